Context: an optimization exercise on an open-source flow, tuned for a short achievable clock period and few clock cycles. The choices shown serve that exercise and are no tape-out recipe.
The RTL was checked by simulation tests, not by an equivalence proof against the original design.
The runs stand in the order in which they began. Some may have run side by side, so a run need not build on the results above it, and the first need not be the original design.
The series may have gaps, and a smaller design here may also do less where the tests do not look.
Power and IR drop assume default switching activity.

<file path="flow/config.mk">
export PLATFORM = sky130hd
export DESIGN_NAME = NIOS_II
export DESIGN_NICKNAME = NIOS_II
export VERILOG_FILES = /design/flow/design.v
export SDC_FILE = /design/flow/constraint.sdc
export NUM_CORES = 4
export LEC_CHECK = 0
export CAP_MARGIN = 20
export CORE_MARGIN = 2
export CORE_UTILIZATION = 35
export SLEW_MARGIN = 20
</file>
<file path="flow/constraint.sdc">
create_clock -name core_clock -period 17.5 [get_ports {clock}]
set_input_delay 3.5000 -clock core_clock [delete_from_list [all_inputs] [get_ports {clock}]]
set_output_delay 3.5000 -clock core_clock [all_outputs]
set_load 0.01 [all_outputs]
</file>
<file path="flow/design.v">
`timescale 1ns/1ps
module pgm_cntr(pc_out, sign_ext_imme, inst_out, zero_flag, clock, reset);
output [31:0] pc_out;
input [31:0] sign_ext_imme;
input [31:0] inst_out;
input zero_flag, clock, reset;
reg [31:0] pc_out;
always@(posedge (clock) or posedge (reset))
 begin
   if(reset)
     begin
       pc_out <= 32'b0;
     end
   else
    begin
    if(zero_flag == 1'b0 && (inst_out[5:0] == 6'b010110))  
      pc_out <= sign_ext_imme;
   else if(zero_flag == 1'b1 && (inst_out[5:0] == 6'b000110))  
      pc_out <= sign_ext_imme; 
     else
      pc_out <= pc_out + 32'b100;
    end
 end
endmodule
`timescale 1ns/1ps
module reg_file (read_data_1, read_data_2, inst_out, WB_result, WB_reg, reset, clock, reg_write);
output [31:0] read_data_1, read_data_2;
input [31:0] WB_result,inst_out;
input [4:0] WB_reg;
input reset, clock, reg_write;
reg [31:0] read_data_1, read_data_2;
reg [31:0] register [0:31];  
always@(*)
 begin
	read_data_1 = register[inst_out[31:27]];
	read_data_2 = register[inst_out[26:22]];
 end
always@(posedge (clock) or posedge (reset))
 begin
  if(reset)
    begin 
		register [0] <= 32'b0;
                register [1] <= 32'b0;
		register [2] <= 32'b0;
		register [3] <= 32'b0;
		register [4] <= 32'b0;
		register [5] <= 32'b0;
		register [6] <= 32'b0;
		register [7] <= 32'b0;
		register [8] <= 32'b0;
		register [9] <= 32'b0;
		register [10] <= 32'b0;
		register [11] <= 32'b0;
		register [12] <= 32'b0;
		register [13] <= 32'b0;
		register [14] <= 32'b0;
		register [15] <= 32'b0;
		register [16] <= 32'b0;
		register [17] <= 32'b0;
		register [18] <= 32'b0;
		register [19] <= 32'b0;
		register [20] <= 32'b0;
		register [21] <= 32'b0;
		register [22] <= 32'b0;
		register [23] <= 32'b0;
		register [24] <= 32'b0;
		register [25] <= 32'b0;
		register [26] <= 32'b0;
		register [27] <= 32'b0;
		register [28] <= 32'b0;
		register [29] <= 32'b0;
		register [30] <= 32'b0;
		register [31] <= 32'b0;
	 end
	else if(reg_write)
          register[WB_reg] <= WB_result;
 end
  endmodule
`timescale 1ns/1ps
module ctrl_unit (reg_write,mem_write,mem_read,ALU_Src,RegDst,mem_to_reg,inst_out,reset);
output reg_write,mem_write,mem_read,ALU_Src,RegDst,mem_to_reg;
input [31:0]inst_out;
input reset;
reg reg_write,mem_write,mem_read,ALU_Src,RegDst,mem_to_reg;
always@(*)
 begin
      begin
	case(inst_out[5:0])
	6'b110100:                          
	begin
	  reg_write <= 1'b1;
	  mem_write <= 1'b0;
	  mem_read <= 1'b0;
	  ALU_Src <= 1'b1;
          RegDst <= 1'b0;
	  mem_to_reg <= 1'b0;
	end
	6'b010100:                          
	begin 
	  reg_write <= 1'b1;
	  mem_write <= 1'b0;
	  mem_read <= 1'b0;
	  ALU_Src <= 1'b1;
	  RegDst <= 1'b0;
	  mem_to_reg <= 1'b0;	
	end
	6'b010111:                       
	begin
	  reg_write <= 1'b1;
	  mem_write <= 1'b0;
	  mem_read <= 1'b1;
	  ALU_Src <= 1'b1;
	  RegDst <= 1'b0;
	  mem_to_reg <= 1'b1;
	end
	6'b111010:                       
	begin
	  reg_write <= 1'b1;
	  mem_write <= 1'b0;
	  mem_read <= 1'b0;
	  ALU_Src <= 1'b0;
	  RegDst <= 1'b1;
	  mem_to_reg <= 1'b0;
	end
	6'b000100:                       
	begin
	  reg_write <= 1'b1;
	  mem_write <= 1'b0;
	  mem_read <= 1'b0;
	  ALU_Src <= 1'b1;
	  RegDst <= 1'b0;
	  mem_to_reg <= 1'b0;
	end
	6'b010110:                       
	begin
	  reg_write <= 1'b0;
	  mem_write <= 1'b0;
	  mem_read <= 1'b0;
	  ALU_Src <= 1'b0;
	  RegDst <= 1'b0;
	  mem_to_reg <= 1'b0;
	end
	6'b010101:                       
	begin
	  reg_write <= 1'b0;
	  mem_write <= 1'b1;
	  mem_read <= 1'b0;
	  ALU_Src <= 1'b1;
	  RegDst <= 1'b0;
	  mem_to_reg <= 1'b0;
	end
        6'b000110:                       
	begin
	  reg_write <= 1'b0;
	  mem_write <= 1'b0;
	  mem_read <= 1'b0;
	  ALU_Src <= 1'b0;
	  RegDst <= 1'b0;
	  mem_to_reg <= 1'b0;
	end
	default:                         
	begin
	  reg_write <= 1'b0;
	  mem_write <= 1'b0;
	  mem_read <= 1'b0;
	  ALU_Src <= 1'b0;
	  RegDst <= 1'b0;
	  mem_to_reg <= 1'b0;
	end
	endcase
   end
end
endmodule
`timescale 1ns/1ps
module sign_ext(sign_ext_imme,inst_out,reset);
output [31:0] sign_ext_imme;
input [31:0] inst_out;
input reset;
reg [31:0] sign_ext_imme;
always@(*)
 begin
   if(inst_out[5:0] == 6'b110100)         
       sign_ext_imme = {inst_out[21:6], 16'b0};
   else if(inst_out[5:0] == 6'b010100)    
       sign_ext_imme = {16'b0, inst_out[21:6]};
   else
     begin
       sign_ext_imme [15:0] = inst_out[21:6];
       sign_ext_imme[31:16] = {16{inst_out[21]}};
     end
 end
endmodule
`timescale 1ns/1ps
module ALU_unit (ALU_result, zero_flag, read_data_1, mux_data_out, ALU_ctrl, reset);
output [31:0] ALU_result;
output zero_flag;
input [31:0] read_data_1, mux_data_out;
input [2:0] ALU_ctrl;
input reset;
reg [31:0] ALU_result;
reg zero_flag;
always@(*)
 begin
       case(ALU_ctrl)
	         3'b001: ALU_result = read_data_1 + mux_data_out;
		 3'b010: ALU_result = read_data_1 - mux_data_out;
		 3'b011: ALU_result = read_data_1 * mux_data_out;
		 3'b100: ALU_result = read_data_1 | mux_data_out;
		 3'b101: ALU_result = {31'b0, read_data_1 < mux_data_out};
	         default: ALU_result = 32'b0;
	endcase
 end
always@(*)
 begin
  if(ALU_result==0)
   zero_flag = 1'b1;
  else
   zero_flag = 1'b0;
 end
endmodule
`timescale 1ns/1ps
module ALU_ctrl(ALU_ctrl, inst_out, reset);
output [2:0] ALU_ctrl;
input [31:0] inst_out;
input reset;
reg [2:0] ALU_ctrl;
always@(*)
 begin
   if(inst_out[5:0] == 6'b110100)  
      ALU_ctrl = 3'b100;
   else if(inst_out[5:0] == 6'b010100)   
      ALU_ctrl = 3'b100;
   else if (inst_out[5:0] == 6'b010111)   
      ALU_ctrl = 3'b001;
   else if (inst_out[5:0] == 6'b111010 && inst_out[10:6] == 5'b00000 && inst_out[16:11] == 6'b110001)   
      ALU_ctrl = 3'b001;
   else if (inst_out[5:0] == 6'b111010 && inst_out[10:6] == 5'b00000 && inst_out[16:11] == 6'b100111)      
      ALU_ctrl = 3'b011;
   else if (inst_out[5:0] == 6'b000100)   
      ALU_ctrl = 3'b001;
  else if (inst_out[5:0] == 6'b010110)   
      ALU_ctrl = 3'b101;
  else if (inst_out[5:0] == 6'b010101)   
      ALU_ctrl = 3'b001;
  else if (inst_out[5:0] == 6'b000110)   
      ALU_ctrl = 3'b001;
  else
      ALU_ctrl = 3'b000;
 end
endmodule
`timescale 1ns/1ps
module mux_ALU(mux_data_out, read_data_2, sign_ext_imme, ALU_Src);
output [31:0] mux_data_out;
input [31:0] read_data_2, sign_ext_imme;
input ALU_Src;
assign mux_data_out = ALU_Src ? sign_ext_imme : read_data_2;
endmodule
`timescale 1ns/1ps
module mux_inst_type(WB_reg, inst_out, RegDst);
output [4:0] WB_reg;
input [31:0] inst_out;
input RegDst;
assign WB_reg = RegDst ? inst_out[21:17] : inst_out[26:22];
endmodule
`timescale 1ns/1ps
module mux_write_back(WB_result,ALU_result,read_mem_data,mem_to_reg);
output [31:0] WB_result;
input [31:0] read_mem_data;
input [31:0] ALU_result;
input mem_to_reg;
assign WB_result = mem_to_reg ? read_mem_data : ALU_result;
endmodule
`timescale 1ns/1ps
module NIOS_II(pc_out, inst_in, dmem_addr, dmem_wdata, dmem_we, dmem_re, dmem_rdata, clock, reset);
output [31:0] pc_out;
input  [31:0] inst_in;
output [31:0] dmem_addr;
output [31:0] dmem_wdata;
output dmem_we;
output dmem_re;
input  [31:0] dmem_rdata;
input clock;
input reset;
wire [31:0] pc_out, sign_ext_imme, inst_out, read_data_1, read_data_2, WB_result, ALU_result, mux_data_out, read_mem_data;
wire [4:0] WB_reg;
wire [2:0] ALU_ctrl;
wire zero_flag, reg_write, mem_write, mem_read, ALU_Src, RegDst, mem_to_reg;
assign inst_out = inst_in;
assign dmem_addr     = ALU_result;
assign dmem_wdata    = read_data_2;
assign dmem_we       = mem_write;
assign dmem_re       = mem_read;
assign read_mem_data = dmem_rdata;
pgm_cntr P1(.pc_out(pc_out), .sign_ext_imme(sign_ext_imme), .inst_out(inst_out), .zero_flag(zero_flag), .clock(clock), .reset(reset));
reg_file R2(.read_data_1(read_data_1), .read_data_2(read_data_2), .inst_out(inst_out), .WB_result(WB_result), .WB_reg(WB_reg), .reset(reset), .clock(clock), .reg_write(reg_write));
ctrl_unit C1(.reg_write(reg_write), .mem_write(mem_write), .mem_read(mem_read), .ALU_Src(ALU_Src), .RegDst(RegDst), .mem_to_reg(mem_to_reg), .inst_out(inst_out), .reset(reset));
sign_ext S1(.sign_ext_imme(sign_ext_imme), .inst_out(inst_out), .reset(reset));
ALU_unit A2(.ALU_result(ALU_result), .zero_flag(zero_flag), .read_data_1(read_data_1), .mux_data_out(mux_data_out), .ALU_ctrl(ALU_ctrl), .reset(reset));
ALU_ctrl A1(.ALU_ctrl(ALU_ctrl), .inst_out(inst_out), .reset(reset));
mux_ALU M1(.mux_data_out(mux_data_out), .read_data_2(read_data_2), .sign_ext_imme(sign_ext_imme), .ALU_Src(ALU_Src));
mux_inst_type M2(.WB_reg(WB_reg), .inst_out(inst_out), .RegDst(RegDst));
mux_write_back M3(.WB_result(WB_result), .ALU_result(ALU_result), .read_mem_data(read_mem_data), .mem_to_reg(mem_to_reg));
endmodule
</file>
<file path="flow/run.sh">
#!/bin/bash
# synth_recipe.tcl (not shown) runs the flow's synth.tcl, then flattens the netlist and writes it again
# the make line also repeats each setting of config.mk as NAME=value (left out here)
make -C /OpenROAD-flow-scripts/flow DESIGN_CONFIG=/design/flow/config.mk WORK_HOME=/design/flow/orfs CLKGATE_MAP_FILE= SYNTH_SCRIPT=/design/flow/synth_recipe.tcl finish
</file>
==> impl_metrics.json, run 1 <==
{
  "worstSetupStartpointType": "input pin",
  "rsz0062_at_grt": "yes",
  "synth_cells": 8283,
  "clockBufferDepth": 3,
  "ir_drop_uv": 97.8,
  "portBuffers": 163,
  "tightestPinTransition_ns": 1.31,
  "net-switching-power_mw": 1.72,
  "status": "timing/DRC/antenna clean",
  "synth.avg_cell_area_um2": 8.64,
  "syn_nets": 8977,
  "p_seq_share_pct": 41.3,
  "synthArstFlopShare_pct": 100,
  "yosysWarnings": 7,
  "gp_congestion": 1.08,
  "internal_power_mw": 4.42,
  "hpwl_um": 320000,
  "drt-total-wl_um": 444000,
  "first_iter_violations": 11500,
  "cts_sinks": 1056,
  "required_ns": 14.00,
  "final_cell_mix": "nand2_1 (1408), dfrtp_1 (1056), o21ai_0 (1050)",
  "crit_slowest_cell": "clkdlybuf4s50_1",
  "via_count": 73900,
  "synthXorXnorAreaFrac_pct": 1.70,
  "cts_tree": "done",
  "ys_seq_elements": 1056,
  "setup_violations": 0,
  "yosys.cell_types.count": 92,
  "power.density_mw_per_mm2": 70.4,
  "netSwitchingFraction_pct": 28.0,
  "grt_usage_pct": 41.6,
  "clock-root-buffer": "clkbuf_16",
  "die_area_mm2": 0.208,
  "multi_input_area_mm2": 0.0413,
  "slew_viol_final": 0,
  "area_delta_synth_final_pct": 21.7,
  "power.share.clock_pct": 47.4,
  "fp.coreArea_mm2": 0.204,
  "finalCriticalPeriod_ns": 17.33,
  "final_common_cell": "nand2_1",
  "crit_arrival_ns": 13.83,
  "finalNetCount": 9437,
  "max_freq_mhz": 57.7,
  "synth_top_family_by_area": "compound AO/OA/AOI/OAI gates",
  "worstPathMaxFanout": 11,
  "synth_edf_count": 0,
  "grt_pass1_wl_um": 601000,
  "critPathKind": "input pin to output port",
  "slew_headroom_pct": 12.2,
  "min_path_type": "flip-flop to flip-flop",
  "power.total_mw": 6.14,
  "period_share_pct": 99.1,
  "synth-compound-area-share_pct": 20.1,
  "nFillCells": 20200,
  "wl_per_cell_um": 38.3,
  "crit_top_cell": "buf_4",
  "synthSimpleGateAreaFrac_pct": 17.8,
  "fin_skew_ns": 0.122,
  "cts_buffers": 121,
  "drive_gt1_share_pct": 14.8,
  "grt_pass1_vias": 70600,
  "synth_mux_area_share_pct": 1.20,
  "routed_via_density": 6.39,
  "die_h_um": 456,
  "grt_start_max_net_pins": 181,
  "cts.htree.levels": 3,
  "synth_ff_type": "dfrtp_1",
  "initial_core_util_pct": 35.1,
  "slowest_delay_ns": 0.58,
  "drcViolationCount": 0,
  "max-cap-violations": 0,
  "p_leak_nw": 39.0,
  "ant_nets": 0,
  "die_w_um": 456,
  "grt_overflow_total": 0,
  "pwr-share-comb_pct": 11.3,
  "synth-adder-area-share_pct": 15.3,
  "antenna_found_initial": 46,
  "clk-insertion-delay-late_ns": 0.87,
  "fin_util_pct": 42.7,
  "end_kind": "output port",
  "dr.pass1.iters": 7,
  "io_pins": 164,
  "yosysSeqAreaShare_pct": 36.9,
  "rows": 166,
  "hold_violations": 0,
  "final-seq-area_mm2": 0.0264,
  "syn_area_mm2": 0.0716,
  "clkTransAtPathRegs_ns": 0.05
}
==> final timing paths <==
check,from,to,slack (ns),cells past startpoint
setup / recovery,inst_in[23],dmem_addr[27],0.17,37
hold / removal,P1.pc_out[1]$_DFFE_PP0P_,P1.pc_out[1]$_DFFE_PP0P_,0.48,1
setup reg to reg,R2.register[17][4]$_DFFE_PP0P_,P1.pc_out[3]$_DFF_PP0_,5.49,42
hold reg to reg,P1.pc_out[1]$_DFFE_PP0P_,P1.pc_out[1]$_DFFE_PP0P_,0.48,1
max in group asynchronous,reset,R2.register[12][23]$_DFFE_PP0P_,11.22,5
min in group asynchronous,reset,P1.pc_out[30]$_DFF_PP0_,3.14,2
==> critical path, delay by kind of cell <==
kind	cells	cell delay [ns]
compound gates	8	1.64
fa+ha+maj	9	3.58
buf+inv	14	2.69
simple gates	6	2.36
==> routing by layer <==
metal  share of wire (%)  wire [um]  up-vias  GRT usage [%]
li1                    -          -    29600              -
met1                  38     166000    36500           52.2
met2                  41     184000     5946           60.4
met3                  13      55700     1834           14.6
met4                 8.4      37200       28           27.3
met5               0.068        301        -          0.758
==> cell families (layout without fill, tap and decap cells) <==
logic type	Yosys count	in the layout
simple gates	2850	2850
compound gates	2245	2245
buf+inv	1290	1853
flops	1056	1056
fa+ha+maj	628	628
xor+xnor	129	129
mux	85	85
other cells	0	34
==> cells in the mapped netlist (19+ instances only) <==
cell type,count,area (um^2)
and2_1,28,175
nor2_1,496,1860
nor3_1,54,270
nor2b_1,38,238
or3_1,24,150
xor2_1,29,254
and3_1,127,795
inv_1,610,2290
a222oi_1,23,230
a31oi_1,35,219
o31ai_2,30,375
clkbuf_1,484,1820
a221oi_1,51,447
ha_1,218,2730
nor4_1,32,200
a22o_1,58,508
o21ai_0,1055,5280
or4_1,21,158
o21a_1,19,143
nand4_1,166,1040
a22oi_1,593,4450
buf_2,124,621
fa_1,410,8210
mux2i_1,77,771
a21oi_1,141,706
nand3_1,313,1570
dfrtp_1,1056,26400
nand2b_1,29,181
xnor2_1,94,823
nand2_1,1442,5410
and4_1,22,193
buf_1,44,165
a2111oi_0,29,254
a21o_1,27,203
==> flip-flops by register name, summed over array words and instances, names as in the netlist <==
signal,cells
R2.register,1024
P1.pc_out,32
==> cell type report <==
| type | instances | share of cell area [%] |
|---|---|---|
| multi-input cells | 5937 | 47.4 |
| clock buffers | 148 | 3.75 |
| diodes | 34 | 0.0976 |
| repair buffers | 1001 | 10.5 |
| clock inverters | 78 | 1.38 |
| well taps | 2688 | 3.86 |
| flip-flops and latches | 1056 | 30.3 |
| inverters | 626 | 2.72 |
==> repair_timing <==
action / 4_1_cts / 5_1_grt
hold endpoints to repair: 0 / 0
hold buffers: 0 / 0
setup endpoints to repair: 6 / 7
resized for setup: 8 / 20
pin swaps: 0 / 9
buffers inserted: 0 / 18
==> per-stage QoR <==
stage / setup TNS [ns] / cell area (um^2) / hold WS [ns] / worst slack, ns / std cells
after floorplan: -592.98 / 71600 / 0.450 / -0.562 / 8283
after global placement: -1.69 / 82100 / 0.468 / -0.484 / 11300
after detailed placement: -1.53 / 82100 / 0.477 / -0.497 / 11300
after CTS: 0 / 86600 / 0.489 / 0.0279 / 11500
after global routing: -0.0757 / 87100 / 0.521 / -0.0595 / 11500
final: 0 / 87100 / 0.482 / 0.166 / 11600
==> power by group through the flow <==
stage                     sequential [mW]  clock (mW)  combinational [mW]
final                                2.53        2.91               0.695
after global routing                 2.54        3.01               0.707
after CTS                            2.53        2.91               0.667
after detailed placement             2.58           0               0.664
after global placement               2.57           0               0.661
after floorplan                      2.59           0               0.253
Testbench counts, summed over its fixed seeds: cycles 48,113.
--- run 2: outline of the changes from run 1 ---
flow/design.v: 303 -> 1931 lines; modules unchanged: 0
  mul_s1: new, 1464 lines, shown in part
  mul_s2: new, 123 lines
  mul_fuse: new, 185 lines
  mul_pipe: new, 9 lines
  NIOS_II: edited, 30 -> 149 lines
  removed: pgm_cntr, reg_file, ctrl_unit, sign_ext, ALU_unit, ALU_ctrl, mux_ALU, mux_inst_type, mux_write_back
  code outside the modules changed too, not shown
==> module mul_s1 as of run 2, first 61 of 1464 lines <==
module mul_s1(input [31:0] a, input [31:0] b, output [121:0] r);
  wire s1_1 = a[0] & b[0];
  wire s1_2 = a[0] & b[1];
  wire s1_3 = a[0] & b[2];
  wire s1_4 = a[0] & b[3];
  wire s1_5 = a[0] & b[4];
  wire s1_6 = a[0] & b[5];
  wire s1_7 = a[0] & b[6];
  wire s1_8 = a[0] & b[7];
  wire s1_9 = a[0] & b[8];
  wire s1_10 = a[0] & b[9];
  wire s1_11 = a[0] & b[10];
  wire s1_12 = a[0] & b[11];
  wire s1_13 = a[0] & b[12];
  wire s1_14 = a[0] & b[13];
  wire s1_15 = a[0] & b[14];
  wire s1_16 = a[0] & b[15];
  wire s1_17 = a[0] & b[16];
  wire s1_18 = a[0] & b[17];
  wire s1_19 = a[0] & b[18];
  wire s1_20 = a[0] & b[19];
  wire s1_21 = a[0] & b[20];
  wire s1_22 = a[0] & b[21];
  wire s1_23 = a[0] & b[22];
  wire s1_24 = a[0] & b[23];
  wire s1_25 = a[0] & b[24];
  wire s1_26 = a[0] & b[25];
  wire s1_27 = a[0] & b[26];
  wire s1_28 = a[0] & b[27];
  wire s1_29 = a[0] & b[28];
  wire s1_30 = a[0] & b[29];
  wire s1_31 = a[0] & b[30];
  wire s1_32 = a[0] & b[31];
  wire s1_33 = a[1] & b[0];
  wire s1_34 = a[1] & b[1];
  wire s1_35 = a[1] & b[2];
  wire s1_36 = a[1] & b[3];
  wire s1_37 = a[1] & b[4];
  wire s1_38 = a[1] & b[5];
  wire s1_39 = a[1] & b[6];
  wire s1_40 = a[1] & b[7];
  wire s1_41 = a[1] & b[8];
  wire s1_42 = a[1] & b[9];
  wire s1_43 = a[1] & b[10];
  wire s1_44 = a[1] & b[11];
  wire s1_45 = a[1] & b[12];
  wire s1_46 = a[1] & b[13];
  wire s1_47 = a[1] & b[14];
  wire s1_48 = a[1] & b[15];
  wire s1_49 = a[1] & b[16];
  wire s1_50 = a[1] & b[17];
  wire s1_51 = a[1] & b[18];
  wire s1_52 = a[1] & b[19];
  wire s1_53 = a[1] & b[20];
  wire s1_54 = a[1] & b[21];
  wire s1_55 = a[1] & b[22];
  wire s1_56 = a[1] & b[23];
  wire s1_57 = a[1] & b[24];
  wire s1_58 = a[1] & b[25];
  wire s1_59 = a[1] & b[26];
  wire s1_60 = a[1] & b[27];
==> module mul_s2 as of run 2 <==
module mul_s2(input [121:0] r, output [31:0] p);
  wire s2_1 = r[6] ^ r[7];
  wire s2_2 = r[6] & r[7];
  wire s2_3 = r[10] ^ r[11] ^ r[12];
  wire s2_4 = (r[10] & r[11]) | (r[10] & r[12]) | (r[11] & r[12]);
  wire s2_5 = r[14] ^ r[15] ^ r[16];
  wire s2_6 = (r[14] & r[15]) | (r[14] & r[16]) | (r[15] & r[16]);
  wire s2_7 = r[18] ^ r[19] ^ r[20];
  wire s2_8 = (r[18] & r[19]) | (r[18] & r[20]) | (r[19] & r[20]);
  wire s2_9 = r[22] ^ r[23] ^ r[24];
  wire s2_10 = (r[22] & r[23]) | (r[22] & r[24]) | (r[23] & r[24]);
  wire s2_11 = r[26] ^ r[27] ^ r[28];
  wire s2_12 = (r[26] & r[27]) | (r[26] & r[28]) | (r[27] & r[28]);
  wire s2_13 = r[30] ^ r[31] ^ r[32];
  wire s2_14 = (r[30] & r[31]) | (r[30] & r[32]) | (r[31] & r[32]);
  wire s2_15 = r[34] ^ r[35] ^ r[36];
  wire s2_16 = (r[34] & r[35]) | (r[34] & r[36]) | (r[35] & r[36]);
  wire s2_17 = r[38] ^ r[39] ^ r[40];
  wire s2_18 = (r[38] & r[39]) | (r[38] & r[40]) | (r[39] & r[40]);
  wire s2_19 = r[42] ^ r[43] ^ r[44];
  wire s2_20 = (r[42] & r[43]) | (r[42] & r[44]) | (r[43] & r[44]);
  wire s2_21 = r[46] ^ r[47] ^ r[48];
  wire s2_22 = (r[46] & r[47]) | (r[46] & r[48]) | (r[47] & r[48]);
  wire s2_23 = r[50] ^ r[51] ^ r[52];
  wire s2_24 = (r[50] & r[51]) | (r[50] & r[52]) | (r[51] & r[52]);
  wire s2_25 = r[54] ^ r[55] ^ r[56];
  wire s2_26 = (r[54] & r[55]) | (r[54] & r[56]) | (r[55] & r[56]);
  wire s2_27 = r[58] ^ r[59] ^ r[60];
  wire s2_28 = (r[58] & r[59]) | (r[58] & r[60]) | (r[59] & r[60]);
  wire s2_29 = r[62] ^ r[63] ^ r[64];
  wire s2_30 = (r[62] & r[63]) | (r[62] & r[64]) | (r[63] & r[64]);
  wire s2_31 = r[66] ^ r[67] ^ r[68];
  wire s2_32 = (r[66] & r[67]) | (r[66] & r[68]) | (r[67] & r[68]);
  wire s2_33 = r[70] ^ r[71] ^ r[72];
  wire s2_34 = (r[70] & r[71]) | (r[70] & r[72]) | (r[71] & r[72]);
  wire s2_35 = r[74] ^ r[75] ^ r[76];
  wire s2_36 = (r[74] & r[75]) | (r[74] & r[76]) | (r[75] & r[76]);
  wire s2_37 = r[78] ^ r[79] ^ r[80];
  wire s2_38 = (r[78] & r[79]) | (r[78] & r[80]) | (r[79] & r[80]);
  wire s2_39 = r[82] ^ r[83] ^ r[84];
  wire s2_40 = (r[82] & r[83]) | (r[82] & r[84]) | (r[83] & r[84]);
  wire s2_41 = r[86] ^ r[87] ^ r[88];
  wire s2_42 = (r[86] & r[87]) | (r[86] & r[88]) | (r[87] & r[88]);
  wire s2_43 = r[90] ^ r[91] ^ r[92];
  wire s2_44 = (r[90] & r[91]) | (r[90] & r[92]) | (r[91] & r[92]);
  wire s2_45 = r[94] ^ r[95] ^ r[96];
  wire s2_46 = (r[94] & r[95]) | (r[94] & r[96]) | (r[95] & r[96]);
  wire s2_47 = r[98] ^ r[99] ^ r[100];
  wire s2_48 = (r[98] & r[99]) | (r[98] & r[100]) | (r[99] & r[100]);
  wire s2_49 = r[102] ^ r[103] ^ r[104];
  wire s2_50 = (r[102] & r[103]) | (r[102] & r[104]) | (r[103] & r[104]);
  wire s2_51 = r[106] ^ r[107] ^ r[108];
  wire s2_52 = (r[106] & r[107]) | (r[106] & r[108]) | (r[107] & r[108]);
  wire s2_53 = r[110] ^ r[111] ^ r[112];
  wire s2_54 = (r[110] & r[111]) | (r[110] & r[112]) | (r[111] & r[112]);
  wire s2_55 = r[114] ^ r[115] ^ r[116];
  wire s2_56 = (r[114] & r[115]) | (r[114] & r[116]) | (r[115] & r[116]);
  wire s2_57 = r[118] ^ r[119] ^ r[120];
  wire s2_58 = (r[118] & r[119]) | (r[118] & r[120]) | (r[119] & r[120]);
  wire s2_59 = r[3] ^ r[4];
  wire s2_60 = r[3] & r[4];
  wire s2_61 = r[8] ^ r[9] ^ s2_1;
  wire s2_62 = (r[8] & r[9]) | (r[8] & s2_1) | (r[9] & s2_1);
  wire s2_63 = r[13] ^ s2_2 ^ s2_3;
  wire s2_64 = (r[13] & s2_2) | (r[13] & s2_3) | (s2_2 & s2_3);
  wire s2_65 = r[17] ^ s2_4 ^ s2_5;
  wire s2_66 = (r[17] & s2_4) | (r[17] & s2_5) | (s2_4 & s2_5);
  wire s2_67 = r[21] ^ s2_6 ^ s2_7;
  wire s2_68 = (r[21] & s2_6) | (r[21] & s2_7) | (s2_6 & s2_7);
  wire s2_69 = r[25] ^ s2_8 ^ s2_9;
  wire s2_70 = (r[25] & s2_8) | (r[25] & s2_9) | (s2_8 & s2_9);
  wire s2_71 = r[29] ^ s2_10 ^ s2_11;
  wire s2_72 = (r[29] & s2_10) | (r[29] & s2_11) | (s2_10 & s2_11);
  wire s2_73 = r[33] ^ s2_12 ^ s2_13;
  wire s2_74 = (r[33] & s2_12) | (r[33] & s2_13) | (s2_12 & s2_13);
  wire s2_75 = r[37] ^ s2_14 ^ s2_15;
  wire s2_76 = (r[37] & s2_14) | (r[37] & s2_15) | (s2_14 & s2_15);
  wire s2_77 = r[41] ^ s2_16 ^ s2_17;
  wire s2_78 = (r[41] & s2_16) | (r[41] & s2_17) | (s2_16 & s2_17);
  wire s2_79 = r[45] ^ s2_18 ^ s2_19;
  wire s2_80 = (r[45] & s2_18) | (r[45] & s2_19) | (s2_18 & s2_19);
  wire s2_81 = r[49] ^ s2_20 ^ s2_21;
  wire s2_82 = (r[49] & s2_20) | (r[49] & s2_21) | (s2_20 & s2_21);
  wire s2_83 = r[53] ^ s2_22 ^ s2_23;
  wire s2_84 = (r[53] & s2_22) | (r[53] & s2_23) | (s2_22 & s2_23);
  wire s2_85 = r[57] ^ s2_24 ^ s2_25;
  wire s2_86 = (r[57] & s2_24) | (r[57] & s2_25) | (s2_24 & s2_25);
  wire s2_87 = r[61] ^ s2_26 ^ s2_27;
  wire s2_88 = (r[61] & s2_26) | (r[61] & s2_27) | (s2_26 & s2_27);
  wire s2_89 = r[65] ^ s2_28 ^ s2_29;
  wire s2_90 = (r[65] & s2_28) | (r[65] & s2_29) | (s2_28 & s2_29);
  wire s2_91 = r[69] ^ s2_30 ^ s2_31;
  wire s2_92 = (r[69] & s2_30) | (r[69] & s2_31) | (s2_30 & s2_31);
  wire s2_93 = r[73] ^ s2_32 ^ s2_33;
  wire s2_94 = (r[73] & s2_32) | (r[73] & s2_33) | (s2_32 & s2_33);
  wire s2_95 = r[77] ^ s2_34 ^ s2_35;
  wire s2_96 = (r[77] & s2_34) | (r[77] & s2_35) | (s2_34 & s2_35);
  wire s2_97 = r[81] ^ s2_36 ^ s2_37;
  wire s2_98 = (r[81] & s2_36) | (r[81] & s2_37) | (s2_36 & s2_37);
  wire s2_99 = r[85] ^ s2_38 ^ s2_39;
  wire s2_100 = (r[85] & s2_38) | (r[85] & s2_39) | (s2_38 & s2_39);
  wire s2_101 = r[89] ^ s2_40 ^ s2_41;
  wire s2_102 = (r[89] & s2_40) | (r[89] & s2_41) | (s2_40 & s2_41);
  wire s2_103 = r[93] ^ s2_42 ^ s2_43;
  wire s2_104 = (r[93] & s2_42) | (r[93] & s2_43) | (s2_42 & s2_43);
  wire s2_105 = r[97] ^ s2_44 ^ s2_45;
  wire s2_106 = (r[97] & s2_44) | (r[97] & s2_45) | (s2_44 & s2_45);
  wire s2_107 = r[101] ^ s2_46 ^ s2_47;
  wire s2_108 = (r[101] & s2_46) | (r[101] & s2_47) | (s2_46 & s2_47);
  wire s2_109 = r[105] ^ s2_48 ^ s2_49;
  wire s2_110 = (r[105] & s2_48) | (r[105] & s2_49) | (s2_48 & s2_49);
  wire s2_111 = r[109] ^ s2_50 ^ s2_51;
  wire s2_112 = (r[109] & s2_50) | (r[109] & s2_51) | (s2_50 & s2_51);
  wire s2_113 = r[113] ^ s2_52 ^ s2_53;
  wire s2_114 = (r[113] & s2_52) | (r[113] & s2_53) | (s2_52 & s2_53);
  wire s2_115 = r[117] ^ s2_54 ^ s2_55;
  wire s2_116 = (r[117] & s2_54) | (r[117] & s2_55) | (s2_54 & s2_55);
  wire s2_117 = r[121] ^ s2_56 ^ s2_57;
  wire s2_118 = (r[121] & s2_56) | (r[121] & s2_57) | (s2_56 & s2_57);
  wire [31:0] x = {s2_116, s2_114, s2_112, s2_110, s2_108, s2_106, s2_104, s2_102, s2_100, s2_98, s2_96, s2_94, s2_92, s2_90, s2_88, s2_86, s2_84, s2_82, s2_80, s2_78, s2_76, s2_74, s2_72, s2_70, s2_68, s2_66, s2_64, s2_62, s2_60, r[5], r[1], r[0]};
  wire [31:0] y = {s2_117, s2_115, s2_113, s2_111, s2_109, s2_107, s2_105, s2_103, s2_101, s2_99, s2_97, s2_95, s2_93, s2_91, s2_89, s2_87, s2_85, s2_83, s2_81, s2_79, s2_77, s2_75, s2_73, s2_71, s2_69, s2_67, s2_65, s2_63, s2_61, s2_59, r[2], 1'b0};
  assign p = x + y;
endmodule
==> module mul_fuse as of run 2 <==
module mul_fuse(input [121:0] r, input [31:0] z, output [31:0] p);
  wire f_1 = r[6] ^ r[7];
  wire f_2 = r[6] & r[7];
  wire f_3 = r[10] ^ r[11] ^ r[12];
  wire f_4 = (r[10] & r[11]) | (r[10] & r[12]) | (r[11] & r[12]);
  wire f_5 = r[14] ^ r[15] ^ r[16];
  wire f_6 = (r[14] & r[15]) | (r[14] & r[16]) | (r[15] & r[16]);
  wire f_7 = r[18] ^ r[19] ^ r[20];
  wire f_8 = (r[18] & r[19]) | (r[18] & r[20]) | (r[19] & r[20]);
  wire f_9 = r[22] ^ r[23] ^ r[24];
  wire f_10 = (r[22] & r[23]) | (r[22] & r[24]) | (r[23] & r[24]);
  wire f_11 = r[26] ^ r[27] ^ r[28];
  wire f_12 = (r[26] & r[27]) | (r[26] & r[28]) | (r[27] & r[28]);
  wire f_13 = r[30] ^ r[31] ^ r[32];
  wire f_14 = (r[30] & r[31]) | (r[30] & r[32]) | (r[31] & r[32]);
  wire f_15 = r[34] ^ r[35] ^ r[36];
  wire f_16 = (r[34] & r[35]) | (r[34] & r[36]) | (r[35] & r[36]);
  wire f_17 = r[38] ^ r[39] ^ r[40];
  wire f_18 = (r[38] & r[39]) | (r[38] & r[40]) | (r[39] & r[40]);
  wire f_19 = r[42] ^ r[43] ^ r[44];
  wire f_20 = (r[42] & r[43]) | (r[42] & r[44]) | (r[43] & r[44]);
  wire f_21 = r[46] ^ r[47] ^ r[48];
  wire f_22 = (r[46] & r[47]) | (r[46] & r[48]) | (r[47] & r[48]);
  wire f_23 = r[50] ^ r[51] ^ r[52];
  wire f_24 = (r[50] & r[51]) | (r[50] & r[52]) | (r[51] & r[52]);
  wire f_25 = r[54] ^ r[55] ^ r[56];
  wire f_26 = (r[54] & r[55]) | (r[54] & r[56]) | (r[55] & r[56]);
  wire f_27 = r[58] ^ r[59] ^ r[60];
  wire f_28 = (r[58] & r[59]) | (r[58] & r[60]) | (r[59] & r[60]);
  wire f_29 = r[62] ^ r[63] ^ r[64];
  wire f_30 = (r[62] & r[63]) | (r[62] & r[64]) | (r[63] & r[64]);
  wire f_31 = r[66] ^ r[67] ^ r[68];
  wire f_32 = (r[66] & r[67]) | (r[66] & r[68]) | (r[67] & r[68]);
  wire f_33 = r[70] ^ r[71] ^ r[72];
  wire f_34 = (r[70] & r[71]) | (r[70] & r[72]) | (r[71] & r[72]);
  wire f_35 = r[74] ^ r[75] ^ r[76];
  wire f_36 = (r[74] & r[75]) | (r[74] & r[76]) | (r[75] & r[76]);
  wire f_37 = r[78] ^ r[79] ^ r[80];
  wire f_38 = (r[78] & r[79]) | (r[78] & r[80]) | (r[79] & r[80]);
  wire f_39 = r[82] ^ r[83] ^ r[84];
  wire f_40 = (r[82] & r[83]) | (r[82] & r[84]) | (r[83] & r[84]);
  wire f_41 = r[86] ^ r[87] ^ r[88];
  wire f_42 = (r[86] & r[87]) | (r[86] & r[88]) | (r[87] & r[88]);
  wire f_43 = r[90] ^ r[91] ^ r[92];
  wire f_44 = (r[90] & r[91]) | (r[90] & r[92]) | (r[91] & r[92]);
  wire f_45 = r[94] ^ r[95] ^ r[96];
  wire f_46 = (r[94] & r[95]) | (r[94] & r[96]) | (r[95] & r[96]);
  wire f_47 = r[98] ^ r[99] ^ r[100];
  wire f_48 = (r[98] & r[99]) | (r[98] & r[100]) | (r[99] & r[100]);
  wire f_49 = r[102] ^ r[103] ^ r[104];
  wire f_50 = (r[102] & r[103]) | (r[102] & r[104]) | (r[103] & r[104]);
  wire f_51 = r[106] ^ r[107] ^ r[108];
  wire f_52 = (r[106] & r[107]) | (r[106] & r[108]) | (r[107] & r[108]);
  wire f_53 = r[110] ^ r[111] ^ r[112];
  wire f_54 = (r[110] & r[111]) | (r[110] & r[112]) | (r[111] & r[112]);
  wire f_55 = r[114] ^ r[115] ^ r[116];
  wire f_56 = (r[114] & r[115]) | (r[114] & r[116]) | (r[115] & r[116]);
  wire f_57 = r[118] ^ r[119] ^ r[120];
  wire f_58 = (r[118] & r[119]) | (r[118] & r[120]) | (r[119] & r[120]);
  wire f_59 = r[3] ^ r[4];
  wire f_60 = r[3] & r[4];
  wire f_61 = r[8] ^ r[9] ^ z[3];
  wire f_62 = (r[8] & r[9]) | (r[8] & z[3]) | (r[9] & z[3]);
  wire f_63 = r[13] ^ z[4] ^ f_2;
  wire f_64 = (r[13] & z[4]) | (r[13] & f_2) | (z[4] & f_2);
  wire f_65 = r[17] ^ z[5] ^ f_4;
  wire f_66 = (r[17] & z[5]) | (r[17] & f_4) | (z[5] & f_4);
  wire f_67 = r[21] ^ z[6] ^ f_6;
  wire f_68 = (r[21] & z[6]) | (r[21] & f_6) | (z[6] & f_6);
  wire f_69 = r[25] ^ z[7] ^ f_8;
  wire f_70 = (r[25] & z[7]) | (r[25] & f_8) | (z[7] & f_8);
  wire f_71 = r[29] ^ z[8] ^ f_10;
  wire f_72 = (r[29] & z[8]) | (r[29] & f_10) | (z[8] & f_10);
  wire f_73 = r[33] ^ z[9] ^ f_12;
  wire f_74 = (r[33] & z[9]) | (r[33] & f_12) | (z[9] & f_12);
  wire f_75 = r[37] ^ z[10] ^ f_14;
  wire f_76 = (r[37] & z[10]) | (r[37] & f_14) | (z[10] & f_14);
  wire f_77 = r[41] ^ z[11] ^ f_16;
  wire f_78 = (r[41] & z[11]) | (r[41] & f_16) | (z[11] & f_16);
  wire f_79 = r[45] ^ z[12] ^ f_18;
  wire f_80 = (r[45] & z[12]) | (r[45] & f_18) | (z[12] & f_18);
  wire f_81 = r[49] ^ z[13] ^ f_20;
  wire f_82 = (r[49] & z[13]) | (r[49] & f_20) | (z[13] & f_20);
  wire f_83 = r[53] ^ z[14] ^ f_22;
  wire f_84 = (r[53] & z[14]) | (r[53] & f_22) | (z[14] & f_22);
  wire f_85 = r[57] ^ z[15] ^ f_24;
  wire f_86 = (r[57] & z[15]) | (r[57] & f_24) | (z[15] & f_24);
  wire f_87 = r[61] ^ z[16] ^ f_26;
  wire f_88 = (r[61] & z[16]) | (r[61] & f_26) | (z[16] & f_26);
  wire f_89 = r[65] ^ z[17] ^ f_28;
  wire f_90 = (r[65] & z[17]) | (r[65] & f_28) | (z[17] & f_28);
  wire f_91 = r[69] ^ z[18] ^ f_30;
  wire f_92 = (r[69] & z[18]) | (r[69] & f_30) | (z[18] & f_30);
  wire f_93 = r[73] ^ z[19] ^ f_32;
  wire f_94 = (r[73] & z[19]) | (r[73] & f_32) | (z[19] & f_32);
  wire f_95 = r[77] ^ z[20] ^ f_34;
  wire f_96 = (r[77] & z[20]) | (r[77] & f_34) | (z[20] & f_34);
  wire f_97 = r[81] ^ z[21] ^ f_36;
  wire f_98 = (r[81] & z[21]) | (r[81] & f_36) | (z[21] & f_36);
  wire f_99 = r[85] ^ z[22] ^ f_38;
  wire f_100 = (r[85] & z[22]) | (r[85] & f_38) | (z[22] & f_38);
  wire f_101 = r[89] ^ z[23] ^ f_40;
  wire f_102 = (r[89] & z[23]) | (r[89] & f_40) | (z[23] & f_40);
  wire f_103 = r[93] ^ z[24] ^ f_42;
  wire f_104 = (r[93] & z[24]) | (r[93] & f_42) | (z[24] & f_42);
  wire f_105 = r[97] ^ z[25] ^ f_44;
  wire f_106 = (r[97] & z[25]) | (r[97] & f_44) | (z[25] & f_44);
  wire f_107 = r[101] ^ z[26] ^ f_46;
  wire f_108 = (r[101] & z[26]) | (r[101] & f_46) | (z[26] & f_46);
  wire f_109 = r[105] ^ z[27] ^ f_48;
  wire f_110 = (r[105] & z[27]) | (r[105] & f_48) | (z[27] & f_48);
  wire f_111 = r[109] ^ z[28] ^ f_50;
  wire f_112 = (r[109] & z[28]) | (r[109] & f_50) | (z[28] & f_50);
  wire f_113 = r[113] ^ z[29] ^ f_52;
  wire f_114 = (r[113] & z[29]) | (r[113] & f_52) | (z[29] & f_52);
  wire f_115 = r[117] ^ z[30] ^ f_54;
  wire f_116 = (r[117] & z[30]) | (r[117] & f_54) | (z[30] & f_54);
  wire f_117 = r[121] ^ z[31] ^ f_56;
  wire f_118 = (r[121] & z[31]) | (r[121] & f_56) | (z[31] & f_56);
  wire f_119 = r[1] ^ r[2];
  wire f_120 = r[1] & r[2];
  wire f_121 = r[5] ^ z[2] ^ f_59;
  wire f_122 = (r[5] & z[2]) | (r[5] & f_59) | (z[2] & f_59);
  wire f_123 = f_1 ^ f_60 ^ f_61;
  wire f_124 = (f_1 & f_60) | (f_1 & f_61) | (f_60 & f_61);
  wire f_125 = f_3 ^ f_62 ^ f_63;
  wire f_126 = (f_3 & f_62) | (f_3 & f_63) | (f_62 & f_63);
  wire f_127 = f_5 ^ f_64 ^ f_65;
  wire f_128 = (f_5 & f_64) | (f_5 & f_65) | (f_64 & f_65);
  wire f_129 = f_7 ^ f_66 ^ f_67;
  wire f_130 = (f_7 & f_66) | (f_7 & f_67) | (f_66 & f_67);
  wire f_131 = f_9 ^ f_68 ^ f_69;
  wire f_132 = (f_9 & f_68) | (f_9 & f_69) | (f_68 & f_69);
  wire f_133 = f_11 ^ f_70 ^ f_71;
  wire f_134 = (f_11 & f_70) | (f_11 & f_71) | (f_70 & f_71);
  wire f_135 = f_13 ^ f_72 ^ f_73;
  wire f_136 = (f_13 & f_72) | (f_13 & f_73) | (f_72 & f_73);
  wire f_137 = f_15 ^ f_74 ^ f_75;
  wire f_138 = (f_15 & f_74) | (f_15 & f_75) | (f_74 & f_75);
  wire f_139 = f_17 ^ f_76 ^ f_77;
  wire f_140 = (f_17 & f_76) | (f_17 & f_77) | (f_76 & f_77);
  wire f_141 = f_19 ^ f_78 ^ f_79;
  wire f_142 = (f_19 & f_78) | (f_19 & f_79) | (f_78 & f_79);
  wire f_143 = f_21 ^ f_80 ^ f_81;
  wire f_144 = (f_21 & f_80) | (f_21 & f_81) | (f_80 & f_81);
  wire f_145 = f_23 ^ f_82 ^ f_83;
  wire f_146 = (f_23 & f_82) | (f_23 & f_83) | (f_82 & f_83);
  wire f_147 = f_25 ^ f_84 ^ f_85;
  wire f_148 = (f_25 & f_84) | (f_25 & f_85) | (f_84 & f_85);
  wire f_149 = f_27 ^ f_86 ^ f_87;
  wire f_150 = (f_27 & f_86) | (f_27 & f_87) | (f_86 & f_87);
  wire f_151 = f_29 ^ f_88 ^ f_89;
  wire f_152 = (f_29 & f_88) | (f_29 & f_89) | (f_88 & f_89);
  wire f_153 = f_31 ^ f_90 ^ f_91;
  wire f_154 = (f_31 & f_90) | (f_31 & f_91) | (f_90 & f_91);
  wire f_155 = f_33 ^ f_92 ^ f_93;
  wire f_156 = (f_33 & f_92) | (f_33 & f_93) | (f_92 & f_93);
  wire f_157 = f_35 ^ f_94 ^ f_95;
  wire f_158 = (f_35 & f_94) | (f_35 & f_95) | (f_94 & f_95);
  wire f_159 = f_37 ^ f_96 ^ f_97;
  wire f_160 = (f_37 & f_96) | (f_37 & f_97) | (f_96 & f_97);
  wire f_161 = f_39 ^ f_98 ^ f_99;
  wire f_162 = (f_39 & f_98) | (f_39 & f_99) | (f_98 & f_99);
  wire f_163 = f_41 ^ f_100 ^ f_101;
  wire f_164 = (f_41 & f_100) | (f_41 & f_101) | (f_100 & f_101);
  wire f_165 = f_43 ^ f_102 ^ f_103;
  wire f_166 = (f_43 & f_102) | (f_43 & f_103) | (f_102 & f_103);
  wire f_167 = f_45 ^ f_104 ^ f_105;
  wire f_168 = (f_45 & f_104) | (f_45 & f_105) | (f_104 & f_105);
  wire f_169 = f_47 ^ f_106 ^ f_107;
  wire f_170 = (f_47 & f_106) | (f_47 & f_107) | (f_106 & f_107);
  wire f_171 = f_49 ^ f_108 ^ f_109;
  wire f_172 = (f_49 & f_108) | (f_49 & f_109) | (f_108 & f_109);
  wire f_173 = f_51 ^ f_110 ^ f_111;
  wire f_174 = (f_51 & f_110) | (f_51 & f_111) | (f_110 & f_111);
  wire f_175 = f_53 ^ f_112 ^ f_113;
  wire f_176 = (f_53 & f_112) | (f_53 & f_113) | (f_112 & f_113);
  wire f_177 = f_55 ^ f_114 ^ f_115;
  wire f_178 = (f_55 & f_114) | (f_55 & f_115) | (f_114 & f_115);
  wire f_179 = f_57 ^ f_116 ^ f_117;
  wire f_180 = (f_57 & f_116) | (f_57 & f_117) | (f_116 & f_117);
  wire [31:0] x = {f_178, f_176, f_174, f_172, f_170, f_168, f_166, f_164, f_162, f_160, f_158, f_156, f_154, f_152, f_150, f_148, f_146, f_144, f_142, f_140, f_138, f_136, f_134, f_132, f_130, f_128, f_126, f_124, f_122, f_120, z[1], r[0]};
  wire [31:0] y = {f_179, f_177, f_175, f_173, f_171, f_169, f_167, f_165, f_163, f_161, f_159, f_157, f_155, f_153, f_151, f_149, f_147, f_145, f_143, f_141, f_139, f_137, f_135, f_133, f_131, f_129, f_127, f_125, f_123, f_121, f_119, z[0]};
  assign p = x + y;
endmodule
==> module mul_pipe as of run 2 <==
module mul_pipe(input clock, input [31:0] a, input [31:0] b, input [31:0] z,
                output [31:0] p, output [31:0] pf);
  wire [121:0] r1;
  reg  [121:0] rows;
  mul_s1 u_s1(.a(a), .b(b), .r(r1));
  always @(posedge clock) rows <= r1;
  mul_s2 u_s2(.r(rows), .p(p));
  mul_fuse u_f(.r(rows), .z(z), .p(pf));
endmodule
==> module NIOS_II as of run 2 <==
module NIOS_II(pc_out, inst_in, dmem_addr, dmem_wdata, dmem_we, dmem_re, dmem_rdata, clock, reset);
output [31:0] pc_out;
input  [31:0] inst_in;
output [31:0] dmem_addr;
output [31:0] dmem_wdata;
output dmem_we;
output dmem_re;
input  [31:0] dmem_rdata;
input clock;
input reset;
localparam [5:0] OP_ORHI = 6'h34, OP_ORI = 6'h14, OP_ADDI = 6'h04, OP_LDW = 6'h17,
                 OP_STW = 6'h15, OP_BLT = 6'h16, OP_BR = 6'h06, OP_RT = 6'h3A;
reg  [31:0] fpc;                  
reg  [31:0] ir;                   
reg         d_v;                  
reg  [31:0] d_pc4;                
reg         e_v, e_wr, e_add, e_or, e_ldw, e_mul, e_fuse, e_blt, e_br;
reg  [4:0]  e_rd;
reg  [31:0] e_a, e_y, e_b;        
reg  [31:0] e_ma, e_mb, e_fz;     
reg  [31:0] e_pc4;
reg         m_v, m_wr, m_mul;
reg  [4:0]  m_rd;
reg  [31:0] m_res;
reg  [31:0] rf [0:31];
reg  [31:0] r_daddr, r_wdata;
reg         r_we, r_re;
assign pc_out     = fpc;
assign dmem_addr  = r_daddr;
assign dmem_wdata = r_wdata;
assign dmem_we    = r_we;
assign dmem_re    = r_re;
wire [5:0]  f_op   = inst_in[5:0];
wire        f_br   = (f_op == OP_BLT) || (f_op == OP_BR);
wire [31:0] f_tgt  = {{16{inst_in[21]}}, inst_in[21:6]};
wire [5:0]  d_op   = ir[5:0];
wire [4:0]  d_ra   = ir[31:27];
wire [4:0]  d_rb   = ir[26:22];
wire [4:0]  d_rc   = ir[21:17];
wire [15:0] d_imm  = ir[21:6];
wire        d_rt   = d_op == OP_RT;
wire        d_radd = d_rt && ir[16:11] == 6'h31 && ir[10:6] == 5'd0;
wire        d_rmul = d_rt && ir[16:11] == 6'h27 && ir[10:6] == 5'd0;
wire        d_orhi = d_op == OP_ORHI;
wire        d_ori  = d_op == OP_ORI;
wire        d_addi = d_op == OP_ADDI;
wire        d_ldw  = d_op == OP_LDW;
wire        d_stw  = d_op == OP_STW;
wire        d_blt  = d_op == OP_BLT;
wire        d_brq  = d_op == OP_BR;
wire        d_usea = d_orhi | d_ori | d_addi | d_ldw | d_stw | d_blt | d_brq | d_radd | d_rmul;
wire        d_useb = d_stw | d_blt | d_brq | d_radd | d_rmul;
wire        d_wr   = d_orhi | d_ori | d_addi | d_ldw | d_rt;
wire [4:0]  d_rd   = d_rt ? d_rc : d_rb;
wire [31:0] d_simm = {{16{d_imm[15]}}, d_imm};
wire eh_a = e_v && e_wr && e_rd == d_ra && d_usea;
wire eh_b = e_v && e_wr && e_rd == d_rb && d_useb;
wire mh_a = m_v && m_wr && m_rd == d_ra;
wire mh_b = m_v && m_wr && m_rd == d_rb;
wire fuse_a = e_mul && eh_a && !eh_b && (d_radd || d_addi);
wire fuse_b = e_mul && eh_b && !eh_a && d_radd;
wire d_fuse = fuse_a || fuse_b;
wire stall_e = (eh_a || eh_b) && (e_mul || e_fuse) && !d_fuse;
wire stall_ag = (d_ldw || d_stw) && (eh_a || (mh_a && m_mul));
wire stall = d_v && (stall_e || stall_ag);
wire [31:0] e_res;                
wire [31:0] m_final;              
wire [31:0] mul_p, mul_pf;
wire [31:0] rf_a = rf[d_ra];
wire [31:0] rf_b = rf[d_rb];
wire [31:0] m_a  = mh_a ? m_final : rf_a;
wire [31:0] m_b  = mh_b ? m_final : rf_b;
wire [31:0] v_a  = eh_a ? e_res : m_a;
wire [31:0] v_b  = eh_b ? e_res : m_b;
wire [31:0] ag_a = mh_a ? m_res : rf_a;           
wire [31:0] d_addr = ag_a + d_simm;
wire [31:0] d_y = d_addi ? d_simm :
                  d_orhi ? {d_imm, 16'h0} :
                  d_ori  ? {16'h0, d_imm} : v_b;
wire [31:0] e_sum  = e_a + e_y;
wire        e_lt   = e_a < e_b;
wire        e_take = e_blt ? e_lt : (e_sum == 32'h0);
wire        misp   = e_v && (e_blt || e_br) && !e_take;
wire [31:0] e_alu  = e_add ? e_sum : e_or ? (e_a | e_y) : 32'h0;
assign e_res = e_ldw ? dmem_rdata : e_alu;
mul_pipe u_mul(.clock(clock), .a(e_ma), .b(e_mb), .z(e_fz), .p(mul_p), .pf(mul_pf));
assign m_final = m_mul ? mul_p : m_res;
wire d_go = d_v && !stall && !misp;
always @(posedge clock or posedge reset) begin
  if (reset) begin
    fpc  <= 32'h0;
    d_v  <= 1'b0;
    e_v  <= 1'b0;
    m_v  <= 1'b0;
    r_we <= 1'b0;
    r_re <= 1'b0;
  end else begin
    if (misp)
      fpc <= e_pc4;
    else if (!stall)
      fpc <= f_br ? f_tgt : fpc + 32'd4;
    if (misp)
      d_v <= 1'b0;
    else if (!stall)
      d_v <= 1'b1;
    e_v  <= d_go;
    r_we <= d_go && d_stw;
    r_re <= d_go && d_ldw;
    m_v  <= e_v && e_wr;
  end
end
always @(posedge clock) begin
  if (!stall && !misp) begin
    ir    <= inst_in;
    d_pc4 <= fpc + 32'd4;
  end
  e_wr   <= d_wr;
  e_rd   <= d_rd;
  e_add  <= d_radd | d_addi;
  e_or   <= d_orhi | d_ori;
  e_ldw  <= d_ldw;
  e_mul  <= d_rmul;
  e_fuse <= d_fuse;
  e_blt  <= d_blt;
  e_br   <= d_brq;
  e_a    <= v_a;
  e_y    <= d_y;
  e_b    <= v_b;
  e_ma   <= v_a;
  e_mb   <= v_b;
  e_fz   <= fuse_a ? (d_addi ? d_simm : v_b) : v_a;
  e_pc4  <= d_pc4;
  r_daddr <= d_addr;
  r_wdata <= v_b;
  m_wr   <= e_wr;
  m_rd   <= e_rd;
  m_mul  <= e_mul;
  m_res  <= e_fuse ? mul_pf : e_res;
end
integer i;
always @(posedge clock or posedge reset) begin
  if (reset) begin
    for (i = 0; i < 32; i = i + 1)
      rf[i] <= 32'h0;
  end else if (m_v && m_wr) begin
    rf[m_rd] <= m_final;
  end
end
endmodule
--- a/flow/config.mk
+++ b/flow/config.mk
@@ -7,2 +7,3 @@
 export LEC_CHECK = 0
+export ABC_CLOCK_PERIOD_IN_PS = 4000
 export CAP_MARGIN = 20
@@ -10,2 +11,3 @@
 export CORE_UTILIZATION = 35
+export SETUP_SLACK_MARGIN = 5
 export SLEW_MARGIN = 20
==> run 2 against run 1 <==
Compared with the run above:
- sequential power increased by 46%
- synthesized cell count increased by 16%
- register-to-register slack improved by 4.7 ns
- critical path type is now flip-flop to flip-flop
- largest power group unchanged
==> impl_metrics.json, run 2 <==
{
  "hpwl_um": 281000,
  "synthArstFlopShare_pct": 71.2,
  "net-switching-power_mw": 2.14,
  "grt_start_max_net_pins": 162,
  "holdCritStartpoint": "d_pc4[5]$_DFFE_PP_",
  "min_path_type": "flip-flop to flip-flop",
  "cts.htree.levels": 4,
  "crit_arrival_ns": 8.10,
  "end_kind": "flip-flop",
  "critPathKind": "flip-flop to flip-flop",
  "die_area_mm2": 0.251,
  "rows": 182,
  "finalNonFillerCells": 12900,
  "cts_buffers": 168,
  "clk-insertion-delay-late_ns": 0.91,
  "grt_overflow_total": 0,
  "clock-root-buffer": "clkbuf_16",
  "drt-total-wl_um": 434000,
  "wl_per_cell_um": 33.8,
  "dr.pass1.iters": 14,
  "routed_via_density": 6.32,
  "finalCriticalPeriod_ns": 7.32,
  "die_h_um": 501,
  "period_share_pct": 41.8,
  "slew_headroom_pct": 12.2,
  "ir_drop_uv": 82.4,
  "r2r_cells": 19,
  "finalNetCount": 10200,
  "nFillCells": 24100,
  "postCtsHoldBufs": 0,
  "rsz0062_at_grt": "no",
  "power.share.clock_pct": 47.1,
  "hold_violations": 0,
  "synth.area.top_cells": "dfrtp_1 (31%), fa_1 (11%), dfxtp_1 (8.5%), a22oi_1 (8.3%), nand2_1 (7.0%)",
  "power.density_mw_per_mm2": 82.4,
  "worstPathMaxFanout": 19,
  "slew_viol_final": 0,
  "final_common_cell": "nand2_1",
  "die_w_um": 501,
  "whs_ns": 0.320,
  "via_count": 81200,
  "yosysMostFrequentCell": "nand2_1",
  "required_ns": 18.28,
  "fin_skew_ns": 0.104,
  "synth_top_cell_area_share_pct": 30.8,
  "pwr-share-comb_pct": 7.1,
  "max_freq_mhz": 137,
  "internal_power_mw": 5.93,
  "tightestPinTransition_ns": 1.31,
  "cts_setup_buffers": 0,
  "final_cell_mix": "nand2_1 (1587), o21ai_0 (1179), dfrtp_1 (1061)",
  "final-seq-area_mm2": 0.0358,
  "first_iter_violations": 13300,
  "io_pins": 164,
  "worstSetupStartpointType": "flip-flop",
  "synth_edf_count": 64,
  "synth_top_cell_by_area": "dfrtp_1",
  "cts_tree": "done",
  "dpl.cell_count": 12500,
  "min_path_cells": 0,
  "slowest_delay_ns": 0.89,
  "ff2ff_setup_slack_ns": 10.18,
  "p_seq_share_pct": 45.8,
  "multi_input_area_mm2": 0.0463,
  "path_cells": "nand2b_1 > nor2_4 > buf_4 > a22oi_1 > nand2_1 > nor3_1 > a21oi_1 > a21o_1 > ha_1 > inv_1 > o21bai_1 > a21boi_0 > o21ai_0 > a21boi_0 > o41ai_1 > a211oi_1 > o31ai_1 > a21oi_1 > xnor2_1",
  "synth_ff_type": "dfrtp_1",
  "yosysWarnings": 3,
  "setup_violations": 0,
  "cts_resized": 0,
  "clockBufferDepth": 3,
  "drive_gt1_share_pct": 7.74,
  "initial_core_util_pct": 35.2,
  "grt_usage_pct": 33.8,
  "gp_congestion": 1.02,
  "ant_nets": 0,
  "reg2reg_from": "ir[30]$_DFFE_PP_",
  "grt_pass1_vias": 78000,
  "status": "timing/DRC/antenna clean",
  "max-cap-violations": 0,
  "dp_worst_setup_slack_ns": 10.13,
  "syn_area_mm2": 0.0863,
  "yosys.cell_types.count": 87,
  "cts_sinks": 1491,
  "placed_area_mm2": 0.0921,
  "yosysSeqAreaShare_pct": 41.5,
  "drcViolationCount": 0,
  "p_leak_nw": 42.2,
  "ys_seq_elements": 1491,
  "setup_ws_ns": 10.18,
  "crit_slowest_cell": "nor2_4",
  "rr_endpoint": "r_daddr[31]$_DFF_P_",
  "synth_cells": 9587,
  "yosys-top-cells-count": "nand2_1 (1611), o21ai_0 (1186), dfrtp_1 (1061)",
  "area_delta_synth_final_pct": 13.6,
  "fp.coreArea_mm2": 0.245,
  "synth.avg_cell_area_um2": 9.00,
  "syn_nets": 10400,
  "largest_reg_flops": 1024,
  "fin_area_mm2": 0.0981,
  "antenna_found_initial": 27,
  "top_regs": "rf (1024), u_mul.rows (122)",
  "power.total_mw": 8.08,
  "top_register": "rf",
  "whs_endpoint": "e_pc4[5]$_DFF_P_",
  "clkTransAtPathRegs_ns": 0.06,
  "grt_pass1_wl_um": 602000,
  "portBuffers": 163,
  "netSwitchingFraction_pct": 26.5
}
==> run 2: cell type report <==
| type | instances | area share [%] |
|---|---|---|
| repair buffers | 399 | 3.52 |
| clock buffers | 226 | 4.88 |
| multi-input cells | 6739 | 47.2 |
| flip-flops and latches | 1491 | 36.5 |
| inverters | 674 | 2.58 |
| well taps | 3220 | 4.11 |
| clock inverters | 88 | 1.17 |
| diodes | 13 | 0.0332 |
==> run 2: cell families (layout without fill, tap and decap cells) <==
family | count (synthesis) | in the layout | share of synthesized area [%]
AOI/OAI and AO/OA | 2908 | 2908 | 21.3
xor gates and xnor gates | 195 | 195 | 1.98
adders and majority gates | 698 | 698 | 14.2
buffers and inverters | 1357 | 1387 | 5.97
DFF | 1491 | 1491 | 41.5
muxes | 79 | 79 | 1.01
other | 0 | 13 | 0
and+or+nand+nor | 2859 | 2859 | 14.0
==> run 2: worst max path at each step <==
stage / startpoint / to / slack [ns]
2_1_floorplan: reset / d_v$_DFFE_PP0P_ / -0.63
4_1_cts: ir[31]$_DFFE_PP_ / r_daddr[31]$_DFF_P_ / 10.60
3_3_place_gp: reset / fpc[0]$_DFFE_PP0P_ / 10.18
3_5_place_dp: reset / fpc[1]$_DFFE_PP0P_ / 10.13
5_1_grt: ir[31]$_DFFE_PP_ / r_daddr[31]$_DFF_P_ / 10.07
6_report: ir[30]$_DFFE_PP_ / r_daddr[31]$_DFF_P_ / 10.18
==> run 2: stage by stage <==
step	util (%)	setup TNS (ns)
after floorplan	-	-669.99
after global placement	37.5	0
after detailed placement	37.5	0
after CTS	39.9	0
after global routing	39.9	0
final	39.9	0
==> run 2: layer usage <==
metal | track usage [%] | routed length, um | vias to the layer above
li1 | - | - | 32900
met1 | 40.9 | 154000 | 39400
met2 | 49.0 | 179000 | 6775
met3 | 12.7 | 59500 | 2127
met4 | 24.7 | 41300 | 22
met5 | 0 | 375 | -
==> run 2: power by group through the flow <==
stage / combinational, mW / clock (mW) / sequential [mW]
2_1_floorplan: 0.259 / 0 / 3.74
3_3_place_gp: 0.545 / 0 / 3.76
5_1_grt: 0.596 / 3.96 / 3.71
6_report: 0.574 / 3.80 / 3.70
4_1_cts: 0.557 / 3.82 / 3.70
3_5_place_dp: 0.553 / 0 / 3.76
==> run 2: critical path, delay by kind of cell, from the launching register on <==
| kind | cells | cell delay (ns) |
|---|---|---|
| fa+ha+maj | 1 | 0.17 |
| compound gates | 11 | 4.05 |
| flops | 1 | 0.51 |
| buf+inv | 2 | 0.69 |
| xor+xnor | 1 | 0.14 |
| simple gates | 4 | 1.65 |
Testbench counts for the RTL of run 2, summed over its fixed seeds: cycles 49,750.
==> run 3, diff against run 2 <==
--- a/flow/design.v
+++ b/flow/design.v
@@ -1807,2 +1807,3 @@
 reg  [31:0] rf [0:31];
+reg  [31:0] rf_v;                 
 reg  [31:0] r_daddr, r_wdata;
@@ -1837,6 +1838,8 @@
 wire [31:0] d_simm = {{16{d_imm[15]}}, d_imm};
-wire eh_a = e_v && e_wr && e_rd == d_ra && d_usea;
-wire eh_b = e_v && e_wr && e_rd == d_rb && d_useb;
-wire mh_a = m_v && m_wr && m_rd == d_ra;
-wire mh_b = m_v && m_wr && m_rd == d_rb;
+reg  ma_e, ma_m, mb_e, mb_m;      
+reg  [31:0] sel_a, sel_b;         
+wire eh_a = e_v && e_wr && ma_e && d_usea;
+wire eh_b = e_v && e_wr && mb_e && d_useb;
+wire mh_a = m_v && ma_m;
+wire mh_b = m_v && mb_m;
 wire fuse_a = e_mul && eh_a && !eh_b && (d_radd || d_addi);
@@ -1850,4 +1853,12 @@
 wire [31:0] mul_p, mul_pf;
-wire [31:0] rf_a = rf[d_ra];
-wire [31:0] rf_b = rf[d_rb];
+reg  [31:0] rf_a, rf_b;
+integer k;
+always @(*) begin
+  rf_a = 32'h0;
+  rf_b = 32'h0;
+  for (k = 0; k < 32; k = k + 1) begin
+    rf_a = rf_a | (rf[k] & {32{sel_a[k] & rf_v[k]}});
+    rf_b = rf_b | (rf[k] & {32{sel_b[k] & rf_v[k]}});
+  end
+end
 wire [31:0] m_a  = mh_a ? m_final : rf_a;
@@ -1863,3 +1874,4 @@
 wire        e_lt   = e_a < e_b;
-wire        e_take = e_blt ? e_lt : (e_sum == 32'h0);
+wire [31:0] e_zx   = (e_a ^ e_b) ^ {(e_a[30:0] | e_b[30:0]), 1'b0};
+wire        e_take = e_blt ? e_lt : (e_zx == 32'h0);
 wire        misp   = e_v && (e_blt || e_br) && !e_take;
@@ -1890,3 +1902,3 @@
     r_re <= d_go && d_ldw;
-    m_v  <= e_v && e_wr;
+    m_v  <= e_v && e_wr;    
   end
@@ -1894,5 +1906,16 @@
 always @(posedge clock) begin
-  if (!stall && !misp) begin
+  if (!stall) begin
     ir    <= inst_in;
     d_pc4 <= fpc + 32'd4;
+    sel_a <= 32'h1 << inst_in[31:27];
+    sel_b <= 32'h1 << inst_in[26:22];
+    ma_e  <= inst_in[31:27] == d_rd;
+    mb_e  <= inst_in[26:22] == d_rd;
+    ma_m  <= inst_in[31:27] == e_rd;
+    mb_m  <= inst_in[26:22] == e_rd;
+  end else begin
+    ma_e  <= d_ra == d_rd;
+    mb_e  <= d_rb == d_rd;
+    ma_m  <= ma_e;
+    mb_m  <= mb_e;
   end
@@ -1921,10 +1944,11 @@
 end
-integer i;
 always @(posedge clock or posedge reset) begin
-  if (reset) begin
-    for (i = 0; i < 32; i = i + 1)
-      rf[i] <= 32'h0;
-  end else if (m_v && m_wr) begin
+  if (reset)
+    rf_v <= 32'h0;
+  else if (m_v)
+    rf_v[m_rd] <= 1'b1;
+end
+always @(posedge clock) begin
+  if (m_v)
     rf[m_rd] <= m_final;
-  end
 end
==> flow/flow/run.sh (new file) <==
#!/bin/bash
set -euo pipefail
export SETUP_SLACK_MARGIN=${SETUP_SLACK_MARGIN_OVERRIDE:-12.5}
bash standard.sh finish > standard.log 2>&1
==> flow/standard.sh (new file) <==
#!/bin/bash
# synth_recipe.tcl (not shown) runs the flow's synth.tcl, then flattens the netlist and writes it again
# the make line also repeats each setting of config.mk as NAME=value (left out here)
make -C /OpenROAD-flow-scripts/flow DESIGN_CONFIG=/design/flow/config.mk WORK_HOME=/design/flow/orfs CLKGATE_MAP_FILE= SYNTH_SCRIPT=/design/flow/synth_recipe.tcl "${@:-finish}"
--- a/flow/config.mk
+++ b/flow/config.mk
@@ -11,3 +11,2 @@
 export CORE_UTILIZATION = 35
-export SETUP_SLACK_MARGIN = 5
 export SLEW_MARGIN = 20
removed: flow/run.sh
==> run 3 against run 2 <==
Compared with the run above:
- utilization up 0.62 points
- sequential power up 17%
- clock power down 1%
- critical path depth up 1
- setup slack better by 2.3 ns
- clock-buffer cell count down 19
- via count down 13%
- final area up 0.44%
- wire length down 9.4%
- first-iteration DRC count up 0.14%
- die area down 1.1%
- combinational power up 110%
- critical endpoint is now r_daddr[29]$_DFF_P_
- highest routed layer unchanged
==> impl_metrics.json, run 3 <==
{
  "min_path_cells": 0,
  "dr.pass1.iters": 20,
  "syn_area_mm2": 0.0853,
  "grt_pass1_wl_um": 538000,
  "r2r_cells": 20,
  "yosysMostFrequentCell": "edfxtp_1",
  "grt_overflow_total": 0,
  "cts_tree": "done",
  "required_ns": 18.22,
  "setup_violations": 0,
  "max-cap-violations": 0,
  "synth_cells": 7313,
  "synth_top_cell_by_area": "edfxtp_1",
  "period_share_pct": 28.7,
  "worstPathMaxFanout": 28,
  "drive_gt1_share_pct": 12.8,
  "fin_skew_ns": 0.0754,
  "status": "timing/DRC/antenna clean",
  "yosys-top-cells-count": "edfxtp_1 (1152), nor2_1 (670), inv_1 (664)",
  "worstSetupStartpointType": "flip-flop",
  "hpwl_um": 244000,
  "finalCriticalPeriod_ns": 5.03,
  "finalSetupTns_ns": 0,
  "path_depth": 20,
  "tightestPinTransition_ns": 1.17,
  "grt_pass1_vias": 68200,
  "die_area_mm2": 0.248,
  "io_pins": 164,
  "crit_slowest_cell": "a221oi_1",
  "rsz0062_at_grt": "yes",
  "antenna_found_initial": 24,
  "ir_drop_uv": 113,
  "synth_ff_type": "edfxtp_1",
  "critPathTopFamily": "compound AO/OA/AOI/OAI gates",
  "cts_sinks": 1590,
  "synth_top_cell_area_share_pct": 40.6,
  "largest_reg_flops": 1024,
  "yosys.cell_types.count": 102,
  "nFillCells": 22800,
  "synth_edf_count": 1152,
  "top_regs": "rf (1024), u_mul.rows (122)",
  "cts_buffers": 168,
  "die_h_um": 498,
  "dp_worst_setup_slack_ns": 11.35,
  "cts.htree.levels": 4,
  "hold_violations": 0,
  "synth.area.top_cells": "edfxtp_1 (41%), fa_1 (11%), dfxtp_1 (8.7%), ha_1 (3.9%), a22oi_1 (3.8%)",
  "crit_buf_inv": 1,
  "crit_arrival_ns": 5.74,
  "min_path_type": "flip-flop to flip-flop",
  "drcViolationCount": 0,
  "gp_congestion": 0.976,
  "yosysWarnings": 2,
  "drt-total-wl_um": 393000,
  "slew_viol_final": 0,
  "top_register": "rf",
  "finalNonFillerCells": 10900,
  "initial_core_util_pct": 35.1,
  "postCtsHoldBufs": 0,
  "final_common_cell": "edfxtp_1",
  "clkTransAtPathRegs_ns": 0.06,
  "fin_area_mm2": 0.0985,
  "clock-root-buffer": "clkbuf_16",
  "portBuffers": 163,
  "final_cell_mix": "edfxtp_1 (1152), inv_1 (661), nor2_1 (634)",
  "wl_per_cell_um": 36.1,
  "routed_via_density": 6.48,
  "slew_headroom_pct": 21.9,
  "synth.avg_cell_area_um2": 11.7,
  "syn_nets": 8114,
  "clk-insertion-delay-late_ns": 0.87,
  "p_leak_nw": 37.3,
  "setup_ws_ns": 12.47,
  "dpl.cell_count": 10500,
  "finalNetCount": 8334,
  "grt_usage_pct": 30.8,
  "power.density_mw_per_mm2": 94.7,
  "die_w_um": 498,
  "fp.coreArea_mm2": 0.243,
  "critPathKind": "flip-flop to flip-flop",
  "yosysSeqAreaShare_pct": 51.2,
  "path_cells": "and2_4 > buf_6 > a21oi_1 > nand2_1 > a221oi_1 > nand4_1 > nor3_1 > nand2_1 > o21a_1 > ha_1 > a21o_1 > a21oi_1 > nor2b_1 > o21a_1 > o21a_1 > o21ai_0 > nand2_1 > a21oi_1 > o21ai_0 > xor2_1",
  "placed_area_mm2": 0.0914,
  "first_iter_violations": 13400,
  "power.total_mw": 9.33,
  "ys_seq_elements": 1590,
  "grt_start_max_net_pins": 112,
  "max_freq_mhz": 199,
  "synthArstFlopShare_pct": 4.34,
  "via_count": 70600,
  "area_delta_synth_final_pct": 15.5,
  "clockBufferDepth": 3,
  "end_kind": "flip-flop",
  "ant_nets": 0,
  "slowest_delay_ns": 0.53,
  "rows": 181
}
==> run 3: logic make-up after synthesis <==
group | Yosys count | share of synthesized area, %
and+or+nand+nor | 1679 | 9.08
AOI/OAI and AO/OA | 1874 | 16.4
muxes | 101 | 1.27
xor gates and xnor gates | 214 | 2.21
adders and majority gates | 735 | 14.9
DFF | 1590 | 51.2
buffers and inverters | 1120 | 4.95
==> run 3: path summary, 6_finish.rpt <==
kind                                      from                   to  slack, ns
setup / recovery                 m_v$_DFF_PP0_  r_daddr[29]$_DFF_P_      12.47
hold / removal             d_pc4[24]$_DFFE_PN_    e_pc4[24]$_DFF_P_       0.32
setup reg to reg                 m_v$_DFF_PP0_  r_daddr[29]$_DFF_P_      12.47
hold reg to reg            d_pc4[24]$_DFFE_PN_    e_pc4[24]$_DFF_P_       0.32
max in group asynchronous                reset   fpc[9]$_DFFE_PP0P_      13.67
min in group asynchronous                reset  fpc[18]$_DFFE_PP0P_       3.25
==> run 3: layout make-up <==
cell class                      instances  area, um^2  share of cell area (%)
Antenna cell                           16        40.0                  0.0406
Timing Repair Buffer                  476        4040                    4.10
Timing Repair inverter                  2        15.0                  0.0152
Inverter                              691        2610                    2.65
Clock buffer                          207        4520                    4.59
Multi-Input combinational cell       4604       38200                    38.8
Clock inverter                         99        1240                    1.26
Tap cell                             3202        4010                    4.07
Sequential cell                      1590       43800                    44.5
==> run 3: routing by layer <==
metal / wire length [um] / part of all wire [%] / global-route usage (%) / vias up
met4: 29400 / 7.5 / 17.4 / 32
met5: 463 / 0.12 / 0.560 / -
met1: 140000 / 35 / 38.4 / 34600
met3: 61000 / 16 / 12.5 / 1942
met2: 163000 / 41 / 45.0 / 6767
li1: - / - / - / 27200
==> run 3: power breakdown <==
part	internal [mW]	switching, mW
registers	4.21	0.131
logic	0.451	0.779
clock network	2.18	1.59
==> run 3: timing repair <==
item	in CTS	in global routing
gates cloned	1	2
pin swaps	4	16
setup endpoints to repair	299	117
gates resized for setup	462	105
setup buffers	67	26
==> run 3: per-stage QoR <==
stage,hold WS [ns],util (%)
5_1_grt,0.333,40.6
6_report,0.324,40.6
3_5_place_dp,0.327,37.6
4_1_cts,0.321,40.3
2_1_floorplan,0.323,-
3_3_place_gp,0.324,37.6
Testbench counts for the RTL of run 3, summed over its fixed seeds: cycles 49,750.
==> run 4, diff against run 3 <==
--- a/flow/design.v
+++ b/flow/design.v
@@ -1840,2 +1840,3 @@
 reg  [31:0] sel_a, sel_b;         
+reg  [31:0] rs_a, rs_b;           
 wire eh_a = e_v && e_wr && ma_e && d_usea;
@@ -1859,4 +1860,4 @@
   for (k = 0; k < 32; k = k + 1) begin
-    rf_a = rf_a | (rf[k] & {32{sel_a[k] & rf_v[k]}});
-    rf_b = rf_b | (rf[k] & {32{sel_b[k] & rf_v[k]}});
+    rf_a = rf_a | (rf[k] & {32{rs_a[k]}});
+    rf_b = rf_b | (rf[k] & {32{rs_b[k]}});
   end
@@ -1911,2 +1912,4 @@
     sel_b <= 32'h1 << inst_in[26:22];
+    rs_a  <= (32'h1 << inst_in[31:27]) & rfv_next;
+    rs_b  <= (32'h1 << inst_in[26:22]) & rfv_next;
     ma_e  <= inst_in[31:27] == d_rd;
@@ -1916,2 +1919,4 @@
   end else begin
+    rs_a  <= sel_a & rfv_next;
+    rs_b  <= sel_b & rfv_next;
     ma_e  <= d_ra == d_rd;
@@ -1944,2 +1949,3 @@
 end
+wire [31:0] rfv_next = rf_v | ({31'h0, m_v} << m_rd);
 always @(posedge clock or posedge reset) begin
==> flow/flow/run.sh (replaced) <==
#!/bin/bash
set -euo pipefail
export SETUP_SLACK_MARGIN=${SETUP_SLACK_MARGIN_OVERRIDE:-12.8}
bash standard.sh finish > standard.log 2>&1
--- a/flow/config.mk
+++ b/flow/config.mk
@@ -10,3 +10,4 @@
 export CORE_MARGIN = 2
-export CORE_UTILIZATION = 35
+export CORE_UTILIZATION = 55
+export PLACE_DENSITY = 0.65
 export SLEW_MARGIN = 20
==> run 4 against run 3 <==
Compared with the run above:
- still clean
- sequential cell count grew 64
- first-iteration DRC count grew 17%
- final area increased by 0.83%
- critical path type is now flip-flop to output port
- critical endpoint is now dmem_wdata[1]
- largest cell class unchanged
==> impl_metrics.json, run 4 <==
{
  "top_register": "rf",
  "first_iter_violations": 15700,
  "fp.coreArea_mm2": 0.157,
  "p_leak_nw": 37.0,
  "slowest_delay_ns": 0.37,
  "die_h_um": 401,
  "cts_sinks": 1654,
  "r2r_cells": 17,
  "synth.area.top_cells": "edfxtp_1 (40%), fa_1 (11%), dfxtp_1 (10%), a22oi_1 (6.5%), ha_1 (3.9%)",
  "min_path_type": "flip-flop to flip-flop",
  "gp_congestion": 1.06,
  "synth_top_cell_area_share_pct": 39.8,
  "routed_via_density": 7.48,
  "ys_seq_elements": 1654,
  "fin_area_mm2": 0.0993,
  "max_freq_mhz": 202,
  "yosysMostFrequentCell": "edfxtp_1",
  "clkTransAtPathRegs_ns": 0.06,
  "finalNonFillerCells": 10000,
  "finalNetCount": 8585,
  "dr.pass1.iters": 10,
  "grt_usage_pct": 48.8,
  "tightestPinTransition_ns": 1.42,
  "cts.htree.levels": 4,
  "crit_slowest_cell": "dfxtp_4",
  "crit_buf_inv": 2,
  "finalSetupTns_ns": 0,
  "worstPathMaxFanout": 2,
  "internal_power_mw": 7.09,
  "grt_pass1_vias": 70200,
  "final_cell_mix": "edfxtp_1 (1152), a22oi_1 (749), nor2_1 (656)",
  "max-cap-violations": 0,
  "hpwl_um": 246000,
  "grt_overflow_total": 0,
  "power.total_mw": 9.77,
  "net-switching-power_mw": 2.67,
  "worstSetupStartpointType": "flip-flop",
  "critPathTopFamily": "flip-flops",
  "area_delta_synth_final_pct": 14.4,
  "clockBufferDepth": 3,
  "clk-insertion-delay-late_ns": 0.86,
  "via_count": 74800,
  "netSwitchingFraction_pct": 27.4,
  "die_w_um": 401,
  "antenna_found_initial": 27,
  "status": "timing/DRC/antenna clean",
  "cts_buffers": 175,
  "power.density_mw_per_mm2": 98.3,
  "slew_viol_final": 0,
  "period_share_pct": 28.3,
  "drcViolationCount": 0,
  "yosys.cell_types.count": 103,
  "ir_drop_uv": 127,
  "p_seq_share_pct": 46.0,
  "setup_violations": 0,
  "setup_ws_ns": 12.55,
  "hold_violations": 0,
  "pwr-share-comb_pct": 13.9,
  "rows": 145,
  "final_common_cell": "edfxtp_1",
  "rsz0062_at_grt": "yes",
  "whs_ns": 0.339,
  "critPathKind": "flip-flop to output port",
  "slew_headroom_pct": 5.55,
  "path_cells": "buf_12 > buf_6",
  "synth_edf_count": 1152,
  "yosysWarnings": 2,
  "initial_core_util_pct": 55.4,
  "grt_start_max_net_pins": 132,
  "min_path_cells": 0,
  "synth_ff_type": "edfxtp_1",
  "io_pins": 164,
  "cts_tree": "done",
  "required_ns": 14.00,
  "wl_per_cell_um": 40.4,
  "fin_util_pct": 63.4,
  "drt-total-wl_um": 404000,
  "drive_gt1_share_pct": 13.1,
  "portBuffers": 163,
  "top_regs": "rf (1024), u_mul.rows (122)",
  "syn_area_mm2": 0.0868,
  "yosysSeqAreaShare_pct": 51.8,
  "dpl.cell_count": 9559,
  "end_kind": "output port",
  "synth_top_cell_by_area": "edfxtp_1",
  "ant_nets": 0,
  "crit_arrival_ns": 1.45,
  "synth_cells": 7541,
  "synth.avg_cell_area_um2": 11.5,
  "dp_worst_setup_slack_ns": 11.45,
  "synthArstFlopShare_pct": 4.17,
  "path_depth": 2,
  "finalCriticalPeriod_ns": 4.95,
  "fin_skew_ns": 0.0582,
  "placed_area_mm2": 0.0913,
  "die_area_mm2": 0.161,
  "largest_reg_flops": 1024,
  "clock-root-buffer": "clkbuf_16",
  "syn_nets": 8342,
  "power.share.clock_pct": 40.1,
  "grt_pass1_wl_um": 546000,
  "yosys-top-cells-count": "edfxtp_1 (1152), a22oi_1 (749), nor2_1 (682)"
}
[run 4: cell types whose count changed in the layout (fill, tap and decap cells not counted), moves of 70 or more]
cell,previous run,this run
nand2_1,334,462
a221oi_1,249,81
a21oi_1,264,343
buf_6,24,97
dfxtp_2,10,80
a22oi_1,437,749
a22o_1,237,86
[run 4: worst paths after layout]
kind	startpoint	slack (ns)	to
setup / recovery	r_wdata[1]$_DFF_P_	12.55	dmem_wdata[1]
hold / removal	d_pc4[29]$_DFFE_PN_	0.34	e_pc4[29]$_DFF_P_
setup reg to reg	u_mul.rows[22]$_DFF_P_	12.69	m_res[31]$_DFF_P_
hold reg to reg	d_pc4[29]$_DFFE_PN_	0.34	e_pc4[29]$_DFF_P_
max in group asynchronous	reset	13.46	m_v$_DFF_PP0_
min in group asynchronous	reset	3.30	fpc[22]$_DFFE_PP0P_
[run 4: kinds of logic (layout without fill, tap and decap cells)]
group	count (synthesis)	after routing	share of synthesized area (%)
compound gates	1970	1971	16.1
simple gates	1784	1785	9.35
flops	1654	1654	51.8
buf+inv	1090	1482	4.83
fa+ha+maj	735	735	14.6
xor+xnor	244	244	2.46
mux	64	65	0.778
other cells	0	12	0
[run 4: final cells by class]
type | instances | area [um^2]
diodes | 12 | 30.0
clock buffers | 222 | 4780
clock inverters | 107 | 1210
fillers | 12300 | 57200
inverters | 690 | 2640
multi-input cells | 4800 | 38600
flip-flops and latches | 1654 | 45300
well taps | 2058 | 2570
repair buffers | 463 | 4200
[run 4: power by group through the flow]
stage | logic, mW | registers (mW) | clock network [mW]
6_report | 1.36 | 4.49 | 3.92
4_1_cts | 1.27 | 4.48 | 3.89
3_5_place_dp | 1.16 | 4.58 | 0
3_3_place_gp | 1.14 | 4.58 | 0
5_1_grt | 1.41 | 4.50 | 4.05
2_1_floorplan | 0.635 | 4.54 | 0
[run 4: what timing repair did]
item	4_1_cts	5_1_grt
hold buffers	0	0
pin swaps	13	19
buffers inserted	75	25
endpoints found under the setup margin	436	327
gates cloned	3	3
gates resized for setup	664	160
[run 4: metal layers]
metal / vias to the layer above / track usage (%) / routed length (um)
met5: - / 0.327 / 459
li1: 28100 / - / -
met1: 36100 / 63.5 / 136000
met3: 2223 / 26.6 / 82000
met4: 42 / 29.8 / 34300
met2: 8313 / 62.8 / 152000
Testbench counts for the RTL of run 4, summed over its fixed seeds: cycles 49,750.
==> run 5, diff against run 4 <==
--- a/flow/design.v
+++ b/flow/design.v
@@ -1838,9 +1838,9 @@
 wire [31:0] d_simm = {{16{d_imm[15]}}, d_imm};
-reg  ma_e, ma_m, mb_e, mb_m;      
+reg  ma_e, mb_e;                  
+reg  mha_alu, mha_mul, mhb_alu, mhb_mul;    
 reg  [31:0] sel_a, sel_b;         
 reg  [31:0] rs_a, rs_b;           
-wire eh_a = e_v && e_wr && ma_e && d_usea;
-wire eh_b = e_v && e_wr && mb_e && d_useb;
-wire mh_a = m_v && ma_m;
-wire mh_b = m_v && mb_m;
+reg  e_w;                         
+wire eh_a = e_w && ma_e;
+wire eh_b = e_w && mb_e;
 wire fuse_a = e_mul && eh_a && !eh_b && (d_radd || d_addi);
@@ -1849,3 +1849,3 @@
 wire stall_e = (eh_a || eh_b) && (e_mul || e_fuse) && !d_fuse;
-wire stall_ag = (d_ldw || d_stw) && (eh_a || (mh_a && m_mul));
+wire stall_ag = (d_ldw || d_stw) && (eh_a || mha_mul);
 wire stall = d_v && (stall_e || stall_ag);
@@ -1864,11 +1864,22 @@
 end
-wire [31:0] m_a  = mh_a ? m_final : rf_a;
-wire [31:0] m_b  = mh_b ? m_final : rf_b;
+wire [31:0] ag_a = (m_res & {32{mha_alu}}) | rf_a;     
+wire [31:0] m_a  = ag_a | (mul_p & {32{mha_mul}});
+wire [31:0] m_b  = (m_res & {32{mhb_alu}}) | (mul_p & {32{mhb_mul}}) | rf_b;
 wire [31:0] v_a  = eh_a ? e_res : m_a;
 wire [31:0] v_b  = eh_b ? e_res : m_b;
-wire [31:0] ag_a = mh_a ? m_res : rf_a;           
 wire [31:0] d_addr = ag_a + d_simm;
-wire [31:0] d_y = d_addi ? d_simm :
-                  d_orhi ? {d_imm, 16'h0} :
-                  d_ori  ? {16'h0, d_imm} : v_b;
+reg         y_imm;                
+wire [31:0] d_immv = d_addi ? d_simm : d_orhi ? {d_imm, 16'h0} : {16'h0, d_imm};
+wire [31:0] d_y = y_imm ? d_immv : v_b;
+wire [5:0]  f_opc  = inst_in[5:0];
+wire        f_rt   = f_opc == OP_RT;
+wire        f_usea = f_opc == OP_ORHI || f_opc == OP_ORI || f_opc == OP_ADDI || f_opc == OP_LDW ||
+                     f_opc == OP_STW || f_opc == OP_BLT || f_opc == OP_BR ||
+                     (f_rt && inst_in[10:6] == 5'd0 && (inst_in[16:11] == 6'h31 || inst_in[16:11] == 6'h27));
+wire        f_useb = f_opc == OP_STW || f_opc == OP_BLT || f_opc == OP_BR ||
+                     (f_rt && inst_in[10:6] == 5'd0 && (inst_in[16:11] == 6'h31 || inst_in[16:11] == 6'h27));
+wire        nm_a   = stall ? ma_e : inst_in[31:27] == e_rd;    
+wire        nm_b   = stall ? mb_e : inst_in[26:22] == e_rd;
+wire        nmh_a  = e_w && nm_a;
+wire        nmh_b  = e_w && nm_b;
 wire [31:0] e_sum  = e_a + e_y;
@@ -1888,2 +1899,3 @@
     e_v  <= 1'b0;
+    e_w  <= 1'b0;
     m_v  <= 1'b0;
@@ -1901,2 +1913,3 @@
     e_v  <= d_go;
+    e_w  <= d_go && d_wr;
     r_we <= d_go && d_stw;
@@ -1912,16 +1925,17 @@
     sel_b <= 32'h1 << inst_in[26:22];
-    rs_a  <= (32'h1 << inst_in[31:27]) & rfv_next;
-    rs_b  <= (32'h1 << inst_in[26:22]) & rfv_next;
-    ma_e  <= inst_in[31:27] == d_rd;
-    mb_e  <= inst_in[26:22] == d_rd;
-    ma_m  <= inst_in[31:27] == e_rd;
-    mb_m  <= inst_in[26:22] == e_rd;
+    rs_a  <= (32'h1 << inst_in[31:27]) & rfv_next & {32{!nmh_a}};
+    rs_b  <= (32'h1 << inst_in[26:22]) & rfv_next & {32{!nmh_b}};
+    ma_e  <= inst_in[31:27] == d_rd && f_usea;
+    mb_e  <= inst_in[26:22] == d_rd && f_useb;
+    y_imm <= f_opc == OP_ADDI || f_opc == OP_ORHI || f_opc == OP_ORI;
   end else begin
-    rs_a  <= sel_a & rfv_next;
-    rs_b  <= sel_b & rfv_next;
-    ma_e  <= d_ra == d_rd;
-    mb_e  <= d_rb == d_rd;
-    ma_m  <= ma_e;
-    mb_m  <= mb_e;
+    rs_a  <= sel_a & rfv_next & {32{!nmh_a}};
+    rs_b  <= sel_b & rfv_next & {32{!nmh_b}};
+    ma_e  <= d_ra == d_rd && d_usea;
+    mb_e  <= d_rb == d_rd && d_useb;
   end
+  mha_alu <= nmh_a && !e_mul;
+  mha_mul <= nmh_a && e_mul;
+  mhb_alu <= nmh_b && !e_mul;
+  mhb_mul <= nmh_b && e_mul;
   e_wr   <= d_wr;
==> run 5 against run 4 <==
Compared with the run above:
- non-clock buffer count grew 23
- sequential share of layout area shrank 0.38 points
- sequential cell count grew 4
- final area grew 0.98%
- hold slack is essentially flat
- setup slack lost 0.014 ns
- critical path depth is the same
- final cell count grew 0.65%
- die area grew 0.78%
- via count grew 0.88%
- power shrank 0.71%
- clock skew shrank 0.015 ns
==> impl_metrics.json, run 5 <==
{
  "finalNonFillerCells": 10100,
  "globalRouteMet1Util_pct": 62.3,
  "whs_ns": 0.339,
  "grt_overflow_total": 0,
  "critPathKind": "flip-flop to output port",
  "grt_start_max_net_pins": 95,
  "largest_reg_flops": 1024,
  "cts_buffers": 173,
  "worstPathMaxFanout": 2,
  "die_w_um": 403,
  "rsz0062_at_grt": "yes",
  "tightestPinTransition_ns": 1.28,
  "crit_slowest_cell": "dfxtp_4",
  "yosysWarnings": 2,
  "max_freq_mhz": 202,
  "power.density_mw_per_mm2": 96.7,
  "end_kind": "output port",
  "synth_ff_type": "edfxtp_1",
  "fin_skew_ns": 0.0435,
  "synth_cells": 7560,
  "cts.htree.levels": 4,
  "grt_usage_pct": 49.2,
  "postCtsHoldBufs": 0,
  "yosys-top-cells-count": "edfxtp_1 (1153), nor2_1 (719), inv_1 (673)",
  "worstSetupStartpointType": "flip-flop",
  "first_iter_violations": 16000,
  "dpl.cell_count": 9605,
  "placed_area_mm2": 0.0922,
  "initial_core_util_pct": 55.3,
  "p_leak_nw": 38.1,
  "wl_per_cell_um": 40.4,
  "yosysSeqAreaShare_pct": 51.5,
  "final_common_cell": "edfxtp_1",
  "slew_headroom_pct": 14.5,
  "top_register": "rf",
  "synth_edf_count": 1153,
  "synth_top_cell_by_area": "edfxtp_1",
  "rows": 146,
  "synth_top_cell_area_share_pct": 39.6,
  "dr.pass1.iters": 10,
  "syn_area_mm2": 0.0875,
  "met3_usage_pct": 24.1,
  "ant_nets": 0,
  "grt_pass1_vias": 70500,
  "portBuffers": 163,
  "via_count": 75500,
  "ir_drop_uv": 111,
  "hpwl_um": 252000,
  "finalSetupTns_ns": 0,
  "cts_sinks": 1658,
  "yosys.cell_types.count": 90,
  "antenna_found_initial": 25,
  "grt_pass1_wl_um": 553000,
  "finalCriticalPeriod_ns": 4.96,
  "clockBufferDepth": 3,
  "synth.area.top_cells": "edfxtp_1 (40%), fa_1 (11%), dfxtp_1 (10%), a22oi_1 (4.4%), ha_1 (3.8%)",
  "path_cells": "buf_12 > buf_6",
  "final_cell_mix": "edfxtp_1 (1153), nor2_1 (683), inv_1 (671)",
  "yosysMostFrequentCell": "edfxtp_1",
  "min_path_type": "flip-flop to flip-flop",
  "area_delta_synth_final_pct": 14.6,
  "die_area_mm2": 0.162,
  "required_ns": 14.00,
  "die_h_um": 403,
  "slew_viol_final": 0,
  "ys_seq_elements": 1658,
  "cts_tree": "done",
  "ff2ff_setup_slack_ns": 12.73,
  "drive_gt1_share_pct": 13.7,
  "fp.coreArea_mm2": 0.158,
  "clock-root-buffer": "clkbuf_16",
  "clk-insertion-delay-late_ns": 0.87,
  "finalNetCount": 8617,
  "max-cap-violations": 0,
  "synth.avg_cell_area_um2": 11.6,
  "gr-max-usage-layer": "met2",
  "gp_congestion": 1.05,
  "crit_buf_inv": 2,
  "io_pins": 164,
  "fin_area_mm2": 0.100,
  "period_share_pct": 28.3,
  "crit_arrival_ns": 1.46,
  "synthArstFlopShare_pct": 4.22,
  "slowest_delay_ns": 0.36,
  "hold_violations": 0,
  "setup_violations": 0,
  "use_met2_pct": 65.7,
  "syn_nets": 8361,
  "status": "timing/DRC/antenna clean",
  "critPathTopFamily": "flip-flops",
  "top_regs": "rf (1024), u_mul.rows (122)",
  "drcViolationCount": 0,
  "clkTransAtPathRegs_ns": 0.06,
  "drt-total-wl_um": 407000,
  "routed_via_density": 7.49
}
==> run 5: cell types whose count changed in the layout (fill, tap and decap cells not counted), moves of 37 or more <==
cell      change
a22oi_1     -233
a221oi_1    +162
nand2_1     -156
a22o_1      +153
nor3_1      +151
o21ai_0      -50
nor4_1       -49
nand3_1      -42
xnor2_1      -42
a21oi_1      +40
xor2_1       +38
mux2_2       +37
o21bai_1     -37
==> run 5: metrics by stage <==
stage | utilization (%) | power [mW] | setup WS [ns]
2_1_floorplan | - | 5.17 | 12.50
3_3_place_gp | 58.3 | 5.74 | 11.23
3_5_place_dp | 58.3 | 5.75 | 11.45
4_1_cts | 62.7 | 9.58 | 12.52
5_1_grt | 63.4 | 9.89 | 12.54
6_report | 63.4 | 9.70 | 12.54
==> run 5: routing by layer <==
| metal | share of wire (%) | routed length (um) |
|---|---|---|
| met1 | 33 | 133000 |
| met2 | 39 | 157000 |
| met3 | 19 | 76500 |
| met4 | 9.6 | 39100 |
| met5 | 0.25 | 1020 |
==> run 5: worst register-to-register path, delay by kind of cell, from the launching register on <==
kind	cells	cell delay [ns]
fa+ha+maj	1	0.37
compound gates	10	1.85
buf+inv	3	1.03
flops	1	0.67
simple gates	4	0.73
==> run 5: repair_timing <==
action | in CTS | in global routing
cloned | 5 | 7
setup endpoints to repair | 582 | 727
pin swaps | 7 | 18
gates resized for setup | 641 | 164
buffers inserted | 73 | 22
==> run 5: path summary, 6_finish.rpt <==
path,startpoint,cells past startpoint,endpoint
worst max-delay path,r_wdata[2]$_DFF_P_,2,dmem_wdata[2]
max in group asynchronous,reset,3,fpc[4]$_DFFE_PP0P_
min in group asynchronous,reset,3,fpc[19]$_DFFE_PP0P_
worst min-delay path,d_pc4[23]$_DFFE_PN_,0,e_pc4[23]$_DFF_P_
worst max register to register,rs_a[28]$_DFF_P_,18,r_daddr[28]$_DFF_P_
worst min register to register,d_pc4[23]$_DFFE_PN_,0,e_pc4[23]$_DFF_P_
==> run 5: final cells by class <==
cell class / count / area, um^2
fillers: 12200 / 57900
flip-flops and latches: 1658 / 45300
multi-input cells: 4797 / 39300
clock buffers: 225 / 4750
repair buffers: 486 / 4480
inverters: 700 / 2660
well taps: 2072 / 2590
clock inverters: 101 / 1090
diodes: 32 / 80.1
==> run 5: logic make-up (layout without fill, tap and decap cells) <==
| kind of cell | Yosys count | after routing | share of synthesized area (%) |
|---|---|---|---|
| AO/OA/AOI/OAI | 1949 | 1954 | 16.2 |
| AND/OR/NAND/NOR | 1754 | 1755 | 9.22 |
| flip-flops | 1658 | 1658 | 51.5 |
| buffers and inverters | 1114 | 1512 | 4.83 |
| adder cells (fa/ha/maj) | 735 | 735 | 14.5 |
| XOR/XNOR | 250 | 250 | 2.50 |
| multiplexers | 100 | 103 | 1.24 |
| other | 0 | 32 | 0 |
==> run 5: power breakdown <==
| group | leakage [nW] | switching (mW) | total (mW) | internal, mW |
|---|---|---|---|---|
| clock | 2.86 | 1.68 | 3.84 | 2.16 |
| sequential | 15.7 | 0.141 | 4.51 | 4.37 |
| combinational | 19.6 | 0.838 | 1.34 | 0.506 |
Testbench counts for the RTL of run 5, summed over its fixed seeds: cycles 49,750.
==> run 6, diff against run 5 <==
--- a/flow/design.v
+++ b/flow/design.v
@@ -1795,5 +1795,6 @@
 reg  [31:0] fpc;                  
+reg  [31:0] npc;                  
 reg  [31:0] ir;                   
 reg         d_v;                  
-reg  [31:0] d_pc4;                
+reg  [31:0] d_pc4, d_pc8;         
 reg         e_v, e_wr, e_add, e_or, e_ldw, e_mul, e_fuse, e_blt, e_br;
@@ -1802,3 +1803,3 @@
 reg  [31:0] e_ma, e_mb, e_fz;     
-reg  [31:0] e_pc4;
+reg  [31:0] e_pc4, e_pc8;
 reg         m_v, m_wr, m_mul;
@@ -1818,2 +1819,3 @@
 wire [31:0] f_tgt  = {{16{inst_in[21]}}, inst_in[21:6]};
+wire [31:0] f_tgt4 = f_tgt + 32'd4;
 wire [5:0]  d_op   = ir[5:0];
@@ -1897,2 +1899,3 @@
     fpc  <= 32'h0;
+    npc  <= 32'h4;
     d_v  <= 1'b0;
@@ -1904,6 +1907,9 @@
   end else begin
-    if (misp)
+    if (misp) begin
       fpc <= e_pc4;
-    else if (!stall)
-      fpc <= f_br ? f_tgt : fpc + 32'd4;
+      npc <= e_pc8;
+    end else if (!stall) begin
+      fpc <= f_br ? f_tgt : npc;
+      npc <= f_br ? f_tgt4 : npc + 32'd4;
+    end
     if (misp)
@@ -1922,3 +1928,4 @@
     ir    <= inst_in;
-    d_pc4 <= fpc + 32'd4;
+    d_pc4 <= npc;
+    d_pc8 <= npc + 32'd4;
     sel_a <= 32'h1 << inst_in[31:27];
@@ -1951,9 +1958,14 @@
   e_y    <= d_y;
-  e_b    <= v_b;
-  e_ma   <= v_a;
-  e_mb   <= v_b;
+  if (d_blt || d_brq)
+    e_b  <= v_b;
+  if (d_rmul) begin
+    e_ma <= v_a;
+    e_mb <= v_b;
+  end
   e_fz   <= fuse_a ? (d_addi ? d_simm : v_b) : v_a;
   e_pc4  <= d_pc4;
+  e_pc8  <= d_pc8;
   r_daddr <= d_addr;
-  r_wdata <= v_b;
+  if (d_stw)
+    r_wdata <= v_b;
   m_wr   <= e_wr;
==> run 6 against run 5 <==
Compared with the run above:
- still clean
- clock power rose by 11%
- global-route usage down 2.9 points
- via count is 0.91% higher
- wire length is 0.60% higher
- register-to-register slack lost 0.08 ns
- critical endpoint is now dmem_wdata[1]
- largest cell class unchanged
==> impl_metrics.json, run 6 <==
{
  "cts_tree": "done",
  "dp_worst_setup_slack_ns": 10.56,
  "die_w_um": 419,
  "yosys.cell_types.count": 90,
  "routed_via_density": 7.20,
  "rsz0062_at_grt": "yes",
  "multi_input_area_mm2": 0.0413,
  "power.density_mw_per_mm2": 92.1,
  "clkTransAtPathRegs_ns": 0.07,
  "hpwl_um": 247000,
  "r2r_cells": 15,
  "min_path_cells": 0,
  "syn_area_mm2": 0.0948,
  "synth_top_cell_by_area": "edfxtp_1",
  "hold_violations": 0,
  "grt_pass1_vias": 73900,
  "nFillCells": 13400,
  "via_count": 76200,
  "first_iter_violations": 15300,
  "rows": 152,
  "status": "timing/DRC/antenna clean",
  "period_share_pct": 28.7,
  "p_leak_nw": 41.9,
  "grt_overflow_total": 0,
  "crit_buf_inv": 1,
  "postCtsHoldBufs": 0,
  "ant_nets": 0,
  "worstSetupStartpointType": "flip-flop",
  "clock-root-buffer": "clkbuf_16",
  "placed_area_mm2": 0.0996,
  "synth.avg_cell_area_um2": 12.0,
  "largest_reg_flops": 1024,
  "synthArstFlopShare_pct": 5.53,
  "clk-insertion-delay-late_ns": 0.88,
  "ys_seq_elements": 1846,
  "fin_area_mm2": 0.108,
  "yosysMostFrequentCell": "edfxtp_1",
  "required_ns": 14.00,
  "die_area_mm2": 0.176,
  "cts_sinks": 1846,
  "crit_slowest_cell": "edfxtp_1",
  "ir_drop_uv": 136,
  "syn_nets": 8712,
  "tightestPinTransition_ns": 1.22,
  "synth_top_cell_area_share_pct": 41.5,
  "grt_pass1_wl_um": 564000,
  "critPathKind": "flip-flop to output port",
  "wl_per_cell_um": 38.7,
  "final_cell_mix": "edfxtp_1 (1311), inv_1 (697), a22oi_1 (485)",
  "grt_start_max_net_pins": 103,
  "fin_util_pct": 62.8,
  "antenna_found_initial": 29,
  "slew_headroom_pct": 18.0,
  "dpl.cell_count": 10100,
  "drive_gt1_share_pct": 13.1,
  "setup_ws_ns": 12.48,
  "synth.area.top_cells": "edfxtp_1 (42%), fa_1 (9.9%), dfxtp_1 (9.1%), a22oi_1 (3.8%), ha_1 (3.4%)",
  "top_regs": "rf (1024), u_mul.rows (122)",
  "end_kind": "output port",
  "drt-total-wl_um": 410000,
  "area_delta_synth_final_pct": 13.7,
  "fp.coreArea_mm2": 0.172,
  "whs_endpoint": "e_pc4[9]$_DFF_P_",
  "max_freq_mhz": 199,
  "reg2reg_from": "u_mul.rows[10]$_DFF_P_",
  "final_common_cell": "edfxtp_1",
  "critPathTopFamily": "flip-flops",
  "slowest_delay_ns": 0.48,
  "synth_edf_count": 1311,
  "gp_congestion": 0.998,
  "io_pins": 164,
  "drcViolationCount": 0,
  "die_h_um": 419,
  "finalNonFillerCells": 10600,
  "max-cap-violations": 0,
  "grt_usage_pct": 46.3,
  "finalNetCount": 8880,
  "dr.pass1.iters": 12,
  "holdCritStartpoint": "d_pc4[9]$_DFFE_PN_",
  "finalCriticalPeriod_ns": 5.02,
  "ff2ff_setup_slack_ns": 12.65,
  "cts.htree.levels": 4,
  "portBuffers": 163,
  "yosysSeqAreaShare_pct": 53.3,
  "rr_endpoint": "e_ma[20]$_DFFE_PP_",
  "cts_buffers": 191,
  "fin_skew_ns": 0.0378,
  "synth_ff_type": "edfxtp_1",
  "initial_core_util_pct": 55.3,
  "path_cells": "buf_6",
  "crit_arrival_ns": 1.52,
  "clockBufferDepth": 3,
  "top_register": "rf",
  "slew_viol_final": 0,
  "yosys-top-cells-count": "edfxtp_1 (1311), inv_1 (699), a22oi_1 (485)",
  "final-seq-area_mm2": 0.0507,
  "worstPathMaxFanout": 1,
  "yosysWarnings": 2,
  "setup_violations": 0,
  "finalSetupTns_ns": 0,
  "min_path_type": "flip-flop to flip-flop",
  "synth_cells": 7925
}
[run 6: cell count changes after synthesis, moves of 22 or more]
cell	before	now
a211oi_1	41	63
a22oi_1	516	485
and2_1	19	440
clkbuf_1	330	374
clkinv_1	22	0
dfrtp_1	70	101
edfxtp_1	1153	1311
inv_1	673	699
nand2_1	319	407
nor2_1	719	317
o21bai_1	23	52
xnor2_1	153	193
xor2_1	97	68
[run 6: logic make-up after synthesis]
kind of cell	count (synthesis)	synth area share [%]
buffers and inverters	1155	4.75
muxes	79	0.905
AOI/OAI and AO/OA	1988	15.3
xor gates and xnor gates	261	2.41
adders and majority gates	721	13.2
DFF	1846	53.3
and+or+nand+nor	1875	10.1
[run 6: layout make-up]
cell class / count / area share [%]
Antenna cell: 15 / 0.0348
Clock inverter: 93 / 0.975
Clock buffer: 260 / 5.04
Multi-Input combinational cell: 4926 / 38.3
Timing Repair Buffer: 428 / 3.48
Tap cell: 2310 / 2.68
Sequential cell: 1846 / 47.1
Inverter: 700 / 2.45
[run 6: worst reg2reg max path, delay by kind of cell, from the launching register on]
| kind | cells | cell delay, ns |
|---|---|---|
| buffers and inverters | 2 | 0.15 |
| and+or+nand+nor | 4 | 0.88 |
| adders and majority gates | 3 | 1.36 |
| AOI/OAI and AO/OA | 5 | 1.50 |
| DFF | 1 | 0.32 |
| xor gates and xnor gates | 1 | 0.40 |
[run 6: through the flow]
step | hold slack [ns] | power (mW)
global route | 0.340 | 10.2
floorplan | 0.323 | 5.40
finish | 0.331 | 9.92
detailed placement | 0.327 | 5.71
global placement | 0.324 | 5.69
CTS | 0.324 | 9.87
[run 6: layer usage]
metal  part of all wire, %  wire [um]  track usage (%)
met4                   9.7      39600             33.2
met2                    41     170000             66.4
met1                    33     137000             56.4
met3                    15      63300             18.7
met5                  0.11        465             1.08
[run 6: how the worst max path moves through the flow]
stage          cells past startpoint             endpoint  slack, ns                  from
6_report                           1        dmem_wdata[1]      12.48  r_wdata[1]$_DFFE_PP_
5_1_grt                            1        dmem_wdata[1]      12.45  r_wdata[1]$_DFFE_PP_
4_1_cts                            1        dmem_wdata[1]      12.43  r_wdata[1]$_DFFE_PP_
3_5_place_dp                       9  npc[31]$_DFFE_PP0P_      10.56            inst_in[1]
3_3_place_gp                      11  npc[22]$_DFFE_PP0P_      10.50            inst_in[1]
2_1_floorplan                      8         mb_e$_DFF_P_      12.64           inst_in[15]
[run 6: power by group]
part	internal (mW)	total [mW]	switching, mW
Clock	2.45	4.26	1.81
Combinational	0.270	0.631	0.361
Sequential	4.87	5.03	0.160
Total	7.59	9.92	2.33
[run 6: repair_timing]
action / CTS / global route
pin swaps: 24 / 32
setup buffers: 32 / 28
resized for setup: 599 / 135
cloned: 4 / 2
setup endpoints to repair: 504 / 582
Testbench counts for the RTL of run 6, summed over its fixed seeds: cycles 49,750.
==> run 7, diff against run 6 <==
--- a/flow/design.v
+++ b/flow/design.v
@@ -1896,2 +1896,5 @@
 wire d_go = d_v && !stall && !misp;
+wire [31:0] e_yz  = (e_a ^ e_y) ^ {(e_a[30:0] | e_y[30:0]), 1'b0};
+wire        early = d_v && d_blt && eh_b && !eh_a && e_add && !e_fuse &&
+                    !mha_mul && (ag_a == 32'h0) && (e_yz == 32'h0);
 always @(posedge clock or posedge reset) begin
@@ -1910,2 +1913,5 @@
       npc <= e_pc8;
+    end else if (early) begin
+      fpc <= d_pc4;
+      npc <= d_pc8;
     end else if (!stall) begin
@@ -1914,3 +1920,3 @@
     end
-    if (misp)
+    if (misp || early)
       d_v <= 1'b0;
@@ -1954,3 +1960,3 @@
   e_fuse <= d_fuse;
-  e_blt  <= d_blt;
+  e_blt  <= d_blt && !early;
   e_br   <= d_brq;
@@ -1958,8 +1964,5 @@
   e_y    <= d_y;
-  if (d_blt || d_brq)
-    e_b  <= v_b;
-  if (d_rmul) begin
-    e_ma <= v_a;
-    e_mb <= v_b;
-  end
+  e_b    <= (d_blt || d_brq) ? v_b : 32'h0;
+  e_ma   <= d_rmul ? v_a : 32'h0;
+  e_mb   <= d_rmul ? v_b : 32'h0;
   e_fz   <= fuse_a ? (d_addi ? d_simm : v_b) : v_a;
@@ -1968,4 +1971,3 @@
   r_daddr <= d_addr;
-  if (d_stw)
-    r_wdata <= v_b;
+  r_wdata <= v_b;
   m_wr   <= e_wr;
--- a/flow/config.mk
+++ b/flow/config.mk
@@ -10,4 +10,3 @@
 export CORE_MARGIN = 2
-export CORE_UTILIZATION = 55
-export PLACE_DENSITY = 0.65
+export CORE_UTILIZATION = 45
 export SLEW_MARGIN = 20
==> run 7 against run 6 <==
Compared with the run above:
- combinational power up about 70%
- area after synthesis up 0.68%
- sequential share of layout area down 1.6 points
- first-iteration DRC count up 3.8%
- clock skew up 0.0053 ns
- critical endpoint is now pc_out[9]
- largest cell class unchanged
- highest routed layer unchanged
==> impl_metrics.json, run 7 <==
{
  "tightestPinTransition_ns": 1.20,
  "finalNetCount": 9195,
  "dr.pass1.iters": 13,
  "drive_gt1_share_pct": 12.4,
  "clkTransAtPathRegs_ns": 0.06,
  "yosysWarnings": 2,
  "netSwitchingFraction_pct": 25.6,
  "dpl.cell_count": 11000,
  "largest_reg_flops": 1024,
  "required_ns": 14.00,
  "first_iter_violations": 15900,
  "slew_headroom_pct": 19.7,
  "yosysSeqAreaShare_pct": 51.6,
  "ys_seq_elements": 1846,
  "pwr-share-comb_pct": 10.2,
  "dp_worst_setup_slack_ns": 11.39,
  "initial_core_util_pct": 45.2,
  "cts.htree.levels": 4,
  "power.density_mw_per_mm2": 95.9,
  "synth_edf_count": 1183,
  "critPathKind": "flip-flop to output port",
  "wl_met3_um": 65800,
  "ant_nets": 0,
  "status": "timing/DRC/antenna clean",
  "grt_start_max_net_pins": 147,
  "yosysMostFrequentCell": "edfxtp_1",
  "synthArstFlopShare_pct": 5.53,
  "max-cap-violations": 0,
  "clockBufferDepth": 3,
  "routed_via_density": 6.91,
  "synth.area.top_cells": "edfxtp_1 (37%), dfxtp_1 (12%), fa_1 (9.8%), a22oi_1 (5.3%), ha_1 (3.3%)",
  "die_area_mm2": 0.216,
  "portBuffers": 163,
  "worstSetupStartpointType": "flip-flop",
  "fin_skew_ns": 0.0430,
  "gp_congestion": 1.03,
  "top_regs": "rf (1024), u_mul.rows (122)",
  "grt_overflow_total": 0,
  "p_leak_nw": 41.0,
  "via_count": 79000,
  "rsz0062_at_grt": "yes",
  "crit_arrival_ns": 1.53,
  "hold_violations": 0,
  "yosys.cell_types.count": 86,
  "power.share.clock_pct": 40.7,
  "wl_per_cell_um": 38.4,
  "drcViolationCount": 0,
  "setup_ws_ns": 12.47,
  "finalSetupTns_ns": 0,
  "whs_ns": 0.358,
  "synth.avg_cell_area_um2": 11.5,
  "die_h_um": 465,
  "routed.top_layer": "met5",
  "period_share_pct": 28.7,
  "max_freq_mhz": 199,
  "top_register": "rf",
  "postCtsHoldBufs": 0,
  "slowest_delay_ns": 0.45,
  "wl_met2_um": 180000,
  "synth_top_cell_area_share_pct": 37.2,
  "final_common_cell": "edfxtp_1",
  "grt_usage_pct": 39.3,
  "rows": 169,
  "slew_viol_final": 0,
  "hpwl_um": 264000,
  "fp.coreArea_mm2": 0.211,
  "grt_pass1_vias": 75300,
  "cts_tree": "done",
  "synth_ff_type": "edfxtp_1",
  "area_delta_synth_final_pct": 14.3,
  "met1_length_um": 154000,
  "synth_cells": 8270,
  "finalNonFillerCells": 11400,
  "p_seq_share_pct": 49.2,
  "clock-root-buffer": "clkbuf_16",
  "syn_area_mm2": 0.0955,
  "grt_pass1_wl_um": 593000,
  "clk-insertion-delay-late_ns": 0.91,
  "crit_buf_inv": 1,
  "setup_violations": 0,
  "cts_sinks": 1846,
  "antenna_found_initial": 31,
  "final_cell_mix": "edfxtp_1 (1183), inv_1 (726), a22oi_1 (675)",
  "drt-total-wl_um": 439000,
  "end_kind": "output port",
  "path_cells": "buf_2",
  "ir_drop_uv": 83.2,
  "io_pins": 164,
  "finalCriticalPeriod_ns": 5.03,
  "yosys-top-cells-count": "edfxtp_1 (1183), inv_1 (727), a22oi_1 (676)",
  "die_w_um": 465,
  "internal_power_mw": 7.79,
  "cts_buffers": 192,
  "min_path_type": "flip-flop to flip-flop",
  "worstPathMaxFanout": 2,
  "critPathTopFamily": "flip-flops",
  "net-switching-power_mw": 2.68,
  "crit_slowest_cell": "dfrtp_1",
  "syn_nets": 9057,
  "synth_top_cell_by_area": "edfxtp_1"
}
-- run 7: cell types whose count changed after synthesis, sizes merged, moves of 52 or more --
cell,delta
a22o,-95
a22oi,+191
a221oi,-63
nor2,+52
dfxtp,+128
edfxtp,-128
-- run 7: path summary, 6_finish.rpt --
check | startpoint | to | slack, ns | depth (start not counted)
worst max-delay path | fpc[9]$_DFFE_PP0P_ | pc_out[9] | 12.47 | 1
worst min-delay path | d_pc8[31]$_DFFE_PN_ | e_pc8[31]$_DFF_P_ | 0.36 | 0
worst max register to register | rs_a[21]$_DFF_P_ | fpc[27]$_DFFE_PP0P_ | 12.69 | 14
worst min register to register | d_pc8[31]$_DFFE_PN_ | e_pc8[31]$_DFF_P_ | 0.36 | 0
max in group asynchronous | reset | r_re$_DFF_PP0_ | 13.23 | 3
min in group asynchronous | reset | rf_v[0]$_DFFE_PP0P_ | 3.09 | 2
-- run 7: logic make-up (layout without fill, tap and decap cells) --
| family | after synthesis | count (layout) | share of synthesized area, % |
|---|---|---|---|
| AO/OA/AOI/OAI | 2060 | 2060 | 15.6 |
| AND/OR/NAND/NOR | 2054 | 2054 | 11.1 |
| flip-flops | 1846 | 1846 | 51.6 |
| buffers and inverters | 1215 | 1517 | 4.93 |
| adder cells (fa/ha/maj) | 721 | 721 | 13.1 |
| XOR/XNOR | 279 | 279 | 2.57 |
| multiplexers | 95 | 95 | 1.06 |
| other | 0 | 44 | 0 |
-- run 7: layout make-up --
type / count / area [um^2]
antenna: 44 / 110
clock buffer: 266 / 5380
clock inverter: 92 / 1060
fill: 18500 / 102000
inverter: 728 / 2760
multi-input combinational: 5209 / 42500
sequential: 1846 / 49600
tap: 2821 / 3530
timing repair buffer: 431 / 4220
-- run 7: metrics by stage --
stage	util, %	area [um^2]	total power, mW
finish	51.6	109000	10.5
global route	51.6	109000	10.7
CTS	51.2	108000	10.4
detailed placement	47.6	101000	6.19
global placement	47.6	101000	6.17
floorplan	-	95700	5.67
-- run 7: power by group through the flow --
stage	clock network [mW]	logic (mW)	registers, mW
after CTS	4.26	1.01	5.14
after global routing	4.42	1.12	5.17
after detailed placement	0	0.961	5.22
after global placement	0	0.960	5.21
after floorplan	0	0.537	5.13
final	4.26	1.07	5.15
-- run 7: layer usage --
layer	track usage, %	vias to the layer above
met5	0.134	-
met4	25.5	22
met3	15.1	2198
met2	55.9	7461
met1	49.7	38800
li1	-	30500
-- run 7: timing repair --
action                     4_1_cts  5_1_grt
setup endpoints to repair      719      651
buffers inserted                37       30
gates cloned                     4        0
gates resized for setup        698      116
pin swaps                        9       16
Testbench counts for the RTL of run 7, summed over its fixed seeds: cycles 49,133.
==> run 8, diff against run 7 <==
--- a/flow/design.v
+++ b/flow/design.v
@@ -1803,3 +1803,4 @@
 reg  [31:0] e_ma, e_mb, e_fz;     
-reg  [31:0] e_pc4, e_pc8;
+reg  [31:0] e_pc4, e_pc8;         
+reg         e_pnt;                
 reg         m_v, m_wr, m_mul;
@@ -1833,2 +1834,3 @@
 wire        d_stw  = d_op == OP_STW;
+reg         ir_pnt;               
 wire        d_blt  = d_op == OP_BLT;
@@ -1890,3 +1892,3 @@
 wire        e_take = e_blt ? e_lt : (e_zx == 32'h0);
-wire        misp   = e_v && (e_blt || e_br) && !e_take;
+wire        misp   = e_v && (e_blt || e_br) && (e_take == e_pnt);
 wire [31:0] e_alu  = e_add ? e_sum : e_or ? (e_a | e_y) : 32'h0;
@@ -1896,4 +1898,14 @@
 wire d_go = d_v && !stall && !misp;
+reg  [31:0] is_one;
+reg         pre_nt;               
+wire [31:0] is_one_nx;
+genvar gi;
+generate
+  for (gi = 0; gi < 32; gi = gi + 1) begin : g_one
+    assign is_one_nx[gi] = (m_v && m_rd == gi) ? (!m_mul && m_res == 32'h1) : is_one[gi];
+  end
+endgenerate
+wire        f_pnt  = (f_op == OP_BLT) && pre_nt && d_v;
 wire [31:0] e_yz  = (e_a ^ e_y) ^ {(e_a[30:0] | e_y[30:0]), 1'b0};
-wire        early = d_v && d_blt && eh_b && !eh_a && e_add && !e_fuse &&
+wire        early = d_v && d_blt && !ir_pnt && eh_b && !eh_a && e_add && !e_fuse &&
                     !mha_mul && (ag_a == 32'h0) && (e_yz == 32'h0);
@@ -1903,2 +1915,3 @@
     npc  <= 32'h4;
+    is_one <= 32'h0;
     d_v  <= 1'b0;
@@ -1917,4 +1930,4 @@
     end else if (!stall) begin
-      fpc <= f_br ? f_tgt : npc;
-      npc <= f_br ? f_tgt4 : npc + 32'd4;
+      fpc <= (f_br && !f_pnt) ? f_tgt : npc;
+      npc <= (f_br && !f_pnt) ? f_tgt4 : npc + 32'd4;
     end
@@ -1924,2 +1937,3 @@
       d_v <= 1'b1;
+    is_one <= is_one_nx;
     e_v  <= d_go;
@@ -1934,2 +1948,4 @@
     ir    <= inst_in;
+    ir_pnt <= f_pnt;
+    pre_nt <= f_opc == OP_ADDI && inst_in[21:6] == 16'hFFFF && is_one_nx[inst_in[31:27]];
     d_pc4 <= npc;
@@ -1968,4 +1984,5 @@
   e_fz   <= fuse_a ? (d_addi ? d_simm : v_b) : v_a;
-  e_pc4  <= d_pc4;
-  e_pc8  <= d_pc8;
+  e_pc4  <= ir_pnt ? d_simm : d_pc4;
+  e_pc8  <= ir_pnt ? d_simm + 32'd4 : d_pc8;
+  e_pnt  <= ir_pnt;
   r_daddr <= d_addr;
--- a/flow/config.mk
+++ b/flow/config.mk
@@ -10,3 +10,3 @@
 export CORE_MARGIN = 2
-export CORE_UTILIZATION = 45
+export CORE_UTILIZATION = 40
 export SLEW_MARGIN = 20
==> run 8 against run 7 <==
Compared with the run above:
- critical path depth is the same
- die area grew 16%
- maximum frequency shrank 0.70%
- final area grew 3.8%
- via count grew 4.7%
- sequential power grew 1%
- first-iteration DRC count grew 9.5%
- sequential cell count grew 35
- critical path type unchanged
- largest cell class unchanged
- largest power group unchanged
- highest routed layer unchanged
==> impl_metrics.json, run 8 <==
{
  "final-seq-area_mm2": 0.0504,
  "grt_usage_pct": 35.6,
  "largest_reg_flops": 1024,
  "synth_edf_count": 1185,
  "fp.coreArea_mm2": 0.244,
  "multi_input_area_mm2": 0.0442,
  "placed_area_mm2": 0.104,
  "p_leak_nw": 44.7,
  "drcViolationCount": 0,
  "cts_buffers": 199,
  "tightestPinTransition_ns": 1.32,
  "synth_top_cell_by_area": "edfxtp_1",
  "yosys.cell_types.count": 89,
  "clk-insertion-delay-late_ns": 0.94,
  "final_common_cell": "edfxtp_1",
  "worstPathMaxFanout": 2,
  "r2r_cells": 14,
  "crit_arrival_ns": 1.56,
  "cts_sinks": 1881,
  "rsz0062_at_grt": "yes",
  "power.total_mw": 10.8,
  "wl_per_cell_um": 37.7,
  "yosys-top-cells-count": "edfxtp_1 (1185), inv_1 (778), a22oi_1 (704)",
  "slew_viol_final": 0,
  "gp_congestion": 1.01,
  "fin_util_pct": 46.5,
  "end_kind": "output port",
  "io_pins": 164,
  "drt-total-wl_um": 459000,
  "nFillCells": 22000,
  "max-cap-violations": 0,
  "ant_nets": 0,
  "hpwl_um": 275000,
  "portBuffers": 163,
  "cts_tree": "done",
  "yosysWarnings": 2,
  "crit_slowest_cell": "dfrtp_2",
  "slew_headroom_pct": 11.3,
  "period_share_pct": 28.9,
  "clockBufferDepth": 3,
  "critPathTopFamily": "flip-flops",
  "finalNetCount": 9527,
  "ys_seq_elements": 1881,
  "cts.htree.levels": 4,
  "clkTransAtPathRegs_ns": 0.06,
  "finalCriticalPeriod_ns": 5.06,
  "synth_ff_type": "edfxtp_1",
  "synth.avg_cell_area_um2": 11.5,
  "required_ns": 14.00,
  "syn_area_mm2": 0.0982,
  "via_count": 82700,
  "grt_pass1_vias": 78100,
  "crit_buf_inv": 1,
  "worstSetupStartpointType": "flip-flop",
  "final_cell_mix": "edfxtp_1 (1185), inv_1 (776), a22oi_1 (702)",
  "min_path_cells": 0,
  "dr.pass1.iters": 14,
  "rows": 181,
  "routed_via_density": 6.79,
  "drive_gt1_share_pct": 13.7,
  "top_register": "rf",
  "status": "timing/DRC/antenna clean",
  "grt_pass1_wl_um": 623000,
  "whs_ns": 0.372,
  "top_regs": "rf (1024), u_mul.rows (122)",
  "yosysMostFrequentCell": "edfxtp_1",
  "die_area_mm2": 0.249,
  "first_iter_violations": 17400,
  "yosysSeqAreaShare_pct": 51.1,
  "clock-root-buffer": "clkbuf_16",
  "finalSetupTns_ns": 0,
  "initial_core_util_pct": 40.3,
  "path_cells": "buf_6",
  "slowest_delay_ns": 0.49,
  "fin_area_mm2": 0.113,
  "synth.area.top_cells": "edfxtp_1 (36%), dfxtp_1 (11%), fa_1 (9.5%), a22oi_1 (5.4%), dfrtp_1 (3.4%)",
  "grt_start_max_net_pins": 77,
  "hold_violations": 0,
  "syn_nets": 9346,
  "synth_cells": 8555,
  "die_w_um": 499,
  "fin_skew_ns": 0.0791,
  "synth_top_cell_area_share_pct": 36.2,
  "antenna_found_initial": 48,
  "synthArstFlopShare_pct": 7.12,
  "min_path_type": "flip-flop to flip-flop",
  "path_depth": 1,
  "area_delta_synth_final_pct": 15.4,
  "critPathKind": "flip-flop to output port",
  "postCtsHoldBufs": 0,
  "power.density_mw_per_mm2": 95.2,
  "setup_violations": 0,
  "grt_overflow_total": 0,
  "max_freq_mhz": 198,
  "die_h_um": 499,
  "ir_drop_uv": 88.0
}
## run 8: cell count changes after synthesis, moves of 19 or more
cell	delta
a21o_1	+21
o31ai_1	-25
dfrtp_1	+32
a21oi_1	+35
nand2_1	-42
mux2_2	+40
a221oi_1	-39
inv_1	+51
o21bai_1	-39
nor2_1	+68
nor4_1	+21
a22oi_1	+28
mux2i_1	+80
nand3_1	+19
## run 8: final timing paths
check,startpoint,slack [ns],endpoint
setup / recovery,fpc[29]$_DFFE_PP0P_,12.44,pc_out[29]
hold / removal,e_rd[3]$_DFF_P_,0.37,m_rd[3]$_DFF_P_
setup reg to reg,u_mul.rows[10]$_DFF_P_,12.62,e_y[18]$_DFF_P_
hold reg to reg,e_rd[3]$_DFF_P_,0.37,m_rd[3]$_DFF_P_
max in group asynchronous,reset,13.02,npc[2]$_DFFE_PP1P_
min in group asynchronous,reset,3.17,rf_v[10]$_DFFE_PP0P_
## run 8: repair_timing
item | CTS | global route
pin swaps | 19 | 14
resized for setup | 688 | 125
cloned | 4 | 4
setup buffers | 52 | 38
setup endpoints to repair | 944 | 701
endpoints found under the hold margin | 0 | 0
## run 8: report_power, final
part           internal [mW]  switching (mW)  total, mW
clock                   2.56            1.97       4.53
sequential              4.97           0.241       5.21
combinational          0.445           0.598       1.04
## run 8: worst register-to-register path: cells and delay by family, from the launching register on
kind	cells	cell delay (ns)
buffers and inverters	3	0.34
AO/OA/AOI/OAI	7	1.91
XOR/XNOR	1	0.90
adder cells (fa/ha/maj)	3	1.36
flip-flops	1	0.31
## run 8: kinds of logic after synthesis
kind of cell,Yosys count,synth area share (%)
simple gates,2086,10.9
mux,238,2.72
fa+ha+maj,725,12.8
buf+inv,1287,5.06
compound gates,2040,14.7
xor+xnor,298,2.66
flops,1881,51.1
## run 8: cell type report
cell class | count | share of cell area [%]
multi-input cells | 5390 | 39.0
repair inverters | 2 | 0.0110
well taps | 3202 | 3.54
repair buffers | 482 | 4.03
flip-flops and latches | 1881 | 44.5
diodes | 60 | 0.133
clock inverters | 125 | 1.32
inverters | 780 | 2.59
clock buffers | 250 | 4.86
## run 8: through the flow
step / setup WS [ns] / instances
final: 12.44 / 12200
after global routing: 12.42 / 12100
after CTS: 12.39 / 12100
after detailed placement: 11.02 / 11600
after global placement: 11.05 / 11600
after floorplan: 12.34 / 8555
## run 8: metal layers
metal  wire length [um]  part of all wire [%]  vias up  GRT usage, %
met4              40400                   8.8       48          23.4
met1             161000                    35    40500          44.8
met2             180000                    39     8262          48.5
li1                   -                     -    31500             -
met5                673                  0.15        -          1.33
met3              76500                    17     2368          16.7
Testbench counts for the RTL of run 8, summed over its fixed seeds: cycles 48,516.

[what the ideal ports hide]
How much do the figures lean on ideal ports? The routed layouts below were timed once more, with nothing changed but the port constraints.
Step 1: set_driving_cell puts a clkbuf_16 on clock and a buf_2 on each other input, an assumption about the parent block.
Step 2 times the ports against the registers' clock, not the clock port: input delays grow and output delays shrink by t, the midpoint of the rising clock arrivals with the driver on.
a / b / c = ideal / step 1 / step 2; a / b = the first two.
run | t, ns | setup WS [ns] | worst register clock-pin slew, ns
run 1 | 0.901 | 0.166 / 0.050 / 0.050 | 0.07 / 0.07
run 2 | 0.952 | 10.178 / 10.178 / 10.178 | 0.07 / 0.07
run 3 | 0.931 | 12.472 / 12.441 / 11.727 | 0.07 / 0.07
run 4 | 0.916 | 12.555 / 12.466 / 11.869 | 0.07 / 0.07
run 5 | 0.935 | 12.541 / 12.452 / 11.953 | 0.07 / 0.07
run 6 | 0.950 | 12.476 / 12.390 / 11.789 | 0.07 / 0.07
run 7 | 0.972 | 12.474 / 12.395 / 11.888 | 0.07 / 0.07
run 8 | 0.999 | 12.439 / 12.342 / 11.868 | 0.07 / 0.07
After both steps setup and hold are still met in every run listed. For run 3, which loses most, drivers alone change the setup slack by -0.031 ns; drivers and shift together by -0.745 ns.
